Background: an optimization exercise with open tools, aiming at small area, a short achievable clock period and few clock cycles per item. Do not read the settings as production practice.
Function was checked by simulation only, so behaviour that the tests miss may differ from the original.
Runs are listed by start time; runs that overlapped did not see each other's results, and the first one shown may already differ from the original design.
The series may have gaps, and a smaller design here may also do less where the tests do not look.

==> design/flow/design.v <==
`timescale 1ns/1ps
module shift_add_multiplier (
    input  wire         clk,
    input  wire         rst_n,
    input  wire         start,         
    input  wire [31:0]  A,             
    input  wire [31:0]  B,             
    output wire [63:0]  product,       
    output wire         done           
);
    reg [63:0] partial_product;
    reg [31:0] multiplicand;
    reg [63:0] multiplicand_tmp;
    reg [31:0] multiplier;
    reg [5 :0] bit_count;   
    reg        done_reg;
    reg        start_flag;
    assign done    = done_reg;
    assign product = partial_product;
    always @(posedge clk or negedge rst_n) begin
        if (!rst_n) begin
            partial_product  <= 64'd0;
            multiplicand_tmp <= 64'd0;
            multiplier       <= 32'd0;
            bit_count        <= 6'd0;
            done_reg         <= 1'b0;
            start_flag       <= 1'b0;
        end
        else begin
            if (start) begin
                partial_product  <= 64'd0;
                multiplicand_tmp <= {32'b0,A};
                multiplier       <= B;
                bit_count        <= 6'd0;
                done_reg         <= 1'b0;
                start_flag       <= 1'b1;
            end
            else if (!done_reg && start_flag) begin
                if (multiplier[0] == 1'b1) begin
                    partial_product <= partial_product + multiplicand_tmp;
                end
                multiplier       <= multiplier >> 1;
                multiplicand_tmp <= multiplicand_tmp << 1;
                bit_count        <= bit_count + 1'b1;
                if (bit_count == 6'd31) begin
                    done_reg   <= 1'b1;
                    start_flag <= 1'b0;
                end
            end
        end
    end
endmodule
==> design/flow/run.sh <==
#!/bin/bash
# synth_recipe.tcl (not shown) runs the flow's synth.tcl, then flattens the netlist and writes it again
# the make line also repeats each setting of config.mk as NAME=value (left out here)
make -C /OpenROAD-flow-scripts/flow DESIGN_CONFIG=/design/flow/config.mk WORK_HOME=/design/flow/orfs CLKGATE_MAP_FILE= SYNTH_SCRIPT=/design/flow/synth_recipe.tcl finish
==> design/flow/config.mk <==
export PLATFORM = sky130hd
export DESIGN_NAME = shift_add_multiplier
export DESIGN_NICKNAME = shift_add_multiplier
export VERILOG_FILES = /design/flow/design.v
export SDC_FILE = /design/flow/constraint.sdc
export NUM_CORES = 4
export LEC_CHECK = 0
export CAP_MARGIN = 20
export CORE_MARGIN = 2
export CORE_UTILIZATION = 40
export SLEW_MARGIN = 20
==> design/flow/constraint.sdc <==
create_clock -name core_clock -period 4.5 [get_ports {clk}]
set_input_delay 0.9000 -clock core_clock [delete_from_list [all_inputs] [get_ports {clk}]]
set_output_delay 0.9000 -clock core_clock [all_outputs]
set_load 0.01 [all_outputs]
==> results of run 1 <==
-- cells by family after synthesis --
| family | share of synthesized area (%) |
|---|---|
| compound gates | 23.1 |
| simple gates | 13.9 |
| flops | 40.5 |
| buf+inv | 3.42 |
| fa+ha+maj | 7.90 |
| mux | 6.08 |
| xor+xnor | 5.14 |
-- cell type report --
cell class              count  area share, %
clock buffers              17           3.40
clock inverters            15           1.38
inverters                  16          0.480
multi-input cells         921           46.7
flip-flops and latches    168           33.6
well taps                 330           3.30
repair buffers            142           11.1
-- stage by stage --
| stage | utilization (%) | worst slack (ns) |
|---|---|---|
| after global routing | 49.4 | 0.571 |
| after CTS | 49.4 | 0.942 |
| after detailed placement | 47.1 | 0.960 |
| after floorplan | - | 1.54 |
| final | 49.4 | 0.918 |
| after global placement | 47.1 | 1.08 |
-- layout by cell type, fill, tap and decap left out, types with 7 or more instances in the layout --
cell type                         count
sky130_fd_sc_hd__nand3_1             10
sky130_fd_sc_hd__xnor2_1             27
sky130_fd_sc_hd__nor2_1              31
sky130_fd_sc_hd__nor3_1               7
sky130_fd_sc_hd__nand4_1             19
sky130_fd_sc_hd__a21o_1              42
sky130_fd_sc_hd__clkbuf_16           17
sky130_fd_sc_hd__a31oi_1             11
sky130_fd_sc_hd__inv_1               16
sky130_fd_sc_hd__nand2_1            235
sky130_fd_sc_hd__o21a_1              11
sky130_fd_sc_hd__xor2_1              34
sky130_fd_sc_hd__mux2i_1             62
sky130_fd_sc_hd__a211oi_1             7
sky130_fd_sc_hd__a21oi_1            100
sky130_fd_sc_hd__o21ai_0            157
sky130_fd_sc_hd__ha_1                64
sky130_fd_sc_hd__nor2b_1              7
sky130_fd_sc_hd__and3_1               8
sky130_fd_sc_hd__buf_4               12
sky130_fd_sc_hd__o21bai_1             9
sky130_fd_sc_hd__clkdlybuf4s50_1    129
sky130_fd_sc_hd__dfrtp_1            168
-- metal layers --
layer,GRT usage [%],vias to the layer above,routed length [um]
li1,-,4376,-
met1,27.6,4163,12700
met2,32.5,207,12200
met3,4.87,22,1490
met4,4.62,0,252
met5,0,-,0
-- worst paths after layout --
check / endpoint / cells after the start
worst max-delay path: partial_product[60]$_DFFE_PN0P_ / 14
worst min-delay path: start_flag$_DFFE_PN0P_ / 1
worst max register to register: partial_product[60]$_DFFE_PN0P_ / 14
worst min register to register: start_flag$_DFFE_PN0P_ / 1
max in group asynchronous: multiplier[25]$_DFFE_PN0P_ / 2
min in group asynchronous: multiplicand_tmp[42]$_DFFE_PN0P_ / 1
==> results_tabular.tex, run 1 <==
\begin{tabular}{lr}
\hline
Metric & Value \\
\hline
\multicolumn{2}{l}{\textbf{STA}} \\
Accumulated negative setup slack & 0 ns \\
Transition time at the pin with the least slew margin & 0.971 ns \\
Worst hold slack after final layout & 0.521 ns \\
Slew Viols, Final & 0 \\
Hold Vio Cnt, Final & 0 \\
Worst clock skew & 0.0153 ns \\
Number of endpoints failing setup at the final stage & 0 \\
Highest clock rate & 279 MHz \\
Final worst-path cycle share & 79.6\% \\
Unrepaired setup endpoints after global routing & false \\
Post-layout minimum cycle time & 3.58 ns \\
Slew margin rel. & 35.2\% \\
\multicolumn{2}{l}{\textbf{Clock tree}} \\
Buffer type at the clock tree root & sky130\_fd\_sc\_hd\_\_clkbuf\_16 \\
TritonCTS clock tree & built \\
Clock transition time at the flip-flop clock pins of the worst setup and hold paths & 0.07 ns \\
TritonCTS sink count & 168 \\
Number of H-tree levels & 4 \\
Hold bufs inserted after CTS & 0 \\
Number of CTS-inserted buffers & 17 \\
Clk\_lat worst skew & 0.44 ns \\
\# resized after CTS & 0 \\
Largest buffer count on any clock path & 2 \\
Count of buffers added by post-CTS timing repair for setup & 0 \\
\multicolumn{2}{l}{\textbf{Run}} \\
Max-capacitance violation count & 0 \\
\multicolumn{2}{l}{\textbf{Drt}} \\
Number of antenna-violating nets in the routed design & 0 \\
Total wirelength of the detailed-routed design & 26,700 um \\
Post-detailed-route wirelength per cell & 16.6 um \\
Number of search-and-repair iterations in the first detailed-routing pass & 7 \\
Count of vias placed by the detailed router & 8,768 \\
DR iter-0 viols & 509 \\
Average vias per placed instance & 5.45 \\
Residual DRC count & 0 \\
\multicolumn{2}{l}{\textbf{Floorplan}} \\
I/O pin count & 132 \\
Core area & 0.0253 mm2 \\
Standard-cell row count & 58 \\
Die Y-Extent & 165 um \\
Initial core utilization & 41.0\% \\
Die outline area & 0.0273 mm2 \\
Width of the chip & 165 um \\
\multicolumn{2}{l}{\textbf{Logic synthesis}} \\
Avg Synthesized Cell Area & 8.81 um2 \\
Syn nets & 1,312 \\
Number of different library cells in the post-synthesis netlist & 66 \\
Number of storage elements in the synthesis netlist & 168 \\
Ranking of synthesized cells by area & sky130\_fd\_sc\_hd\_\_dfrtp\_1 40\%, sky130\_fd\_sc\_hd\_\_nand2\_1 8.5\%, sky130\_fd\_sc\_hd\_\_ha\_1 7.7\% \\
Number of flops mapped to enable cells by yosys & 0 \\
Warning count from the yosys run & 1 \\
Summed instance area of the synthesized netlist & 0.0104 mm2 \\
Most area-hungry cell type in the Yosys netlist & sky130\_fd\_sc\_hd\_\_dfrtp\_1 \\
Seq/Total Area, Yosys & 40.5\% \\
FFs w/ async S/R, synth & 100\% \\
Most frequent cell after synthesis & sky130\_fd\_sc\_hd\_\_nand2\_1 \\
Area fraction of the dominant cell type after synthesis & 40.5\% \\
Top FF cell, synth & sky130\_fd\_sc\_hd\_\_dfrtp\_1 \\
List of most frequent post-synthesis cells & 235 x sky130\_fd\_sc\_hd\_\_nand2\_1, 168 x sky130\_fd\_sc\_hd\_\_dfrtp\_1, 157 x sky130\_fd\_sc\_hd\_\_o21ai\_0 \\
Gate Count Post-Synth & 1,180 \\
\multicolumn{2}{l}{\textbf{Place}} \\
Inst Count DP & 1,577 \\
Placed inst area & 0.0119 mm2 \\
Port bufs & 131 \\
Placed wire-length estimate & 18,900 um \\
RePlAce Congestion & 0.892 \\
\multicolumn{2}{l}{\textbf{Critical path}} \\
Crit path kind & flop to flop \\
Maximum net fanout on the critical path & 4 \\
Arrival time at the worst endpoint & 3.90 ns \\
Register-to-Register Setup Slack & 0.92 ns \\
Launch point of the critical path & partial\_product[0]\$\_DFFE\_PN0P\_ \\
CP Cell Sequence & ha\_1 > inv\_1 > fa\_1 > nor2b\_1 > o31a\_1 > o22ai\_1 > o21ai\_2 > a31oi\_1 > buf\_4 > o41ai\_1 > nor2\_1 > o22ai\_1 > o41ai\_1 > nand2b\_1 \\
Critical Path End Type & flop \\
Category of cells accounting for the largest share of critical-path delay & compound AO/OA/AOI/OAI gates \\
Launching element type of the critical path & flop \\
Slowest CP cell & sky130\_fd\_sc\_hd\_\_o41ai\_1 \\
Worst path max stage delay & 0.68 ns \\
Reg2Reg Launch Point & partial\_product[0]\$\_DFFE\_PN0P\_ \\
Required time of the critical path & 4.82 ns \\
Buf/Inv on CP & 2 \\
\multicolumn{2}{l}{\textbf{Cells and area}} \\
FF/Latch Area & 0.00420 mm2 \\
Multi-input gate area & 0.00585 mm2 \\
Nets & 1,398 \\
Final non-filler cell area & 0.0125 mm2 \\
Number of filler instances in the final layout & 2,428 \\
Synth-to-Final Area Change & 20.5\% \\
Antenna cell count & 0 \\
Count of non-filler cells in the finished layout & 1,609 \\
Share of final-layout standard cells stronger than drive strength 1 & 4.85\% \\
\multicolumn{2}{l}{\textbf{Global route}} \\
Initial antenna violation count & 0 \\
First-pass GRT wire length & 44,100 um \\
Via count of the first global-routing pass & 8,671 \\
Maximum number of pins on one net before global-route repair & 111 \\
Global-route usage over all layers & 20.2\% \\
Sum of overflow across all layers after global routing & 0 \\
\multicolumn{2}{l}{\textbf{Worst hold path}} \\
Hold Crit Class & flop to flop \\
Source of the worst hold timing path & start\_flag\$\_DFFE\_PN0P\_ \\
\multicolumn{2}{l}{\textbf{Outcome}} \\
Run status & timing/DRC/antenna clean \\
\hline
\end{tabular}
Testbench counts, summed over its fixed seeds: cycles 52,800, items 1,600.
Power of run 1 is not shown: the default activity estimate is doubtful for this run.
--- run 2: outline of the changes from run 1 ---
design/flow/design.v: 52 -> 1438 lines; modules unchanged: 0
  shift_add_multiplier: edited, 51 -> 1437 lines, shown in part
==> module shift_add_multiplier, changes in run 2, first 52 of 1480 lines <==
@@ -1,51 +1,1437 @@
 module shift_add_multiplier (
     input  wire         clk,
     input  wire         rst_n,
-    input  wire         start,         
-    input  wire [31:0]  A,             
-    input  wire [31:0]  B,             
-    output wire [63:0]  product,       
-    output wire         done           
+    input  wire         start,
+    input  wire [31:0]  A,
+    input  wire [31:0]  B,
+    output wire [63:0]  product,
+    output wire         done
 );
-    reg [63:0] partial_product;
-    reg [31:0] multiplicand;
-    reg [63:0] multiplicand_tmp;
-    reg [31:0] multiplier;
-    reg [5 :0] bit_count;   
-    reg        done_reg;
-    reg        start_flag;
-    assign done    = done_reg;
-    assign product = partial_product;
+    reg done_reg, busy;
+    reg [63:0] prod_q;
+    wire [63:0] prod_d;
+    assign done = done_reg;
+    assign product = prod_q;
     always @(posedge clk or negedge rst_n) begin
         if (!rst_n) begin
-            partial_product  <= 64'd0;
-            multiplicand_tmp <= 64'd0;
-            multiplier       <= 32'd0;
-            bit_count        <= 6'd0;
-            done_reg         <= 1'b0;
-            start_flag       <= 1'b0;
-        end
-        else begin
-            if (start) begin
-                partial_product  <= 64'd0;
-                multiplicand_tmp <= {32'b0,A};
-                multiplier       <= B;
-                bit_count        <= 6'd0;
-                done_reg         <= 1'b0;
-                start_flag       <= 1'b1;
-            end
-            else if (!done_reg && start_flag) begin
-                if (multiplier[0] == 1'b1) begin
-                    partial_product <= partial_product + multiplicand_tmp;
-                end
-                multiplier       <= multiplier >> 1;
==> run 2 against run 1 <==
Effect of this change:
- critical path depth shrank 1
- via count grew to 4.6 times the previous value
- clock skew grew 0.015 ns
- register-to-register slack lost 0.89 ns
- routed wire length grew to 6.0 times the previous value
- sequential cell count grew 142
- final area grew to 3.8 times the previous value
- fmax shrank 20%
- first-iteration DRC count grew to 12 times the previous value
- global-route usage grew 8.9 points
- hold slack lost 0.024 ns
==> results_tabular.tex, run 2 <==
\begin{tabular}{lr}
\hline
Metric & Value \\
\hline
\multicolumn{2}{l}{\textbf{Floorplan}} \\
Die outline area & 0.108 mm2 (+300\%) \\
Initial core utilization & 40.3\% (-0.74 points) \\
Width of the chip & 329 um (+99\%) \\
Standard-cell row count & 119 (+110\%) \\
Die Y-Extent & 329 um (+99\%) \\
Core area & 0.105 mm2 (+320\%) \\
I/O pin count & 132 (unchanged) \\
\multicolumn{2}{l}{\textbf{Critical path}} \\
Buf/Inv on CP & 2 (unchanged) \\
R2R depth & 13 (-1) \\
Worst path max stage delay & 0.60 ns (-0.08 ns) \\
Crit. path cell count & 13 (-1) \\
Maximum net fanout on the critical path & 2 (-2) \\
Reg2Reg Launch Point & cs\_q[135]\$\_DFFE\_PP\_ \\
Register-to-Register Setup Slack & 0.03 ns (-0.89 ns) \\
Required time of the critical path & 4.83 ns (about the same) \\
Slowest CP cell & sky130\_fd\_sc\_hd\_\_or4\_1 \\
Arrival time at the worst endpoint & 4.80 ns (+0.90 ns) \\
Launching element type of the critical path & flop \\
CP Cell Sequence & fa\_1 > inv\_1 > fa\_1 > inv\_1 > ha\_1 > nand3\_1 > or4\_1 > or3\_1 > a31oi\_2 > o211ai\_1 > nand3b\_1 > a21oi\_1 > xnor2\_1 \\
Critical Path End Type & flop \\
Reg-to-reg critical path endpoint & prod\_q[55]\$\_DFFE\_PP\_ \\
Crit path kind & flop to flop \\
Category of cells accounting for the largest share of critical-path delay & adder cells \\
\multicolumn{2}{l}{\textbf{Drt}} \\
Number of search-and-repair iterations in the first detailed-routing pass & 9 (+2) \\
Residual DRC count & 0 (unchanged) \\
Met3 WL post-DR & 18,700 um (+1200\%) \\
Routed length on met2 & 65,900 um (+440\%) \\
Post-detailed-route wirelength per cell & 24.2 um (+46\%) \\
Count of vias placed by the detailed router & 40,200 (+360\%) \\
Average vias per placed instance & 6.08 (+12\%) \\
DR iter-0 viols & 5,862 (+1100\%) \\
Total wirelength of the detailed-routed design & 160,000 um (+500\%) \\
Top layer used by detailed routing & met5 \\
Number of antenna-violating nets in the routed design & 0 (unchanged) \\
Met1 Routed Length & 70,400 um (+450\%) \\
\multicolumn{2}{l}{\textbf{Place}} \\
Placed inst area & 0.0469 mm2 (+290\%) \\
Placement Setup Slack & -0.553 ns (-1.51 ns) \\
RePlAce Congestion & 0.945 (+6.0\%) \\
Port bufs & 131 (unchanged) \\
Placed wire-length estimate & 124,000 um (+560\%) \\
\multicolumn{2}{l}{\textbf{Global route}} \\
Maximum number of pins on one net before global-route repair & 90 (-19\%) \\
First-pass GRT wire length & 239,000 um (+440\%) \\
Global-route usage over all layers & 29.1\% (+8.9 points) \\
Initial antenna violation count & 6 (+6) \\
Sum of overflow across all layers after global routing & 0 (unchanged) \\
Via count of the first global-routing pass & 36,600 (+320\%) \\
\multicolumn{2}{l}{\textbf{STA}} \\
Highest clock rate & 224 MHz (-20\%) \\
Unrepaired setup endpoints after global routing & false \\
Post-layout minimum cycle time & 4.47 ns (+0.885 ns) \\
Worst hold slack after final layout & 0.497 ns (-0.0242 ns) \\
Worst Slack Setup Final & 0.0332 ns (-0.885 ns) \\
Worst clock skew & 0.0308 ns (+0.0155 ns) \\
Transition time at the pin with the least slew margin & 0.851 ns (-0.120 ns) \\
Slew margin rel. & 43.3\% (+8.1 points) \\
Final worst-path cycle share & 99.3\% (+20 points) \\
Hold Vio Cnt, Final & 0 (unchanged) \\
Slew Viols, Final & 0 (unchanged) \\
Number of endpoints failing setup at the final stage & 0 (unchanged) \\
\multicolumn{2}{l}{\textbf{Logic synthesis}} \\
Number of different library cells in the post-synthesis netlist & 68 (+3.0\%) \\
Number of flops mapped to enable cells by yosys & 308 (+308) \\
Area fraction of the dominant cell type after synthesis & 22.4\% (-18 points) \\
Top FF cell, synth & sky130\_fd\_sc\_hd\_\_edfxtp\_1 \\
Number of storage elements in the synthesis netlist & 310 (+85\%) \\
Seq/Total Area, Yosys & 22.0\% (-19 points) \\
List of most frequent post-synthesis cells & 658 x sky130\_fd\_sc\_hd\_\_nand2\_1, 572 x sky130\_fd\_sc\_hd\_\_a21oi\_1, 528 x sky130\_fd\_sc\_hd\_\_clkbuf\_1 \\
FFs w/ async S/R, synth & 0.645\% (-99 points) \\
Gate Count Post-Synth & 5,194 (+340\%) \\
Summed instance area of the synthesized netlist & 0.0423 mm2 (+310\%) \\
Syn nets & 5,827 (+340\%) \\
Most area-hungry cell type in the Yosys netlist & sky130\_fd\_sc\_hd\_\_fa\_1 \\
Ranking of synthesized cells by area & sky130\_fd\_sc\_hd\_\_fa\_1 22\%, sky130\_fd\_sc\_hd\_\_edfxtp\_1 22\%, sky130\_fd\_sc\_hd\_\_a21oi\_1 6.8\% \\
Avg Synthesized Cell Area & 8.15 um2 (-7.4\%) \\
Warning count from the yosys run & 1 (unchanged) \\
Most frequent cell after synthesis & sky130\_fd\_sc\_hd\_\_nand2\_1 \\
\multicolumn{2}{l}{\textbf{Clock tree}} \\
Buffer type at the clock tree root & sky130\_fd\_sc\_hd\_\_clkbuf\_16 \\
Hold bufs inserted after CTS & 0 (unchanged) \\
Clock transition time at the flip-flop clock pins of the worst setup and hold paths & 0.06 ns (about the same) \\
Number of H-tree levels & 2 (-2) \\
Number of CTS-inserted buffers & 37 (+20) \\
TritonCTS sink count & 310 (+85\%) \\
TritonCTS clock tree & built \\
Clk\_lat worst skew & 0.59 ns (+0.15 ns) \\
Largest buffer count on any clock path & 3 (+1) \\
Count of buffers added by post-CTS timing repair for setup & 0 (unchanged) \\
\multicolumn{2}{l}{\textbf{Cells and area}} \\
Number of filler instances in the final layout & 10,200 (+320\%) \\
Largest register FFs & 244 \\
Final non-filler cell area & 0.0482 mm2 (+280\%) \\
Synth-to-Final Area Change & 13.8\% \\
Share of final-layout standard cells stronger than drive strength 1 & 11.9\% (+7.1 points) \\
Leading cell type in the layout, fill and taps excluded & sky130\_fd\_sc\_hd\_\_nand2\_1 \\
Commonest cells after routing, fill and taps aside & 658 x sky130\_fd\_sc\_hd\_\_nand2\_1, 572 x sky130\_fd\_sc\_hd\_\_a21oi\_1, 471 x sky130\_fd\_sc\_hd\_\_fa\_1 \\
Register ranked first by flip-flop count & cs\_q \\
Nets & 5,816 (+320\%) \\
\multicolumn{2}{l}{\textbf{Worst hold path}} \\
Hold Crit Class & input port to asynchronous set/reset pin \\
\multicolumn{2}{l}{\textbf{Outcome}} \\
Run status & timing/DRC/antenna clean \\
\multicolumn{2}{l}{\textbf{Run}} \\
Max-capacitance violation count & 0 (unchanged) \\
\hline
\end{tabular}
==> run 2: timing repair <==
action | CTS | global route
endpoints found under the setup margin | 6 | 15
pin swaps | 0 | 3
resized for setup | 2 | 14
==> run 2: area by class of cell <==
| type | instances | area, um2 | area share, % |
|---|---|---|---|
| multi-input combinational | 3795 | 29100 | 60.4 |
| tap | 1391 | 1740 | 3.61 |
| sequential | 310 | 9300 | 19.3 |
| timing repair buffer | 596 | 5190 | 10.8 |
| clock buffer | 42 | 966 | 2.00 |
| inverter | 443 | 1660 | 3.45 |
| clock inverter | 24 | 219 | 0.454 |
| antenna | 2 | 5.00 | 0.0104 |
==> run 2: layer usage <==
metal	GRT usage, %	vias up
met4	8.52	4
met5	0	-
li1	-	18000
met2	40.9	2313
met1	44.0	19600
met3	6.73	224
==> run 2: worst reg2reg max path, delay by kind of cell (launching register included) <==
kind | cells | cell delay (ns)
simple gates | 4 | 1.38
fa+ha+maj | 3 | 1.43
compound gates | 3 | 0.74
flops | 1 | 0.40
xor+xnor | 1 | 0.14
buf+inv | 2 | 0.13
==> run 2: logic make-up after synthesis <==
logic type / Yosys count / synth area share [%]
adders and majority gates: 645 / 27.0
DFF: 310 / 22.0
xor gates and xnor gates: 125 / 2.59
muxes: 5 / 0.133
buffers and inverters: 1089 / 9.69
and+or+nand+nor: 1161 / 11.3
AOI/OAI and AO/OA: 1859 / 27.4
==> run 2: worst max path at each step <==
stage                         from              endpoint
2_1_floorplan                 B[1]   cs_q[114]$_DFFE_PP_
3_3_place_gp                 B[16]   cs_q[130]$_DFFE_PP_
3_5_place_dp                 B[16]   cs_q[138]$_DFFE_PP_
4_1_cts         cs_q[31]$_DFFE_PP_  prod_q[56]$_DFFE_PP_
5_1_grt        cs_q[135]$_DFFE_PP_  prod_q[55]$_DFFE_PP_
6_report       cs_q[135]$_DFFE_PP_  prod_q[55]$_DFFE_PP_
==> run 2: metrics by stage <==
step / util [%] / std cells / setup TNS (ns)
finish: 45.8 / 6603 / 0
global route: 45.8 / 6603 / 0
CTS: 45.8 / 6601 / 0
detailed placement: 44.6 / 6535 / -25.86
global placement: 44.6 / 6535 / -25.14
floorplan: - / 5194 / 0
Testbench counts for the RTL of run 2, summed over its fixed seeds: cycles 3,200, items 1,600.
Power of run 2 is not shown: the default activity estimate is doubtful for this run.
==> run 3: changes to the inputs <==
--- a/design/flow/design.v
+++ b/design/flow/design.v
@@ -8,29 +8,16 @@
     output wire [63:0]  product,
     output wire         done
 );
-    reg done_reg, busy;
-    reg [63:0] prod_q;
-    wire [63:0] prod_d;
+    reg done_reg;
     assign done = done_reg;
-    assign product = prod_q;
     always @(posedge clk or negedge rst_n) begin
-        if (!rst_n) begin
-            busy <= 1'b0;
+        if (!rst_n)
             done_reg <= 1'b0;
-        end else if (start) begin
-            busy <= 1'b1;
-            done_reg <= 1'b0;
-        end else if (busy) begin
-            busy <= 1'b0;
+        else if (start)
             done_reg <= 1'b1;
-        end
-    end
-    always @(posedge clk) begin
-        if (busy && !start && rst_n)
-            prod_q <= prod_d;
     end
-    reg  [243:0] cs_q;
-    wire [243:0] cs_d;
+    reg  [126:0] cs_q;
+    wire [126:0] cs_d;
     always @(posedge clk) begin
         if (start && rst_n)
             cs_q <= cs_d;
@@ -1068,371 +1055,254 @@
     wire s791, c792;  assign {c792, s791} = pp15_27 + pp16_25 + pp16_24;
     wire s793, c794;  assign {c794, s793} = pp13_32 + pp14_30 + pp15_28;
     wire s795, c796;  assign {c796, s795} = sn13 + pp14_31 + pp15_29;
-    wire s797, c798;  assign {c798, s797} = cs_q[8] + cs_q[9];
-    wire s799, c800;  assign {c800, s799} = cs_q[12] + cs_q[13];
-    wire s801, c802;  assign {c802, s801} = cs_q[15] + cs_q[16] + cs_q[17];
-    wire s803, c804;  assign {c804, s803} = cs_q[19] + cs_q[20] + cs_q[21];
-    wire s805, c806;  assign {c806, s805} = cs_q[23] + cs_q[24] + cs_q[25];
-    wire s807, c808;  assign {c808, s807} = cs_q[27] + cs_q[28] + cs_q[29];
-    wire s809, c810;  assign {c810, s809} = cs_q[31] + cs_q[32] + cs_q[33];
-    wire s811, c812;  assign {c812, s811} = cs_q[35] + cs_q[36] + cs_q[37];
-    wire s813, c814;  assign {c814, s813} = cs_q[39] + cs_q[40] + cs_q[41];
-    wire s815, c816;  assign {c816, s815} = cs_q[43] + cs_q[44] + cs_q[45];
-    wire s817, c818;  assign {c818, s817} = cs_q[47] + cs_q[48] + cs_q[49];
-    wire s819, c820;  assign {c820, s819} = cs_q[51] + cs_q[52] + cs_q[53];
-    wire s821, c822;  assign {c822, s821} = cs_q[55] + cs_q[56] + cs_q[57];
-    wire s823, c824;  assign {c824, s823} = cs_q[59] + cs_q[60] + cs_q[61];
-    wire s825, c826;  assign {c826, s825} = cs_q[63] + cs_q[64] + cs_q[65];
-    wire s827, c828;  assign {c828, s827} = cs_q[67] + cs_q[68] + cs_q[69];
-    wire s829, c830;  assign {c830, s829} = cs_q[71] + cs_q[72] + cs_q[73];
-    wire s831, c832;  assign {c832, s831} = cs_q[75] + cs_q[76] + cs_q[77];
-    wire s833, c834;  assign {c834, s833} = cs_q[79] + cs_q[80] + cs_q[81];
-    wire s835, c836;  assign {c836, s835} = cs_q[83] + cs_q[84] + cs_q[85];
-    wire s837, c838;  assign {c838, s837} = cs_q[87] + cs_q[88] + cs_q[89];
-    wire s839, c840;  assign {c840, s839} = cs_q[91] + cs_q[92] + cs_q[93];
-    wire s841, c842;  assign {c842, s841} = cs_q[95] + cs_q[96] + cs_q[97];
-    wire s843, c844;  assign {c844, s843} = cs_q[99] + cs_q[100] + cs_q[101];
-    wire s845, c846;  assign {c846, s845} = cs_q[103] + cs_q[104] + cs_q[105];
-    wire s847, c848;  assign {c848, s847} = cs_q[107] + cs_q[108] + cs_q[109];
-    wire s849, c850;  assign {c850, s849} = cs_q[111] + cs_q[112] + cs_q[113];
-    wire s851, c852;  assign {c852, s851} = cs_q[115] + cs_q[116] + cs_q[117];
-    wire s853, c854;  assign {c854, s853} = cs_q[119] + cs_q[120] + cs_q[121];
-    wire s855, c856;  assign {c856, s855} = cs_q[123] + cs_q[124] + cs_q[125];
-    wire s857, c858;  assign {c858, s857} = cs_q[127] + cs_q[128] + cs_q[129];
-    wire s859, c860;  assign {c860, s859} = cs_q[131] + cs_q[132] + cs_q[133];
-    wire s861, c862;  assign {c862, s861} = cs_q[135] + cs_q[136] + cs_q[137];
-    wire s863, c864;  assign {c864, s863} = cs_q[139] + cs_q[140] + cs_q[141];
-    wire s865, c866;  assign {c866, s865} = cs_q[143] + cs_q[144] + cs_q[145];
-    wire s867, c868;  assign {c868, s867} = cs_q[147] + cs_q[148] + cs_q[149];
-    wire s869, c870;  assign {c870, s869} = cs_q[151] + cs_q[152] + cs_q[153];
-    wire s871, c872;  assign {c872, s871} = cs_q[155] + cs_q[156] + cs_q[157];
-    wire s873, c874;  assign {c874, s873} = cs_q[159] + cs_q[160] + cs_q[161];
-    wire s875, c876;  assign {c876, s875} = cs_q[163] + cs_q[164] + cs_q[165];
-    wire s877, c878;  assign {c878, s877} = cs_q[167] + cs_q[168] + cs_q[169];
-    wire s879, c880;  assign {c880, s879} = cs_q[171] + cs_q[172] + cs_q[173];
-    wire s881, c882;  assign {c882, s881} = cs_q[175] + cs_q[176] + cs_q[177];
-    wire s883, c884;  assign {c884, s883} = cs_q[179] + cs_q[180] + cs_q[181];
-    wire s885, c886;  assign {c886, s885} = cs_q[183] + cs_q[184] + cs_q[185];
-    wire s887, c888;  assign {c888, s887} = cs_q[187] + cs_q[188] + cs_q[189];
-    wire s889, c890;  assign {c890, s889} = cs_q[191] + cs_q[192] + cs_q[193];
-    wire s891, c892;  assign {c892, s891} = cs_q[195] + cs_q[196] + cs_q[197];
-    wire s893, c894;  assign {c894, s893} = cs_q[199] + cs_q[200] + cs_q[201];
-    wire s895, c896;  assign {c896, s895} = cs_q[203] + cs_q[204] + cs_q[205];
-    wire s897, c898;  assign {c898, s897} = cs_q[207] + cs_q[208] + cs_q[209];
-    wire s899, c900;  assign {c900, s899} = cs_q[211] + cs_q[212] + cs_q[213];
-    wire s901, c902;  assign {c902, s901} = cs_q[215] + cs_q[216] + cs_q[217];
-    wire s903, c904;  assign {c904, s903} = cs_q[219] + cs_q[220] + cs_q[221];
-    wire s905, c906;  assign {c906, s905} = cs_q[223] + cs_q[224] + cs_q[225];
-    wire s907, c908;  assign {c908, s907} = cs_q[227] + cs_q[228] + cs_q[229];
-    wire s909, c910;  assign {c910, s909} = cs_q[231] + cs_q[232] + cs_q[233];
-    wire s911, c912;  assign {c912, s911} = cs_q[235] + cs_q[236] + cs_q[237];
-    wire s913, c914;  assign {c914, s913} = cs_q[3] + cs_q[4];
-    wire s915, c916;  assign {c916, s915} = cs_q[6] + cs_q[7];
-    wire s917, c918;  assign {c918, s917} = s797 + cs_q[10] + cs_q[11];
-    wire s919, c920;  assign {c920, s919} = c798 + s799 + cs_q[14];
-    wire s921, c922;  assign {c922, s921} = c800 + s801 + cs_q[18];
-    wire s923, c924;  assign {c924, s923} = c802 + s803 + cs_q[22];
-    wire s925, c926;  assign {c926, s925} = c804 + s805 + cs_q[26];
-    wire s927, c928;  assign {c928, s927} = c806 + s807 + cs_q[30];
-    wire s929, c930;  assign {c930, s929} = c808 + s809 + cs_q[34];
-    wire s931, c932;  assign {c932, s931} = c810 + s811 + cs_q[38];
-    wire s933, c934;  assign {c934, s933} = c812 + s813 + cs_q[42];
-    wire s935, c936;  assign {c936, s935} = c814 + s815 + cs_q[46];
-    wire s937, c938;  assign {c938, s937} = c816 + s817 + cs_q[50];
-    wire s939, c940;  assign {c940, s939} = c818 + s819 + cs_q[54];
-    wire s941, c942;  assign {c942, s941} = c820 + s821 + cs_q[58];
-    wire s943, c944;  assign {c944, s943} = c822 + s823 + cs_q[62];
-    wire s945, c946;  assign {c946, s945} = c824 + s825 + cs_q[66];
-    wire s947, c948;  assign {c948, s947} = c826 + s827 + cs_q[70];
-    wire s949, c950;  assign {c950, s949} = c828 + s829 + cs_q[74];
-    wire s951, c952;  assign {c952, s951} = c830 + s831 + cs_q[78];
-    wire s953, c954;  assign {c954, s953} = c832 + s833 + cs_q[82];
-    wire s955, c956;  assign {c956, s955} = c834 + s835 + cs_q[86];
-    wire s957, c958;  assign {c958, s957} = c836 + s837 + cs_q[90];
-    wire s959, c960;  assign {c960, s959} = c838 + s839 + cs_q[94];
-    wire s961, c962;  assign {c962, s961} = c840 + s841 + cs_q[98];
-    wire s963, c964;  assign {c964, s963} = c842 + s843 + cs_q[102];
-    wire s965, c966;  assign {c966, s965} = c844 + s845 + cs_q[106];
-    wire s967, c968;  assign {c968, s967} = c846 + s847 + cs_q[110];
-    wire s969, c970;  assign {c970, s969} = c848 + s849 + cs_q[114];
-    wire s971, c972;  assign {c972, s971} = c850 + s851 + cs_q[118];
-    wire s973, c974;  assign {c974, s973} = c852 + s853 + cs_q[122];
-    wire s975, c976;  assign {c976, s975} = c854 + s855 + cs_q[126];
-    wire s977, c978;  assign {c978, s977} = c856 + s857 + cs_q[130];
-    wire s979, c980;  assign {c980, s979} = c858 + s859 + cs_q[134];
-    wire s981, c982;  assign {c982, s981} = c860 + s861 + cs_q[138];
-    wire s983, c984;  assign {c984, s983} = c862 + s863 + cs_q[142];
-    wire s985, c986;  assign {c986, s985} = c864 + s865 + cs_q[146];
-    wire s987, c988;  assign {c988, s987} = c866 + s867 + cs_q[150];
-    wire s989, c990;  assign {c990, s989} = c868 + s869 + cs_q[154];
-    wire s991, c992;  assign {c992, s991} = c870 + s871 + cs_q[158];
-    wire s993, c994;  assign {c994, s993} = c872 + s873 + cs_q[162];
-    wire s995, c996;  assign {c996, s995} = c874 + s875 + cs_q[166];
-    wire s997, c998;  assign {c998, s997} = c876 + s877 + cs_q[170];
-    wire s999, c1000;  assign {c1000, s999} = c878 + s879 + cs_q[174];
-    wire s1001, c1002;  assign {c1002, s1001} = c880 + s881 + cs_q[178];
-    wire s1003, c1004;  assign {c1004, s1003} = c882 + s883 + cs_q[182];
-    wire s1005, c1006;  assign {c1006, s1005} = c884 + s885 + cs_q[186];
-    wire s1007, c1008;  assign {c1008, s1007} = c886 + s887 + cs_q[190];
-    wire s1009, c1010;  assign {c1010, s1009} = c888 + s889 + cs_q[194];
-    wire s1011, c1012;  assign {c1012, s1011} = c890 + s891 + cs_q[198];
-    wire s1013, c1014;  assign {c1014, s1013} = c892 + s893 + cs_q[202];
-    wire s1015, c1016;  assign {c1016, s1015} = c894 + s895 + cs_q[206];
-    wire s1017, c1018;  assign {c1018, s1017} = c896 + s897 + cs_q[210];
-    wire s1019, c1020;  assign {c1020, s1019} = c898 + s899 + cs_q[214];
-    wire s1021, c1022;  assign {c1022, s1021} = c900 + s901 + cs_q[218];
-    wire s1023, c1024;  assign {c1024, s1023} = c902 + s903 + cs_q[222];
-    wire s1025, c1026;  assign {c1026, s1025} = c904 + s905 + cs_q[226];
-    wire s1027, c1028;  assign {c1028, s1027} = c906 + s907 + cs_q[230];
-    wire s1029, c1030;  assign {c1030, s1029} = c908 + s909 + cs_q[234];
-    wire s1031, c1032;  assign {c1032, s1031} = c910 + s911 + cs_q[238];
-    wire s1033, c1034;  assign {c1034, s1033} = c912 + cs_q[239] + cs_q[240];
-    wire s1035, c1036;  assign {c1036, s1035} = cs_q[241] + cs_q[242] + cs_q[243];
-    wire [63:0] sum_x = {c1034, c1032, c1030, c1028, c1026, c1024, c1022, c1020, c1018, c1016, c1014, c1012, c1010, c1008, c1006, c1004, c1002, c1000, c998, c996, c994, c992, c990, c988, c986, c984, c982, c980, c978, c976, c974, c972, c970, c968, c966, c964, c962, c960, c958, c956, c954, c952, c950, c948, c946, c944, c942, c940, c938, c936, c934, c932, c930, c928, c926, c924, c922, c920, c918, c916, c914, s913, cs_q[2], cs_q[0]};
-    wire [63:0] sum_y = {s1035, s1033, s1031, s1029, s1027, s1025, s1023, s1021, s1019, s1017, s1015, s1013, s1011, s1009, s1007, s1005, s1003, s1001, s999, s997, s995, s993, s991, s989, s987, s985, s983, s981, s979, s977, s975, s973, s971, s969, s967, s965, s963, s961, s959, s957, s955, s953, s951, s949, s947, s945, s943, s941, s939, s937, s935, s933, s931, s929, s927, s925, s923, s921, s919, s917, s915, cs_q[5], 1'b0, cs_q[1]};
-    assign prod_d = sum_x + sum_y;
+    wire s797, c798;  assign {c798, s797} = pp0_4 + pp1_2;
+    wire s799, c800;  assign {c800, s799} = pp0_5 + pp1_3;
+    wire s801, c802;  assign {c802, s801} = s589 + pp2_2 + pp3_0;
+    wire s803, c804;  assign {c804, s803} = c590 + s591 + pp2_3;
+    wire s805, c806;  assign {c806, s805} = c592 + s593 + s595;
+    wire s807, c808;  assign {c808, s807} = c594 + c596 + s597;
+    wire s809, c810;  assign {c810, s809} = c598 + c600 + s601;
+    wire s811, c812;  assign {c812, s811} = c602 + c604 + s605;
+    wire s813, c814;  assign {c814, s813} = c606 + c608 + s609;
+    wire s815, c816;  assign {c816, s815} = c610 + c612 + s613;
+    wire s817, c818;  assign {c818, s817} = c614 + c616 + s617;
+    wire s819, c820;  assign {c820, s819} = c618 + c620 + s621;
+    wire s821, c822;  assign {c822, s821} = c622 + c624 + s625;
+    wire s823, c824;  assign {c824, s823} = c626 + c628 + s629;
+    wire s825, c826;  assign {c826, s825} = c630 + c632 + s633;
+    wire s827, c828;  assign {c828, s827} = c634 + c636 + s637;
+    wire s829, c830;  assign {c830, s829} = c638 + c640 + s641;
+    wire s831, c832;  assign {c832, s831} = c642 + c644 + s645;
+    wire s833, c834;  assign {c834, s833} = c646 + c648 + s649;
+    wire s835, c836;  assign {c836, s835} = c650 + c652 + s653;
+    wire s837, c838;  assign {c838, s837} = c654 + c656 + s657;
+    wire s839, c840;  assign {c840, s839} = c658 + c660 + s661;
+    wire s841, c842;  assign {c842, s841} = c662 + c664 + s665;
+    wire s843, c844;  assign {c844, s843} = c666 + c668 + s669;
+    wire s845, c846;  assign {c846, s845} = c670 + c672 + s673;
+    wire s847, c848;  assign {c848, s847} = c674 + c676 + s677;
+    wire s849, c850;  assign {c850, s849} = c678 + c680 + s681;
+    wire s851, c852;  assign {c852, s851} = c682 + c684 + s685;
+    wire s853, c854;  assign {c854, s853} = c686 + c688 + s689;
+    wire s855, c856;  assign {c856, s855} = c690 + c692 + s693;
+    wire s857, c858;  assign {c858, s857} = c694 + c696 + s697;
+    wire s859, c860;  assign {c860, s859} = c698 + c700 + s701;
+    wire s861, c862;  assign {c862, s861} = c702 + c704 + s705;
+    wire s863, c864;  assign {c864, s863} = c706 + c708 + s709;
+    wire s865, c866;  assign {c866, s865} = c710 + c712 + s713;
+    wire s867, c868;  assign {c868, s867} = c714 + c716 + s717;
+    wire s869, c870;  assign {c870, s869} = c718 + c720 + s721;
+    wire s871, c872;  assign {c872, s871} = c722 + c724 + s725;
+    wire s873, c874;  assign {c874, s873} = c726 + c728 + s729;
+    wire s875, c876;  assign {c876, s875} = c730 + c732 + s733;
+    wire s877, c878;  assign {c878, s877} = c734 + c736 + s737;
+    wire s879, c880;  assign {c880, s879} = c738 + c740 + s741;
+    wire s881, c882;  assign {c882, s881} = c742 + c744 + s745;
+    wire s883, c884;  assign {c884, s883} = c746 + c748 + s749;
+    wire s885, c886;  assign {c886, s885} = c750 + c752 + s753;
+    wire s887, c888;  assign {c888, s887} = c754 + c756 + s757;
+    wire s889, c890;  assign {c890, s889} = c758 + c760 + s761;
+    wire s891, c892;  assign {c892, s891} = c762 + c764 + s765;
+    wire s893, c894;  assign {c894, s893} = c766 + c768 + s769;
+    wire s895, c896;  assign {c896, s895} = c770 + c772 + s773;
+    wire s897, c898;  assign {c898, s897} = c774 + c776 + s777;
+    wire s899, c900;  assign {c900, s899} = c778 + c780 + s781;
+    wire s901, c902;  assign {c902, s901} = c782 + c784 + s785;
+    wire s903, c904;  assign {c904, s903} = c786 + c788 + s789;
+    wire s905, c906;  assign {c906, s905} = c790 + c792 + s793;
+    wire s907, c908;  assign {c908, s907} = c794 + s795 + pp16_27;
+    wire s909, c910;  assign {c910, s909} = c796 + pp14_32 + pp15_30;
+    wire s911, c912;  assign {c912, s911} = sn14 + pp15_31 + pp16_29;
+    wire s913, c914;  assign {c914, s913} = pp0_2 + pp1_0;
+    wire s915, c916;  assign {c916, s915} = pp0_3 + pp1_1;
+    wire s917, c918;  assign {c918, s917} = s797 + pp2_0 + neg2;
+    wire s919, c920;  assign {c920, s919} = c798 + s799 + pp2_1;
+    wire s921, c922;  assign {c922, s921} = c800 + s801 + neg3;
+    wire s923, c924;  assign {c924, s923} = c802 + s803 + pp3_1;
+    wire s925, c926;  assign {c926, s925} = c804 + s805 + neg4;
+    wire s927, c928;  assign {c928, s927} = c806 + s807 + s599;
+    wire s929, c930;  assign {c930, s929} = c808 + s809 + s603;
+    wire s931, c932;  assign {c932, s931} = c810 + s811 + s607;
+    wire s933, c934;  assign {c934, s933} = c812 + s813 + s611;
+    wire s935, c936;  assign {c936, s935} = c814 + s815 + s615;
+    wire s937, c938;  assign {c938, s937} = c816 + s817 + s619;
+    wire s939, c940;  assign {c940, s939} = c818 + s819 + s623;
+    wire s941, c942;  assign {c942, s941} = c820 + s821 + s627;
+    wire s943, c944;  assign {c944, s943} = c822 + s823 + s631;
+    wire s945, c946;  assign {c946, s945} = c824 + s825 + s635;
+    wire s947, c948;  assign {c948, s947} = c826 + s827 + s639;
+    wire s949, c950;  assign {c950, s949} = c828 + s829 + s643;
+    wire s951, c952;  assign {c952, s951} = c830 + s831 + s647;
+    wire s953, c954;  assign {c954, s953} = c832 + s833 + s651;
+    wire s955, c956;  assign {c956, s955} = c834 + s835 + s655;
+    wire s957, c958;  assign {c958, s957} = c836 + s837 + s659;
+    wire s959, c960;  assign {c960, s959} = c838 + s839 + s663;
+    wire s961, c962;  assign {c962, s961} = c840 + s841 + s667;
+    wire s963, c964;  assign {c964, s963} = c842 + s843 + s671;
+    wire s965, c966;  assign {c966, s965} = c844 + s845 + s675;
+    wire s967, c968;  assign {c968, s967} = c846 + s847 + s679;
+    wire s969, c970;  assign {c970, s969} = c848 + s849 + s683;
+    wire s971, c972;  assign {c972, s971} = c850 + s851 + s687;
+    wire s973, c974;  assign {c974, s973} = c852 + s853 + s691;
+    wire s975, c976;  assign {c976, s975} = c854 + s855 + s695;
+    wire s977, c978;  assign {c978, s977} = c856 + s857 + s699;
+    wire s979, c980;  assign {c980, s979} = c858 + s859 + s703;
+    wire s981, c982;  assign {c982, s981} = c860 + s861 + s707;
+    wire s983, c984;  assign {c984, s983} = c862 + s863 + s711;
+    wire s985, c986;  assign {c986, s985} = c864 + s865 + s715;
+    wire s987, c988;  assign {c988, s987} = c866 + s867 + s719;
+    wire s989, c990;  assign {c990, s989} = c868 + s869 + s723;
+    wire s991, c992;  assign {c992, s991} = c870 + s871 + s727;
+    wire s993, c994;  assign {c994, s993} = c872 + s873 + s731;
+    wire s995, c996;  assign {c996, s995} = c874 + s875 + s735;
+    wire s997, c998;  assign {c998, s997} = c876 + s877 + s739;
+    wire s999, c1000;  assign {c1000, s999} = c878 + s879 + s743;
+    wire s1001, c1002;  assign {c1002, s1001} = c880 + s881 + s747;
+    wire s1003, c1004;  assign {c1004, s1003} = c882 + s883 + s751;
+    wire s1005, c1006;  assign {c1006, s1005} = c884 + s885 + s755;
+    wire s1007, c1008;  assign {c1008, s1007} = c886 + s887 + s759;
+    wire s1009, c1010;  assign {c1010, s1009} = c888 + s889 + s763;
+    wire s1011, c1012;  assign {c1012, s1011} = c890 + s891 + s767;
+    wire s1013, c1014;  assign {c1014, s1013} = c892 + s893 + s771;
+    wire s1015, c1016;  assign {c1016, s1015} = c894 + s895 + s775;
+    wire s1017, c1018;  assign {c1018, s1017} = c896 + s897 + s779;
+    wire s1019, c1020;  assign {c1020, s1019} = c898 + s899 + s783;
+    wire s1021, c1022;  assign {c1022, s1021} = c900 + s901 + s787;
+    wire s1023, c1024;  assign {c1024, s1023} = c902 + s903 + s791;
+    wire s1025, c1026;  assign {c1026, s1025} = c904 + s905 + k14;
+    wire s1027, c1028;  assign {c1028, s1027} = c906 + s907 + pp16_26;
+    wire s1029, c1030;  assign {c1030, s1029} = c908 + s909 + k15;
+    wire s1031, c1032;  assign {c1032, s1031} = c910 + s911 + pp16_28;
+    wire s1033, c1034;  assign {c1034, s1033} = c912 + pp15_32 + k16;
+    wire s1035, c1036;  assign {c1036, s1035} = sn15 + pp16_31 + pp16_30;
+    wire [63:0] sum_x = {cs_q[125], cs_q[123], cs_q[121], cs_q[119], cs_q[117], cs_q[115], cs_q[113], cs_q[111], cs_q[109], cs_q[107], cs_q[105], cs_q[103], cs_q[101], cs_q[99], cs_q[97], cs_q[95], cs_q[93], cs_q[91], cs_q[89], cs_q[87], cs_q[85], cs_q[83], cs_q[81], cs_q[79], cs_q[77], cs_q[75], cs_q[73], cs_q[71], cs_q[69], cs_q[67], cs_q[65], cs_q[63], cs_q[61], cs_q[59], cs_q[57], cs_q[55], cs_q[53], cs_q[51], cs_q[49], cs_q[47], cs_q[45], cs_q[43], cs_q[41], cs_q[39], cs_q[37], cs_q[35], cs_q[33], cs_q[31], cs_q[29], cs_q[27], cs_q[25], cs_q[23], cs_q[21], cs_q[19], cs_q[17], cs_q[15], cs_q[13], cs_q[11], cs_q[9], cs_q[7], cs_q[5], cs_q[3], cs_q[2], cs_q[0]};
+    wire [63:0] sum_y = {cs_q[126], cs_q[124], cs_q[122], cs_q[120], cs_q[118], cs_q[116], cs_q[114], cs_q[112], cs_q[110], cs_q[108], cs_q[106], cs_q[104], cs_q[102], cs_q[100], cs_q[98], cs_q[96], cs_q[94], cs_q[92], cs_q[90], cs_q[88], cs_q[86], cs_q[84], cs_q[82], cs_q[80], cs_q[78], cs_q[76], cs_q[74], cs_q[72], cs_q[70], cs_q[68], cs_q[66], cs_q[64], cs_q[62], cs_q[60], cs_q[58], cs_q[56], cs_q[54], cs_q[52], cs_q[50], cs_q[48], cs_q[46], cs_q[44], cs_q[42], cs_q[40], cs_q[38], cs_q[36], cs_q[34], cs_q[32], cs_q[30], cs_q[28], cs_q[26], cs_q[24], cs_q[22], cs_q[20], cs_q[18], cs_q[16], cs_q[14], cs_q[12], cs_q[10], cs_q[8], cs_q[6], cs_q[4], 1'b0, cs_q[1]};
+    assign product = sum_x + sum_y;
     assign cs_d[0] = pp0_0;
     assign cs_d[1] = neg0;
     assign cs_d[2] = pp0_1;
-    assign cs_d[3] = pp0_2;
-    assign cs_d[4] = pp1_0;
-    assign cs_d[5] = neg1;
-    assign cs_d[6] = pp0_3;
-    assign cs_d[7] = pp1_1;
-    assign cs_d[8] = pp0_4;
-    assign cs_d[9] = pp1_2;
-    assign cs_d[10] = pp2_0;
-    assign cs_d[11] = neg2;
-    assign cs_d[12] = pp0_5;
-    assign cs_d[13] = pp1_3;
-    assign cs_d[14] = pp2_1;
-    assign cs_d[15] = s589;
-    assign cs_d[16] = pp2_2;
-    assign cs_d[17] = pp3_0;
-    assign cs_d[18] = neg3;
-    assign cs_d[19] = c590;
-    assign cs_d[20] = s591;
-    assign cs_d[21] = pp2_3;
-    assign cs_d[22] = pp3_1;
-    assign cs_d[23] = c592;
-    assign cs_d[24] = s593;
-    assign cs_d[25] = s595;
-    assign cs_d[26] = neg4;
-    assign cs_d[27] = c594;
-    assign cs_d[28] = c596;
-    assign cs_d[29] = s597;
-    assign cs_d[30] = s599;
-    assign cs_d[31] = c598;
-    assign cs_d[32] = c600;
-    assign cs_d[33] = s601;
-    assign cs_d[34] = s603;
-    assign cs_d[35] = c602;
-    assign cs_d[36] = c604;
-    assign cs_d[37] = s605;
-    assign cs_d[38] = s607;
-    assign cs_d[39] = c606;
-    assign cs_d[40] = c608;
-    assign cs_d[41] = s609;
-    assign cs_d[42] = s611;
-    assign cs_d[43] = c610;
-    assign cs_d[44] = c612;
-    assign cs_d[45] = s613;
-    assign cs_d[46] = s615;
-    assign cs_d[47] = c614;
-    assign cs_d[48] = c616;
-    assign cs_d[49] = s617;
-    assign cs_d[50] = s619;
-    assign cs_d[51] = c618;
-    assign cs_d[52] = c620;
-    assign cs_d[53] = s621;
-    assign cs_d[54] = s623;
-    assign cs_d[55] = c622;
-    assign cs_d[56] = c624;
-    assign cs_d[57] = s625;
-    assign cs_d[58] = s627;
-    assign cs_d[59] = c626;
-    assign cs_d[60] = c628;
-    assign cs_d[61] = s629;
-    assign cs_d[62] = s631;
-    assign cs_d[63] = c630;
-    assign cs_d[64] = c632;
-    assign cs_d[65] = s633;
-    assign cs_d[66] = s635;
-    assign cs_d[67] = c634;
-    assign cs_d[68] = c636;
-    assign cs_d[69] = s637;
-    assign cs_d[70] = s639;
-    assign cs_d[71] = c638;
-    assign cs_d[72] = c640;
-    assign cs_d[73] = s641;
-    assign cs_d[74] = s643;
-    assign cs_d[75] = c642;
-    assign cs_d[76] = c644;
-    assign cs_d[77] = s645;
-    assign cs_d[78] = s647;
-    assign cs_d[79] = c646;
-    assign cs_d[80] = c648;
-    assign cs_d[81] = s649;
-    assign cs_d[82] = s651;
-    assign cs_d[83] = c650;
-    assign cs_d[84] = c652;
-    assign cs_d[85] = s653;
-    assign cs_d[86] = s655;
-    assign cs_d[87] = c654;
-    assign cs_d[88] = c656;
-    assign cs_d[89] = s657;
-    assign cs_d[90] = s659;
-    assign cs_d[91] = c658;
-    assign cs_d[92] = c660;
-    assign cs_d[93] = s661;
-    assign cs_d[94] = s663;
-    assign cs_d[95] = c662;
-    assign cs_d[96] = c664;
-    assign cs_d[97] = s665;
-    assign cs_d[98] = s667;
-    assign cs_d[99] = c666;
-    assign cs_d[100] = c668;
-    assign cs_d[101] = s669;
-    assign cs_d[102] = s671;
-    assign cs_d[103] = c670;
-    assign cs_d[104] = c672;
-    assign cs_d[105] = s673;
-    assign cs_d[106] = s675;
-    assign cs_d[107] = c674;
-    assign cs_d[108] = c676;
-    assign cs_d[109] = s677;
-    assign cs_d[110] = s679;
-    assign cs_d[111] = c678;
-    assign cs_d[112] = c680;
-    assign cs_d[113] = s681;
-    assign cs_d[114] = s683;
-    assign cs_d[115] = c682;
-    assign cs_d[116] = c684;
-    assign cs_d[117] = s685;
-    assign cs_d[118] = s687;
-    assign cs_d[119] = c686;
-    assign cs_d[120] = c688;
-    assign cs_d[121] = s689;
-    assign cs_d[122] = s691;
-    assign cs_d[123] = c690;
-    assign cs_d[124] = c692;
-    assign cs_d[125] = s693;
-    assign cs_d[126] = s695;
-    assign cs_d[127] = c694;
-    assign cs_d[128] = c696;
-    assign cs_d[129] = s697;
-    assign cs_d[130] = s699;
-    assign cs_d[131] = c698;
-    assign cs_d[132] = c700;
-    assign cs_d[133] = s701;
-    assign cs_d[134] = s703;
-    assign cs_d[135] = c702;
-    assign cs_d[136] = c704;
-    assign cs_d[137] = s705;
-    assign cs_d[138] = s707;
-    assign cs_d[139] = c706;
-    assign cs_d[140] = c708;
-    assign cs_d[141] = s709;
-    assign cs_d[142] = s711;
-    assign cs_d[143] = c710;
-    assign cs_d[144] = c712;
-    assign cs_d[145] = s713;
-    assign cs_d[146] = s715;
-    assign cs_d[147] = c714;
-    assign cs_d[148] = c716;
-    assign cs_d[149] = s717;
-    assign cs_d[150] = s719;
-    assign cs_d[151] = c718;
-    assign cs_d[152] = c720;
-    assign cs_d[153] = s721;
-    assign cs_d[154] = s723;
-    assign cs_d[155] = c722;
-    assign cs_d[156] = c724;
-    assign cs_d[157] = s725;
-    assign cs_d[158] = s727;
-    assign cs_d[159] = c726;
-    assign cs_d[160] = c728;
-    assign cs_d[161] = s729;
-    assign cs_d[162] = s731;
-    assign cs_d[163] = c730;
-    assign cs_d[164] = c732;
-    assign cs_d[165] = s733;
-    assign cs_d[166] = s735;
-    assign cs_d[167] = c734;
-    assign cs_d[168] = c736;
-    assign cs_d[169] = s737;
-    assign cs_d[170] = s739;
-    assign cs_d[171] = c738;
-    assign cs_d[172] = c740;
-    assign cs_d[173] = s741;
-    assign cs_d[174] = s743;
-    assign cs_d[175] = c742;
-    assign cs_d[176] = c744;
-    assign cs_d[177] = s745;
-    assign cs_d[178] = s747;
-    assign cs_d[179] = c746;
-    assign cs_d[180] = c748;
-    assign cs_d[181] = s749;
-    assign cs_d[182] = s751;
-    assign cs_d[183] = c750;
-    assign cs_d[184] = c752;
-    assign cs_d[185] = s753;
-    assign cs_d[186] = s755;
-    assign cs_d[187] = c754;
-    assign cs_d[188] = c756;
-    assign cs_d[189] = s757;
-    assign cs_d[190] = s759;
-    assign cs_d[191] = c758;
-    assign cs_d[192] = c760;
-    assign cs_d[193] = s761;
-    assign cs_d[194] = s763;
-    assign cs_d[195] = c762;
-    assign cs_d[196] = c764;
-    assign cs_d[197] = s765;
-    assign cs_d[198] = s767;
-    assign cs_d[199] = c766;
-    assign cs_d[200] = c768;
-    assign cs_d[201] = s769;
-    assign cs_d[202] = s771;
-    assign cs_d[203] = c770;
-    assign cs_d[204] = c772;
-    assign cs_d[205] = s773;
-    assign cs_d[206] = s775;
-    assign cs_d[207] = c774;
-    assign cs_d[208] = c776;
-    assign cs_d[209] = s777;
-    assign cs_d[210] = s779;
-    assign cs_d[211] = c778;
-    assign cs_d[212] = c780;
-    assign cs_d[213] = s781;
-    assign cs_d[214] = s783;
-    assign cs_d[215] = c782;
-    assign cs_d[216] = c784;
-    assign cs_d[217] = s785;
-    assign cs_d[218] = s787;
-    assign cs_d[219] = c786;
-    assign cs_d[220] = c788;
-    assign cs_d[221] = s789;
-    assign cs_d[222] = s791;
-    assign cs_d[223] = c790;
-    assign cs_d[224] = c792;
-    assign cs_d[225] = s793;
-    assign cs_d[226] = k14;
-    assign cs_d[227] = c794;
-    assign cs_d[228] = s795;
-    assign cs_d[229] = pp16_27;
-    assign cs_d[230] = pp16_26;
-    assign cs_d[231] = c796;
-    assign cs_d[232] = pp14_32;
-    assign cs_d[233] = pp15_30;
-    assign cs_d[234] = k15;
-    assign cs_d[235] = sn14;
-    assign cs_d[236] = pp15_31;
-    assign cs_d[237] = pp16_29;
-    assign cs_d[238] = pp16_28;
-    assign cs_d[239] = pp15_32;
-    assign cs_d[240] = k16;
-    assign cs_d[241] = sn15;
-    assign cs_d[242] = pp16_31;
-    assign cs_d[243] = pp16_30;
+    assign cs_d[3] = s913;
+    assign cs_d[4] = neg1;
+    assign cs_d[5] = c914;
+    assign cs_d[6] = s915;
+    assign cs_d[7] = c916;
+    assign cs_d[8] = s917;
+    assign cs_d[9] = c918;
+    assign cs_d[10] = s919;
+    assign cs_d[11] = c920;
+    assign cs_d[12] = s921;
+    assign cs_d[13] = c922;
+    assign cs_d[14] = s923;
+    assign cs_d[15] = c924;
+    assign cs_d[16] = s925;
+    assign cs_d[17] = c926;
+    assign cs_d[18] = s927;
+    assign cs_d[19] = c928;
+    assign cs_d[20] = s929;
+    assign cs_d[21] = c930;
+    assign cs_d[22] = s931;
+    assign cs_d[23] = c932;
+    assign cs_d[24] = s933;
+    assign cs_d[25] = c934;
+    assign cs_d[26] = s935;
+    assign cs_d[27] = c936;
+    assign cs_d[28] = s937;
+    assign cs_d[29] = c938;
+    assign cs_d[30] = s939;
+    assign cs_d[31] = c940;
+    assign cs_d[32] = s941;
+    assign cs_d[33] = c942;
+    assign cs_d[34] = s943;
+    assign cs_d[35] = c944;
+    assign cs_d[36] = s945;
+    assign cs_d[37] = c946;
+    assign cs_d[38] = s947;
+    assign cs_d[39] = c948;
+    assign cs_d[40] = s949;
+    assign cs_d[41] = c950;
+    assign cs_d[42] = s951;
+    assign cs_d[43] = c952;
+    assign cs_d[44] = s953;
+    assign cs_d[45] = c954;
+    assign cs_d[46] = s955;
+    assign cs_d[47] = c956;
+    assign cs_d[48] = s957;
+    assign cs_d[49] = c958;
+    assign cs_d[50] = s959;
+    assign cs_d[51] = c960;
+    assign cs_d[52] = s961;
+    assign cs_d[53] = c962;
+    assign cs_d[54] = s963;
+    assign cs_d[55] = c964;
+    assign cs_d[56] = s965;
+    assign cs_d[57] = c966;
+    assign cs_d[58] = s967;
+    assign cs_d[59] = c968;
+    assign cs_d[60] = s969;
+    assign cs_d[61] = c970;
+    assign cs_d[62] = s971;
+    assign cs_d[63] = c972;
+    assign cs_d[64] = s973;
+    assign cs_d[65] = c974;
+    assign cs_d[66] = s975;
+    assign cs_d[67] = c976;
+    assign cs_d[68] = s977;
+    assign cs_d[69] = c978;
+    assign cs_d[70] = s979;
+    assign cs_d[71] = c980;
+    assign cs_d[72] = s981;
+    assign cs_d[73] = c982;
+    assign cs_d[74] = s983;
+    assign cs_d[75] = c984;
+    assign cs_d[76] = s985;
+    assign cs_d[77] = c986;
+    assign cs_d[78] = s987;
+    assign cs_d[79] = c988;
+    assign cs_d[80] = s989;
+    assign cs_d[81] = c990;
+    assign cs_d[82] = s991;
+    assign cs_d[83] = c992;
+    assign cs_d[84] = s993;
+    assign cs_d[85] = c994;
+    assign cs_d[86] = s995;
+    assign cs_d[87] = c996;
+    assign cs_d[88] = s997;
+    assign cs_d[89] = c998;
+    assign cs_d[90] = s999;
+    assign cs_d[91] = c1000;
+    assign cs_d[92] = s1001;
+    assign cs_d[93] = c1002;
+    assign cs_d[94] = s1003;
+    assign cs_d[95] = c1004;
+    assign cs_d[96] = s1005;
+    assign cs_d[97] = c1006;
+    assign cs_d[98] = s1007;
+    assign cs_d[99] = c1008;
+    assign cs_d[100] = s1009;
+    assign cs_d[101] = c1010;
+    assign cs_d[102] = s1011;
+    assign cs_d[103] = c1012;
+    assign cs_d[104] = s1013;
+    assign cs_d[105] = c1014;
+    assign cs_d[106] = s1015;
+    assign cs_d[107] = c1016;
+    assign cs_d[108] = s1017;
+    assign cs_d[109] = c1018;
+    assign cs_d[110] = s1019;
+    assign cs_d[111] = c1020;
+    assign cs_d[112] = s1021;
+    assign cs_d[113] = c1022;
+    assign cs_d[114] = s1023;
+    assign cs_d[115] = c1024;
+    assign cs_d[116] = s1025;
+    assign cs_d[117] = c1026;
+    assign cs_d[118] = s1027;
+    assign cs_d[119] = c1028;
+    assign cs_d[120] = s1029;
+    assign cs_d[121] = c1030;
+    assign cs_d[122] = s1031;
+    assign cs_d[123] = c1032;
+    assign cs_d[124] = s1033;
+    assign cs_d[125] = c1034;
+    assign cs_d[126] = s1035;
 endmodule
==> design/flow/flow/run.sh (new file) <==
#!/bin/bash
# Own layout flow: the standard layout (standard.sh) from synthesis to the final layout,
# except that synthesis leaves the adder logic to ABC instead of mapping it to the platform's
# full/half-adder cells (ADDER_MAP_FILE empty). Registers, their names and cells are those of
# the standard synthesis. Each tool's output: flow.log here, and ORFS's logs under orfs/logs.
set -euo pipefail
bash standard.sh ADDER_MAP_FILE= finish > flow.log 2>&1
==> design/flow/standard.sh (new file) <==
#!/bin/bash
# synth_recipe.tcl (not shown) runs the flow's synth.tcl, then flattens the netlist and writes it again
# the make line also repeats each setting of config.mk as NAME=value (left out here)
make -C /OpenROAD-flow-scripts/flow DESIGN_CONFIG=/design/flow/config.mk WORK_HOME=/design/flow/orfs CLKGATE_MAP_FILE= SYNTH_SCRIPT=/design/flow/synth_recipe.tcl "${@:-finish}"
removed: design/flow/run.sh
==> run 3 against run 2 <==
Effect of this change:
- now fails the layout checks on setup timing
- first-iteration DRC count fell by 14%
- routed wire length grew 12%
- non-clock buffer count is 927 higher
- fmax is 8.4% lower
- area after synthesis up 3.6%
- count of clock-buffer cells in the layout decreased by 15
- cell count increased by 25%
- critical path depth rose by 1
==> results_tabular.tex, run 3 <==
\begin{tabular}{lr}
\hline
Metric & Value \\
\hline
\multicolumn{2}{l}{\textbf{Critical path}} \\
Arrival time at the worst endpoint & 3.97 ns (-0.83 ns) \\
Buf/Inv on CP & 2 (unchanged) \\
Crit path kind & flop to output port \\
R2R depth & 1 (-12) \\
Required time of the critical path & 3.60 ns (-1.23 ns) \\
Launching element type of the critical path & flop \\
Critical Path End Type & output port \\
Register-to-Register Setup Slack & 3.75 ns (+3.72 ns) \\
CP Cell Sequence & xnor2\_2 > or4b\_4 > or3b\_4 > nor4b\_4 > nor4\_4 > o31ai\_2 > buf\_4 > a2111oi\_4 > nor2\_2 > o21ai\_2 > o21a\_2 > o211ai\_1 > xnor2\_1 > buf\_2 \\
Launch point of the critical path & cs\_q[21]\$\_DFFE\_PP\_ \\
Category of cells accounting for the largest share of critical-path delay & simple AND/OR/NAND/NOR gates \\
Maximum net fanout on the critical path & 2 (unchanged) \\
Reg2Reg Launch Point & done\_reg\$\_DFFE\_PN0P\_ \\
Worst path max stage delay & 0.54 ns (-0.06 ns) \\
Slowest CP cell & sky130\_fd\_sc\_hd\_\_or4b\_4 \\
Reg-to-reg critical path endpoint & done\_reg\$\_DFFE\_PN0P\_ \\
\multicolumn{2}{l}{\textbf{Logic synthesis}} \\
Number of storage elements in the synthesis netlist & 128 (-59\%) \\
Number of different library cells in the post-synthesis netlist & 98 (+44\%) \\
Summed instance area of the synthesized netlist & 0.0439 mm2 (+3.6\%) \\
Number of flops mapped to enable cells by yosys & 127 (-59\%) \\
Warning count from the yosys run & 1 (unchanged) \\
Avg Synthesized Cell Area & 7.38 um2 (-9.5\%) \\
Top FF cell, synth & sky130\_fd\_sc\_hd\_\_edfxtp\_1 \\
Seq/Total Area, Yosys & 8.75\% (-13 points) \\
Syn nets & 6,018 (+3.3\%) \\
Ranking of synthesized cells by area & sky130\_fd\_sc\_hd\_\_xnor2\_1 15\%, sky130\_fd\_sc\_hd\_\_maj3\_1 10\%, sky130\_fd\_sc\_hd\_\_edfxtp\_1 8.7\% \\
Most area-hungry cell type in the Yosys netlist & sky130\_fd\_sc\_hd\_\_xnor2\_1 \\
FFs w/ async S/R, synth & 0.781\% (+0.14 points) \\
Area fraction of the dominant cell type after synthesis & 14.8\% (-7.5 points) \\
Most frequent cell after synthesis & sky130\_fd\_sc\_hd\_\_xnor2\_1 \\
List of most frequent post-synthesis cells & 744 x sky130\_fd\_sc\_hd\_\_xnor2\_1, 596 x sky130\_fd\_sc\_hd\_\_a21oi\_1, 446 x sky130\_fd\_sc\_hd\_\_nor2\_1 \\
Gate Count Post-Synth & 5,951 (+15\%) \\
\multicolumn{2}{l}{\textbf{STA}} \\
Highest clock rate & 205 MHz (-8.4\%) \\
Hold Vio Cnt, Final & 0 (unchanged) \\
Final worst-path cycle share & 108\% (+9.1 points) \\
Slew Viols, Final & 0 (unchanged) \\
Transition time at the pin with the least slew margin & 0.865 ns (+0.0142 ns) \\
Slew margin rel. & 41.7\% (-1.6 points) \\
Worst clock skew & 0 ns (-0.0308 ns) \\
Unrepaired setup endpoints after global routing & true \\
Worst Slack Setup Final & -0.375 ns (-0.408 ns) \\
Number of endpoints failing setup at the final stage & 24 (+24) \\
Post-layout minimum cycle time & 4.87 ns (+0.408 ns) \\
\multicolumn{2}{l}{\textbf{Cells and area}} \\
Nets & 6,887 (+18\%) \\
Commonest cells after routing, fill and taps aside & 1,309 x sky130\_fd\_sc\_hd\_\_buf\_4, 716 x sky130\_fd\_sc\_hd\_\_xnor2\_1, 585 x sky130\_fd\_sc\_hd\_\_a21oi\_1 \\
Synth-to-Final Area Change & 26.7\% \\
Leading cell type in the layout, fill and taps excluded & sky130\_fd\_sc\_hd\_\_buf\_4 \\
Number of filler instances in the final layout & 10,600 (+4.0\%) \\
Share of final-layout standard cells stronger than drive strength 1 & 27.2\% (+15 points) \\
Largest register FFs & 127 (-48\%) \\
Count of non-filler cells in the finished layout & 8,240 (+25\%) \\
\multicolumn{2}{l}{\textbf{Clock tree}} \\
Hold bufs inserted after CTS & 0 (unchanged) \\
TritonCTS clock tree & built \\
Largest buffer count on any clock path & 3 (unchanged) \\
Number of H-tree levels & 4 (+2) \\
Clk\_lat worst skew & 0.48 ns (-0.11 ns) \\
Buffer type at the clock tree root & sky130\_fd\_sc\_hd\_\_clkbuf\_16 \\
TritonCTS sink count & 128 (-59\%) \\
Clock transition time at the flip-flop clock pins of the worst setup and hold paths & 0.05 ns (about the same) \\
Number of CTS-inserted buffers & 25 (-32\%) \\
\multicolumn{2}{l}{\textbf{Outcome}} \\
Run status & failed layout checks \\
Layout check fault list & setup timing \\
\multicolumn{2}{l}{\textbf{Drt}} \\
Count of vias placed by the detailed router & 48,900 (+22\%) \\
Residual DRC count & 0 (unchanged) \\
Post-detailed-route wirelength per cell & 21.7 um (-11\%) \\
Average vias per placed instance & 5.94 (-2.4\%) \\
Total wirelength of the detailed-routed design & 179,000 um (+12\%) \\
Number of antenna-violating nets in the routed design & 0 (unchanged) \\
DR iter-0 viols & 5,065 (-14\%) \\
Number of search-and-repair iterations in the first detailed-routing pass & 9 (unchanged) \\
\multicolumn{2}{l}{\textbf{Global route}} \\
Global-route usage over all layers & 30.5\% (+1.4 points) \\
Sum of overflow across all layers after global routing & 0 (unchanged) \\
Via count of the first global-routing pass & 43,900 (+20\%) \\
First-pass GRT wire length & 268,000 um (+12\%) \\
Initial antenna violation count & 3 (-3) \\
Maximum number of pins on one net before global-route repair & 56 (-38\%) \\
\multicolumn{2}{l}{\textbf{Floorplan}} \\
I/O pin count & 132 (unchanged) \\
Standard-cell row count & 121 (+1.7\%) \\
Die Y-Extent & 335 um (+1.8\%) \\
Core area & 0.109 mm2 (+3.6\%) \\
Initial core utilization & 40.3\% (about the same) \\
Die outline area & 0.112 mm2 (+3.6\%) \\
Width of the chip & 335 um (+1.8\%) \\
\multicolumn{2}{l}{\textbf{Worst hold path}} \\
Worst Hold Path Cells & 1 \\
Endpoint, Worst Hold & done\_reg\$\_DFFE\_PN0P\_ \\
Hold Crit Class & flop to flop \\
Source of the worst hold timing path & done\_reg\$\_DFFE\_PN0P\_ \\
\multicolumn{2}{l}{\textbf{Place}} \\
RePlAce Congestion & 0.977 (+3.3\%) \\
Port bufs & 131 (unchanged) \\
Inst Count DP & 8,184 (+25\%) \\
Placed wire-length estimate & 144,000 um (+16\%) \\
\multicolumn{2}{l}{\textbf{Run}} \\
Max-capacitance violation count & 0 (unchanged) \\
\hline
\end{tabular}
-- run 3: cell count changes in the layout (fill, tap and decap cells not counted), sizes merged, moves of 74 or more --
cell,change
o22ai,-115
buf,+961
nor2,+123
xor2,+215
edfxtp,-181
a221o,+166
a31oi,+74
inv,-301
xnor2,+700
ha,-93
nand2,-234
maj3,+422
a22oi,-244
fa,-473
-- run 3: final cells by class --
type                            count  area (um2)  share of cell area (%)
Clock inverter                      5        21.3                  0.0382
Clock buffer                       27         633                    1.14
Antenna cell                        1        2.50                 0.00450
Timing Repair Buffer             1523       12200                    22.0
Tap cell                         1414        1770                    3.18
Multi-Input combinational cell   4992       36600                    65.7
Inverter                          150         566                    1.02
Sequential cell                   128        3840                    6.90
-- run 3: routing by layer --
layer	track usage, %	wire length, um	up-vias
met4	12.3	8190	2
met2	45.1	73900	2175
li1	-	-	23300
met5	0	11	-
met1	43.1	79200	23100
met3	5.64	17300	325
-- run 3: worst max path at each step --
stage          slack (ns)           to  cells after the start
2_1_floorplan        0.16  product[22]                     11
3_3_place_gp        -0.68  product[63]                     14
3_5_place_dp        -0.67  product[63]                     14
4_1_cts             -0.48  product[63]                     14
5_1_grt             -0.55  product[63]                     14
6_report            -0.37  product[63]                     14
-- run 3: kinds of logic (layout without fill, tap and decap cells) --
logic type / after synthesis / count (layout) / synth area share, %
compound gates: 1993 / 1993 / 30.5
simple gates: 1353 / 1353 / 14.5
xor+xnor: 1091 / 1091 / 23.8
buf+inv: 831 / 1705 / 9.56
fa+ha+maj: 501 / 501 / 11.6
flops: 128 / 128 / 8.75
mux: 54 / 54 / 1.32
other cells: 0 / 1 / 0
-- run 3: what timing repair did --
item / in CTS / in global routing
pin swaps: 49 / 69
buffers inserted: 12 / 15
setup endpoints to repair: 47 / 81
resized for setup: 214 / 109
endpoints found under the hold margin: 0 / 0
-- run 3: through the flow --
stage / instance area, um2 / worst slack [ns] / TNS [ns] / hold slack (ns) / utilization [%]
after floorplan: 43900 / 0.159 / 0 / 0.509 / -
final: 55600 / -0.375 / -4.39 / 0.466 / 51.1
after CTS: 55200 / -0.478 / -4.92 / 0.466 / 50.7
after detailed placement: 54200 / -0.669 / -28.82 / 0.451 / 49.8
after global placement: 54200 / -0.682 / -24.72 / 0.450 / 49.8
after global routing: 55600 / -0.546 / -9.29 / 0.493 / 51.1
Power of run 3 is not shown: the default activity estimate is doubtful for this run.

[what the ideal ports hide]
The results above use ideal ports. As a check the final layouts listed here were re-extracted and re-timed, cells and wires unchanged. Step 1: set_driving_cell puts a clkbuf_16 on clk and a buf_2 on each other input, an assumption about the parent block. Step 2 times the ports against the registers' clock, not the clock port: input delays grow and output delays shrink by t, the midpoint of the rising clock arrivals with the driver on. a / b / c = no drivers / after step 1 / after step 2; a / b = the first two.
| run | t, ns | setup WS [ns] | worst data-port slew with drivers (ns) |
|---|---|---|---|
| run 1 | 0.479 | 0.918 / 0.918 / 0.918 | 0.06 |
| run 2 | 0.643 | 0.033 / 0.033 / -0.513 | 0.12 |
| run 3 | 0.530 | -0.375 / -0.433 / -0.415 | 0.15 |
Met with ideal ports but missed after step 2: setup timing in run 2. The setup slack of run 2, which loses most, moves by 0.000 ns with the drivers and by -0.546 ns with both steps.
